Background: an optimization exercise with open tools, aiming at small area. Do not read the settings as production practice. In this exercise RTL edits were held to simulation tests only and were not proved equivalent to the original. The runs stand in the order in which they began. Some may have run side by side, so a run need not build on the results above it, and the first need not be the original design. Some runs may be left out. An edit can pass the tests and still lose a function that they never use. No activity file was given, so power comes from the tool's default toggle rates.

===== design.v =====
module alu (
    input  logic [31:0] a, b,
    input  logic [7:0]  op,
    output logic [31:0] y,
    output logic [3:0]  nzcv
);
    logic c;
    always_comb begin
        unique case (op)
            0: y = a;          
            1: y = a + b;      
            2: y = a - b;      
            3: y = a & b;      
            4: y = a | b;      
            5: y = a ^ b;      
            6: y = ~a;         
            7: y = a << b[4:0];  
            8: y = a >> b[4:0];  
            9: y = $signed(a) >>> b[4:0];  
            default: y = 32'hDEAD_BEEF;
        endcase
        c = (op==1) && (y < a);
        nzcv = {y[31], (y==0), c, 1'b0};  
    end
endmodule
module regfile (
    input  logic        clk,
    input  logic        we,
    input  logic [3:0]  rs1, rs2, rd,
    input  logic [31:0] wd,
    output logic [31:0] rd1, rd2,
    output logic [511:0] dbg
);
    logic [31:0] regs[15:0];
    assign rd1 = (rs1 == 4'd0) ? 32'd0 : regs[rs1];
    assign rd2 = (rs2 == 4'd0) ? 32'd0 : regs[rs2];
    genvar gi;
    generate for (gi=0; gi<16; gi++) begin : G_DBG
        if (gi == 0) begin : G_ZERO
            assign dbg[31:0] = 32'd0;
        end else begin : G_REG
            assign dbg[gi*32 +: 32] = regs[gi];
        end
    end endgenerate
    always_ff @(posedge clk) begin
        if (we && rd != 4'd0) regs[rd] <= wd;
    end
endmodule
module sequencer (
    input  logic        clk, rst,
    input  logic [5:0]  ir_opcode,
    input  logic        flag_z, flag_n,
    input  logic [11:0] ui_next,
    input  logic        ui_dispatch,
    input  logic        ui_jam_z,
    input  logic        ui_jam_n,
    input  logic        ui_endi,
    output logic [11:0] upc
);
    logic [11:0] nxt;
    always_ff @(posedge clk or posedge rst) begin
        if (rst) upc <= 12'd0;
        else begin
            nxt = ui_next;
            if (ui_dispatch) nxt[11:6] = ir_opcode;
            if (ui_jam_z && flag_z) nxt[0] = 1'b1;
            if (ui_jam_n && flag_n) nxt[0] = 1'b1;
            upc <= ui_endi ? 12'd0 : nxt;
        end
    end
endmodule
module uart (
    input logic clk,
    input logic rst,
    input logic we,
    input logic [7:0] din,
    output logic [7:0] dout,
    output logic tx_ready
);
    logic [7:0] tx_reg;
    assign dout = tx_reg;
    assign tx_ready = we;
    always_ff @(posedge clk or posedge rst) begin
        if (rst) tx_reg <= 8'd0;
        else if (we) tx_reg <= din;
    end
endmodule
module timer (
    input logic clk,
    input logic rst,
    output logic irq
);
    logic [31:0] count;
    always_ff @(posedge clk or posedge rst) begin
        if (rst) begin
            count <= 0;
            irq <= 0;
        end else begin
            count <= count + 1;
            if (count == 100000) begin
                irq <= 1;
                count <= 0;
            end else irq <= 0;
        end
    end
endmodule
module soc_top (
    input  logic        clk,
    input  logic        rst,
    input  logic [45:0] ui,
    output logic [11:0] upc,
    output logic [31:0] mem_addr,
    output logic        mem_re,
    input  logic [31:0] mem_rdata,
    output logic        mem_we,
    output logic [31:0] mem_wdata,
    output logic        uart_tx_ready,
    output logic [7:0]  uart_tx_data,
    output logic [3:0]  flags,
    output logic        commit_valid,
    output logic [31:0] commit_instr,
    output logic [511:0] regfile_dbg
);
    wire [11:0] ui_next     = ui[11:0];
    wire        ui_jam_z    = ui[12];
    wire        ui_jam_n    = ui[13];
    wire        ui_dispatch = ui[14];
    wire        ui_endi     = ui[15];
    wire [7:0]  ui_alu_op   = ui[23:16];
    wire [3:0]  ui_src_a    = ui[27:24];
    wire [3:0]  ui_src_b    = ui[31:28];
    wire        ui_a_is_rs1 = ui[32];
    wire        ui_b_is_rs2 = ui[33];
    wire        ui_wr_rd    = ui[34];
    wire        ui_wr_pc    = ui[35];
    wire        ui_wr_mar   = ui[36];
    wire        ui_wr_mdr   = ui[37];
    wire        ui_mem_rd   = ui[39];
    wire        ui_mem_wr   = ui[40];
    wire        ui_ir_load  = ui[41];
    wire        ui_pc_inc   = ui[42];
    wire        ui_flags_we = ui[43];
    wire        ui_imm_load = ui[44];
    wire        ui_io_space = ui[45];
    logic [31:0] pc_q, pc_d;
    logic [31:0] ir_q;                  
    logic [3:0]  rs1, rs2, rd;          
    logic [17:0] imm18;                 
    logic [31:0] mar_q, mdr_q;          
    logic [31:0] imm_q;                 
    logic [3:0]  nzcv_q, nzcv_d;        
    logic        rf_we;
    logic [31:0] rf_rd1, rf_rd2, rf_wd;
    logic [31:0] alu_a, alu_b, alu_y;
    regfile rf (
        .clk (clk),
        .we  (rf_we),
        .rs1 (rs1),
        .rs2 (rs2),
        .rd  (rd),
        .wd  (rf_wd),
        .rd1 (rf_rd1),
        .rd2 (rf_rd2),
        .dbg (regfile_dbg)
    );
    alu alu0 (
        .a  (alu_a),
        .b  (alu_b),
        .op (ui_alu_op),
        .y  (alu_y),
        .nzcv(nzcv_d)
    );
    always_ff @(posedge clk or posedge rst) begin
        if (rst) nzcv_q <= '0; else if (ui_flags_we) nzcv_q <= nzcv_d; end
    assign flags = nzcv_q;
    always_comb begin
        pc_d = pc_q;
        if (ui_pc_inc) pc_d = pc_q + 32'd4;
        if (ui_wr_pc)  pc_d = alu_y;  
    end
    always_ff @(posedge clk or posedge rst) begin
        if (rst) pc_q <= 32'h0000_0000; else pc_q <= pc_d; end
    wire [5:0] opcode = ir_q[31:26];
    always_comb begin
        rd    = ir_q[25:22];
        rs1   = ir_q[21:18];
        rs2   = ir_q[17:14];
        imm18 = ir_q[17:0];
    end
    always_ff @(posedge clk or posedge rst) begin
        if (rst) ir_q <= 32'h0000_0000; else if (ui_ir_load) ir_q <= mdr_q; end
    always_ff @(posedge clk or posedge rst) begin
        if (rst)      imm_q <= 32'd0;
        else if (ui_imm_load) imm_q <= {{14{imm18[17]}}, imm18};
    end
    sequencer useq (
        .clk         (clk),
        .rst         (rst),
        .ir_opcode   (opcode),
        .flag_z      (nzcv_q[2]),  
        .flag_n      (nzcv_q[3]),  
        .ui_next     (ui_next),
        .ui_dispatch (ui_dispatch),
        .ui_jam_z    (ui_jam_z),
        .ui_jam_n    (ui_jam_n),
        .ui_endi     (ui_endi),
        .upc         (upc)
    );
    always_ff @(posedge clk or posedge rst) begin
        if (rst) begin
            commit_valid <= 1'b0;
            commit_instr <= 32'd0;
        end else begin
            commit_valid <= ui_endi;
            if (ui_endi) commit_instr <= ir_q;
        end
    end
    localparam SRC_REG  = 4'd0;
    localparam SRC_PC   = 4'd1;
    localparam SRC_MDR  = 4'd2;
    localparam SRC_IMM  = 4'd3;
    localparam SRC_MAR  = 4'd4;
    localparam SRC_C0   = 4'd5;
    localparam SRC_C1   = 4'd6;
    localparam SRC_C4   = 4'd7;
    logic [31:0] reg_sel_a, reg_sel_b;
    always_comb begin
        reg_sel_a = ui_a_is_rs1 ? rf_rd1 : rf_rd2;
        reg_sel_b = ui_b_is_rs2 ? rf_rd2 : rf_rd1;
    end
    always_comb begin
        case (ui_src_a)
            SRC_REG:  alu_a = reg_sel_a;
            SRC_PC:   alu_a = pc_q;
            SRC_MDR:  alu_a = mdr_q;
            SRC_IMM:  alu_a = imm_q;
            SRC_MAR:  alu_a = mar_q;
            SRC_C0:   alu_a = 32'd0;
            SRC_C1:   alu_a = 32'd1;
            SRC_C4:   alu_a = 32'd4;
            default:  alu_a = 32'd0;
        endcase
        case (ui_src_b)
            SRC_REG:  alu_b = reg_sel_b;
            SRC_PC:   alu_b = pc_q;
            SRC_MDR:  alu_b = mdr_q;
            SRC_IMM:  alu_b = imm_q;
            SRC_MAR:  alu_b = mar_q;
            SRC_C0:   alu_b = 32'd0;
            SRC_C1:   alu_b = 32'd1;
            SRC_C4:   alu_b = 32'd4;
            default:  alu_b = 32'd0;
        endcase
    end
    assign rf_we = ui_wr_rd;
    assign rf_wd = alu_y;  
    always_ff @(posedge clk or posedge rst) begin
        if (rst)      mar_q <= 32'd0; else if (ui_wr_mar) mar_q <= alu_y; end
    wire is_rom   = (mar_q[31:16] == 16'h0000);
    wire is_ram   = (mar_q[31:16] >= 16'h0001 && mar_q[31:16] <= 16'h000F);
    wire is_uart  = (mar_q[31:8] == 24'h100000);
    wire is_timer = (mar_q[31:8] == 24'h100010);
    logic        uart_we;
    logic [7:0]  uart_din, uart_dout;
    uart u_uart (
        .clk     (clk),
        .rst     (rst),
        .we      (uart_we),
        .din     (uart_din),
        .dout    (uart_dout),
        .tx_ready(uart_tx_ready)
    );
    assign uart_tx_data = uart_dout;
    logic timer_irq;
    timer u_tim (.clk(clk), .rst(rst), .irq(timer_irq));  
    wire io_uart  = ui_io_space && is_uart;
    wire io_timer = ui_io_space && is_timer;
    assign mem_addr  = mar_q;
    assign mem_wdata = mdr_q;
    assign mem_re    = ui_mem_rd && !io_uart && !io_timer && (is_rom || is_ram);
    assign mem_we    = ui_mem_wr && !io_uart && is_ram;
    always_ff @(posedge clk or posedge rst) begin
        if (rst) mdr_q <= 32'd0;
        else if (ui_mem_rd) begin
            if (io_uart) begin
                mdr_q <= {24'd0, uart_dout};
            end else if (io_timer) begin
                mdr_q <= {31'd0, timer_irq};
            end else if (is_rom || is_ram) begin
                mdr_q <= mem_rdata;
            end else begin
                mdr_q <= 32'hDEAD_BEEF;
            end
        end
        else if (ui_wr_mdr) mdr_q <= alu_y;
    end
    always_ff @(posedge clk) begin
        if (ui_mem_wr && io_uart) begin
            uart_we  <= 1'b1;
            uart_din <= mdr_q[7:0];
        end else begin
            uart_we  <= 1'b0;
        end
    end
endmodule

===== run.sh =====
#!/bin/bash
# synth_recipe.tcl (not shown) runs the flow's synth.tcl, then flattens the netlist and writes it again
# the make line also repeats each setting of config.mk as NAME=value (left out here)
make -C /OpenROAD-flow-scripts/flow DESIGN_CONFIG=/design/flow/config.mk WORK_HOME=/design/flow/orfs CLKGATE_MAP_FILE= SYNTH_SCRIPT=/design/flow/synth_recipe.tcl finish

===== config.mk =====
export PLATFORM = sky130hd
export DESIGN_NAME = soc_top
export DESIGN_NICKNAME = soc_top
export VERILOG_FILES = /design/flow/design.v
export SDC_FILE = /design/flow/constraint.sdc
export NUM_CORES = 4
export LEC_CHECK = 0
export CAP_MARGIN = 20
export CORE_MARGIN = 2
export CORE_UTILIZATION = 40
export SLEW_MARGIN = 20

===== constraint.sdc =====
create_clock -name core_clock -period 12.0 [get_ports {clk}]
set_input_delay 2.4000 -clock core_clock [delete_from_list [all_inputs] [get_ports {clk}]]
set_output_delay 2.4000 -clock core_clock [all_outputs]
set_load 0.01 [all_outputs]

==> results.toml, run 1 <==
[pwr]
leakagePower_nw = 21.4
p_per_area_nw_per_um2 = 129
p_switching_mw = 2.44
max-vdd-ir-drop_mv = 0.112
power.total_mw = 7.56
clkPwrFrac_pct = 35.9
p_int_mw = 5.12
seq_power_share_pct = 40.0
sw_frac_of_total_pct = 32.3
combinationalPowerShare_pct = 24.0

[clock_network]
cts_tree = "done"
cts_buffer_depth = 3
cts_setup_buffers = 0
cts_buffers = 85
ctsHoldBuffers = 0
clock_latency_ns = 0.70
htree_levels = 3
cts-root-buf = "clkbuf_16"
cts.repair.resized = 0
clk_pin_slew_worst_paths_ns = 0.08
numClockSinks = 756

[run_status]
outcome = "complete, no violations"

[sta]
rsz0062_at_grt = "false"
worst_slew_pin_slew_ns = 1.23
tns_ns = 0
period_minus_slack_ns = 10.99
setup_ws_ns = 1.01
finClkSkew_ns = 0.0675
drv_slew = 0
maxSlewHeadroom_pct = 16.9
finalHoldViolations = 0
setup-violations-final = 0
clock.fmax_ghz = 0.0910
period_share_pct = 91.6

[detailed_routing]
dr_total_vias = 41960
drc = 0
dr.pass1.iters = 9
avgViaCountPerCell = 6.66
wl_per_cell_um = 37.7
wirelength_um = 238000
drt_iter0_drc = 6127
ant_nets = 0

[setup_path]
reg2reg_slack_ns = 2.06
crit_slowest_cell = "clkdlybuf4s50_1"
cp_data_required_time_ns = 12.62
critPathLaunchType = "input port"
cp_max_fo = 38
cp.arrival_ns = 11.61
r2r_start = "ir_q[20]"
worstSetupPathType = "in -> reg"
r2r_cells = 33
critPathMaxStageDelay_ns = 0.58
worstSetupStartpoint = "ui[28]"
cp_common_cell = "a21oi_1"
r2r-end = "nzcv_q[1]"
end_kind = "register"
worstSetupEndpoint = "nzcv_q[1]"

[yosys]
ys_async_sr_fraction_pct = 31.1
yosys_warnings = 6
synth_cell_types = 117
netlist_area_um2 = 46700
yosysMostFrequentCell = "edfxtp_1"
avgSynthCellArea_um2 = 11.7
yosysSeqAreaShare_pct = 46.1
yosysTopAreaCellShare_pct = 33.4
ys.flop_type = "edfxtp_1"
synth_edf_count = 520
syn_inst = 4000
ys_seq_elements = 756
synth_area_leaders = "edfxtp_1 (33%), dfrtp_1 (13%), mux4_2 (11%)"
synth_largest_area_cell = "edfxtp_1"
synth.cells.most_frequent = "edfxtp_1 (520), nor2_1 (305), nand2_1 (245), a21oi_1 (235), dfrtp_1 (235)"

[place]
dpl.hpwl_um = 175000
io_buffers = 681
place.gp.congestion = 1.07
dpl_cell_area_um2 = 55500
place_ws_ns = 0.706

[grt]
antenna_found_initial = 20
grt_max_degree = 92
grt-ovfl-total = 0
grt_util_all_layers_pct = 38.5
grt_pass1_wl_um = 325000
grt_pass1_vias = 39750

[finish]
design_area_um2 = 58400
area_growth_pct = 25.1
nets = 4911
largest_reg_flops = 512
layout-drive-gt1-share_pct = 17.4
top_register = "rf.regs"

[worst_hold_path]
hold_class = "reg -> reg"

[die]
die-width_um = 346
rows = 125
core_area_um2 = 116000
ioPinCount = 716
start_util_pct = 40.3
die_h_um = 346
die-area_um2 = 120000

[flow_run]
drv_cap = 0
-- cells by family after synthesis --
kind of cell / count (synthesis) / share of synthesized area (%)
compound gates: 1043 / 15.5
simple gates: 997 / 10.3
flops: 756 / 46.1
mux: 517 / 17.7
buf+inv: 442 / 4.79
fa+ha+maj: 132 / 3.55
xor+xnor: 112 / 2.10
other cells: 1 / 0.00803
-- worst max-delay path, delay by kind of cell --
family                     cells  cell delay (ns)
buffers and inverters          6             1.82
AOI/OAI and AO/OA             13             3.35
adders and majority gates      2             0.61
and+or+nand+nor               12             3.04
xor gates and xnor gates       2             0.35
-- metal layers --
metal / vias to the layer above / track usage [%] / part of all wire [%]
met5: - / 0 / 0.056
met4: 18 / 22.8 / 7.4
met3: 714 / 9.96 / 11
met2: 3081 / 57.5 / 43
met1: 21228 / 50.6 / 38
li1: 16919 / - / -
-- layout by cell type (no fill, tap or decap), types with 93 or more instances in the layout --
cell type,netlist,layout
clkdlybuf4s50_1,0,675
mux2i_1,118,118
nand2_1,245,245
mux4_2,218,218
a21oi_1,235,235
inv_1,121,120
xnor2_1,93,93
dfrtp_1,235,228
buf_4,60,181
o21ai_0,216,216
edfxtp_1,520,520
nand3_1,121,120
a22oi_1,104,104
ha_1,131,131
nor2_1,305,291
mux2_2,170,170
-- power by group through the flow --
stage	Combinational, mW	Clock, mW	Sequential (mW)
2_1_floorplan	1.07	0	3.01
4_1_cts	1.77	2.74	3.02
5_1_grt	1.88	2.83	3.03
3_5_place_dp	1.76	0	3.07
6_report	1.82	2.72	3.02
3_3_place_gp	1.76	0	3.07
-- final cells by class --
type	count	area, um2
Antenna cell	6	15.0
Clock buffer	108	2290
Clock inverter	49	584
Fill cell	10435	57600
Inverter	125	477
Multi-Input combinational cell	2866	23400
Sequential cell	756	21500
Tap cell	1524	1910
Timing Repair Buffer	865	8220
-- how the worst min path moves through the flow --
stage / from / endpoint / slack (ns) / depth (start not counted)
2_1_floorplan: u_tim.count[31] / u_tim.count[31] / 0.45 / 1
3_3_place_gp: uart_din[2] / u_uart.tx_reg[2] / 0.46 / 1
3_5_place_dp: uart_din[7] / u_uart.tx_reg[7] / 0.46 / 1
4_1_cts: uart_din[7] / u_uart.tx_reg[7] / 0.47 / 1
5_1_grt: uart_din[4] / u_uart.tx_reg[4] / 0.49 / 1
6_report: u_tim.count[31] / u_tim.count[31] / 0.47 / 1
-- through the flow --
stage / cells / util, % / hold slack (ns)
4_1_cts: 6293 / 50.3 / 0.474
6_report: 6299 / 50.3 / 0.474
2_1_floorplan: 4064 / - / 0.446
3_5_place_dp: 6136 / 47.8 / 0.461
5_1_grt: 6298 / 50.3 / 0.491
3_3_place_gp: 6136 / 47.8 / 0.456
==> run 2: changes to the inputs <==
==> design.v (replaced) <==
module alu (
    input  logic [31:0] a, bm,
    input  logic        inv_b, cin,
    input  logic        m_p, m_c, m_g, m_shr, m_shl, sar, m_bad,
    output logic [31:0] y,
    output logic        n, z, cout
);
    localparam logic [31:0] DEAD = 32'hDEAD_BEEF;
    logic [31:0] b, p, g, sh, x;
    logic [32:0] c;
    always_comb begin
        b = bm ^ {32{inv_b}};
        p = a ^ b;
        g = a & b;
        c[0] = cin;
        for (int i = 0; i < 32; i++) c[i+1] = g[i] | (p[i] & c[i]);
        for (int i = 0; i < 32; i++) x[i] = m_shl ? a[31-i] : a[i];
        sh = 32'($signed({sar & a[31], x}) >>> bm[4:0]);
        for (int i = 0; i < 32; i++)
            y[i] = ((p[i] & m_p) ^ (c[i] & m_c)) | (g[i] & m_g) |
                   (sh[i] & m_shr) | (sh[31-i] & m_shl) |
                   (m_bad & DEAD[i]);
        n = y[31];
        z = (y == 32'd0);
        cout = c[32];
    end
endmodule
module regfile (
    input  logic        clk,
    input  logic        we,
    input  logic [3:0]  rd,
    input  logic [31:0] wd,
    output logic [511:0] dbg
);
    logic [31:0] regs [15:1];
    assign dbg[31:0] = 32'd0;
    genvar gi;
    generate for (gi = 1; gi < 16; gi++) begin : G_REG
        assign dbg[gi*32 +: 32] = regs[gi];
        always_ff @(posedge clk)
            if (we && rd == 4'(gi)) regs[gi] <= wd;
    end endgenerate
endmodule
module sequencer (
    input  logic        clk,
    input  logic [5:0]  ir_opcode,
    input  logic        flag_z, flag_n,
    input  logic [11:0] ui_next,
    input  logic        ui_dispatch,
    input  logic        ui_jam_z,
    input  logic        ui_jam_n,
    input  logic        ui_endi,
    output logic [11:0] upc
);
    logic [11:0] nxt;
    always_comb begin
        nxt = ui_next;
        if (ui_dispatch) nxt[11:6] = ir_opcode;
        if ((ui_jam_z && flag_z) || (ui_jam_n && flag_n)) nxt[0] = 1'b1;
    end
    always_ff @(posedge clk) upc <= ui_endi ? 12'd0 : nxt;
endmodule
module uart (
    input  logic       clk,
    input  logic       rst,
    input  logic       wr,
    input  logic [7:0] mdr_lo,
    output logic [7:0] dout,
    output logic       tx_ready
);
    logic       we;
    logic [7:0] din, tx_reg;
    assign dout = tx_reg;
    assign tx_ready = we;
    always_ff @(posedge clk) begin
        we  <= wr;
        din <= mdr_lo;
    end
    always_ff @(posedge clk or posedge rst) begin
        if (rst) tx_reg <= 8'd0;
        else if (we) tx_reg <= din;
    end
endmodule
module timer (
    input  logic clk,
    input  logic rst,
    output logic irq
);
    localparam logic [16:0] S0 = 17'h10ce3;
    localparam logic [16:0] X  = 17'h02ce3;
    logic [16:0] s;
    assign irq = (s == X);
    always_ff @(posedge clk or posedge rst) begin
        if (rst) s <= S0;
        else s <= {s[15:0], s[16] ^ s[13]} ^ {2'b0, irq, 14'b0};
    end
endmodule
module soc_top (
    input  logic        clk,
    input  logic        rst,
    input  logic [45:0] ui,
    output logic [11:0] upc,
    output logic [31:0] mem_addr,
    output logic        mem_re,
    input  logic [31:0] mem_rdata,
    output logic        mem_we,
    output logic [31:0] mem_wdata,
    output logic        uart_tx_ready,
    output logic [7:0]  uart_tx_data,
    output logic [3:0]  flags,
    output logic        commit_valid,
    output logic [31:0] commit_instr,
    output logic [511:0] regfile_dbg
);
    wire [11:0] ui_next     = ui[11:0];
    wire        ui_jam_z    = ui[12];
    wire        ui_jam_n    = ui[13];
    wire        ui_dispatch = ui[14];
    wire        ui_endi     = ui[15];
    wire [7:0]  ui_alu_op   = ui[23:16];
    wire [3:0]  ui_src_a    = ui[27:24];
    wire [3:0]  ui_src_b    = ui[31:28];
    wire        ui_a_is_rs1 = ui[32];
    wire        ui_b_is_rs2 = ui[33];
    wire        ui_wr_rd    = ui[34];
    wire        ui_wr_pc    = ui[35];
    wire        ui_wr_mar   = ui[36];
    wire        ui_wr_mdr   = ui[37];
    wire        ui_mem_rd   = ui[39];
    wire        ui_mem_wr   = ui[40];
    wire        ui_ir_load  = ui[41];
    wire        ui_pc_inc   = ui[42];
    wire        ui_flags_we = ui[43];
    wire        ui_imm_load = ui[44];
    wire        ui_io_space = ui[45];
    logic [31:0] pc_q, ir_q, mar_q, mdr_q;
    logic [17:0] imm_q;             
    logic        n_q, z_q, c_q;
    logic [31:0] alu_y;
    logic        alu_n, alu_z, alu_c;
    wire [3:0] rd  = ir_q[25:22];
    wire [3:0] rs1 = ir_q[21:18];
    wire [3:0] rs2 = ir_q[17:14];
    wire [31:0] imm = {{14{imm_q[17]}}, imm_q};
    wire op_hi0  = (ui_alu_op[7:4] == 4'd0);
    wire op_pass = op_hi0 && ui_alu_op[3:0] == 4'd0;
    wire op_add  = op_hi0 && ui_alu_op[3:0] == 4'd1;
    wire op_sub  = op_hi0 && ui_alu_op[3:0] == 4'd2;
    wire op_and  = op_hi0 && ui_alu_op[3:0] == 4'd3;
    wire op_or   = op_hi0 && ui_alu_op[3:0] == 4'd4;
    wire op_xor  = op_hi0 && ui_alu_op[3:0] == 4'd5;
    wire op_not  = op_hi0 && ui_alu_op[3:0] == 4'd6;
    wire op_shl  = op_hi0 && ui_alu_op[3:0] == 4'd7;
    wire op_shr  = op_hi0 && ui_alu_op[3:0] == 4'd8;
    wire op_sar  = op_hi0 && ui_alu_op[3:0] == 4'd9;
    wire op_bad  = !(op_pass | op_add | op_sub | op_and | op_or | op_xor |
                     op_not | op_shl | op_shr | op_sar);
    wire keep_b  = op_add | op_sub | op_and | op_or | op_xor | op_shl | op_shr | op_sar;
    wire inv_b   = op_sub | op_not;
    wire [3:0] ia = ui_a_is_rs1 ? rs1 : rs2;
    wire [3:0] ib = ui_b_is_rs2 ? rs2 : rs1;
    logic [15:1] sel_ra, sel_rb;
    always_comb begin
        for (int i = 1; i < 16; i++) begin
            sel_ra[i] = (ui_src_a == 4'd0) && (ia == 4'(i));
            sel_rb[i] = (ui_src_b == 4'd0) && (ib == 4'(i)) && keep_b;
        end
    end
    wire sa_pc  = ui_src_a == 4'd1;
    wire sa_mdr = ui_src_a == 4'd2;
    wire sa_imm = ui_src_a == 4'd3;
    wire sa_mar = ui_src_a == 4'd4;
    wire sa_c1  = ui_src_a == 4'd6;
    wire sa_c4  = ui_src_a == 4'd7;
    wire sb_pc  = ui_src_b == 4'd1 && keep_b;
    wire sb_mdr = ui_src_b == 4'd2 && keep_b;
    wire sb_imm = ui_src_b == 4'd3 && keep_b;
    wire sb_mar = ui_src_b == 4'd4 && keep_b;
    wire sb_c1  = ui_src_b == 4'd6 && keep_b;
    wire sb_c4  = ui_src_b == 4'd7 && keep_b;
    logic [31:0] opa, opb;
    always_comb begin
        opa = ({32{sa_pc}} & pc_q) | ({32{sa_mdr}} & mdr_q) |
              ({32{sa_imm}} & imm) | ({32{sa_mar}} & mar_q) |
              {29'd0, sa_c4, 1'b0, sa_c1};
        opb = ({32{sb_pc}} & pc_q) | ({32{sb_mdr}} & mdr_q) |
              ({32{sb_imm}} & imm) | ({32{sb_mar}} & mar_q) |
              {29'd0, sb_c4, 1'b0, sb_c1};
        for (int i = 1; i < 16; i++) begin
            opa = opa | ({32{sel_ra[i]}} & regfile_dbg[i*32 +: 32]);
            opb = opb | ({32{sel_rb[i]}} & regfile_dbg[i*32 +: 32]);
        end
    end
    alu alu0 (
        .a(opa), .bm(opb),
        .inv_b(inv_b), .cin(op_sub),
        .m_p(op_add | op_sub | op_pass | op_not | op_xor | op_or),
        .m_c(op_add | op_sub),
        .m_g(op_and | op_or),
        .m_shr(op_shr | op_sar),
        .m_shl(op_shl),
        .sar(op_sar),
        .m_bad(op_bad),
        .y(alu_y), .n(alu_n), .z(alu_z), .cout(alu_c)
    );
    regfile rf (
        .clk(clk), .we(ui_wr_rd), .rd(rd), .wd(alu_y),
        .dbg(regfile_dbg)
    );
    always_ff @(posedge clk or posedge rst) begin
        if (rst) begin
            n_q <= 1'b0; z_q <= 1'b0; c_q <= 1'b0;
        end else if (ui_flags_we) begin
            n_q <= alu_n; z_q <= alu_z; c_q <= alu_c && op_add;
        end
    end
    assign flags = {n_q, z_q, c_q, 1'b0};
    always_ff @(posedge clk or posedge rst) begin
        if (rst) pc_q <= 32'd0;
        else if (ui_wr_pc) pc_q <= alu_y;
        else if (ui_pc_inc) pc_q <= {pc_q[31:2] + 30'd1, pc_q[1:0]};
    end
    always_ff @(posedge clk or posedge rst) begin
        if (rst) ir_q <= 32'd0;
        else if (ui_ir_load) ir_q <= mdr_q;
    end
    always_ff @(posedge clk) begin
        if (ui_imm_load || rst) imm_q <= ir_q[17:0];
    end
    sequencer useq (
        .clk(clk), .ir_opcode(ir_q[31:26]), .flag_z(z_q), .flag_n(n_q),
        .ui_next(ui_next), .ui_dispatch(ui_dispatch), .ui_jam_z(ui_jam_z),
        .ui_jam_n(ui_jam_n), .ui_endi(ui_endi), .upc(upc)
    );
    always_ff @(posedge clk) begin
        commit_valid <= ui_endi;
        if (ui_endi || rst) commit_instr <= ir_q;
    end
    always_ff @(posedge clk or posedge rst) begin
        if (rst) mar_q <= 32'd0;
        else if (ui_wr_mar) mar_q <= alu_y;
    end
    wire is_mem   = (mar_q[31:20] == 12'h000);        
    wire is_ram   = is_mem && (mar_q[19:16] != 4'h0);
    wire io_uart  = ui_io_space && (mar_q[31:8] == 24'h100000);
    wire io_timer = ui_io_space && (mar_q[31:8] == 24'h100010);
    logic [7:0] uart_dout;
    logic       timer_irq;
    uart u_uart (
        .clk(clk), .rst(rst), .wr(ui_mem_wr && io_uart), .mdr_lo(mdr_q[7:0]),
        .dout(uart_dout), .tx_ready(uart_tx_ready)
    );
    assign uart_tx_data = uart_dout;
    timer u_tim (.clk(clk), .rst(rst), .irq(timer_irq));
    assign mem_addr  = mar_q;
    assign mem_wdata = mdr_q;
    assign mem_re    = ui_mem_rd && is_mem;
    assign mem_we    = ui_mem_wr && is_ram;
    always_ff @(posedge clk or posedge rst) begin
        if (rst) mdr_q <= 32'd0;
        else if (ui_mem_rd) begin
            if (io_uart)       mdr_q <= {24'd0, uart_dout};
            else if (io_timer) mdr_q <= {31'd0, timer_irq};
            else if (is_mem)   mdr_q <= mem_rdata;
            else               mdr_q <= 32'hDEAD_BEEF;
        end
        else if (ui_wr_mdr) mdr_q <= alu_y;
    end
endmodule
==> results.toml, run 2 <==
[worst_hold_path]
hold_class = "reg -> reg"
hold_path_depth = 0

[die]
start_util_pct = 40.3
rows = 114
die-area_um2 = 99800
die-width_um = 316
ioPinCount = 716
die_h_um = 316
core_area_um2 = 96600

[detailed_routing]
wirelength_um = 263000
drt_iter0_drc = 8779
ant_nets = 0
dr_total_vias = 41283
wl_per_cell_um = 47.0
drc = 0
dr.pass1.iters = 15
avgViaCountPerCell = 7.39

[sta]
rsz0062_at_grt = "false"
period_minus_slack_ns = 10.39
finClkSkew_ns = 0.0370
maxSlewHeadroom_pct = 15.7
hold-worst-slack_ns = 0.363
clock.fmax_ghz = 0.0962
setup-violations-final = 0
worst_slew_pin_slew_ns = 1.26
drv_slew = 0
period_share_pct = 86.6
finalHoldViolations = 0
setup_ws_ns = 1.61
tns_ns = 0

[yosys]
yosysTopAreaCellShare_pct = 40.9
synth.cells.most_frequent = "edfxtp_1 (530), nor2_1 (248), nand2_1 (217), clkbuf_1 (179), o21ai_0 (166)"
ys_seq_elements = 708
yosysSeqAreaShare_pct = 52.1
ys_async_sr_fraction_pct = 22.0
avgSynthCellArea_um2 = 11.0
yosys_warnings = 7
netlist_area_um2 = 38900
syn_inst = 3523
synth_area_leaders = "edfxtp_1 (41%), dfrtp_1 (9.5%), a22oi_1 (2.6%)"
ys.flop_type = "edfxtp_1"
yosysMostFrequentCell = "edfxtp_1"
synth_edf_count = 530
synth_cell_types = 118
synth_largest_area_cell = "edfxtp_1"

[clock_network]
cts_buffer_depth = 3
cts_tree = "done"
numClockSinks = 708
ctsHoldBuffers = 0
cts.repair.resized = 0
clk_pin_slew_worst_paths_ns = 0.06
htree_levels = 3
cts_setup_buffers = 0
cts-root-buf = "clkbuf_16"
clock_latency_ns = 0.70
cts_buffers = 75

[setup_path]
critPathLaunchType = "input port"
end_kind = "register"
cp_data_required_time_ns = 12.40
r2r_cells = 25
critPathMaxStageDelay_ns = 0.97
cp_common_cell = "a21oi_1"
cp_max_fo = 19
path_buf_inv = 6
cp.arrival_ns = 10.79
crit_cells = 28
crit_slowest_cell = "a211oi_4"
worstSetupPathType = "in -> reg"
path_delay_family = "compound AO/OA/AOI/OAI gates"

[place]
place_ws_ns = 1.21
io_buffers = 681
placed_cells = 5440
place.gp.congestion = 1.15
dpl.hpwl_um = 194000

[finish]
instances_no_fill = 5589
area_growth_pct = 30.5
top_register = "rf.regs"
nets = 4357
layout-drive-gt1-share_pct = 13.5
fin_util_pct = 52.6
final_cell_mix = "clkdlybuf4s50_1 (675), edfxtp_1 (530), buf_4 (242), nor2_1 (232), nand2_1 (217)"
final_common_cell = "clkdlybuf4s50_1"
largest_reg_flops = 480

[pwr]
leakagePower_nw = 18.0
p_switching_mw = 1.80
clkPwrFrac_pct = 39.0
p_per_area_nw_per_um2 = 120
combinationalPowerShare_pct = 14.3
p_int_mw = 4.32
seq_power_share_pct = 46.7
sw_frac_of_total_pct = 29.4
max-vdd-ir-drop_mv = 0.102

[grt]
grt_pass1_vias = 37716
antenna_found_initial = 37
grt-ovfl-total = 0
grt_util_all_layers_pct = 51.1
grt_pass1_wl_um = 345000
grt_max_degree = 100

[flow_run]
drv_cap = 0

[run_status]
outcome = "complete, no violations"
-- run 2: cell types whose count changed in the layout (fill, tap and decap cells not counted), sizes merged, moves of 43 or more --
cell	before	now
mux4	228	1
ha	131	33
mux2	171	77
dfrtp	235	148
inv	128	48
a21oi	237	162
a21boi	7	79
a222oi	3	70
buf	190	252
nor2	310	250
o21ai	243	183
o22ai	78	23
a22o	22	70
mux2i	118	75
-- run 2: cell families after synthesis --
logic type      after synthesis  synth area share [%]
other cells                   1               0.00964
xor+xnor                     90                  2.03
flops                       708                  52.1
buf+inv                     361                  4.22
fa+ha+maj                    33                  1.06
compound gates             1208                  23.5
mux                         153                  4.27
simple gates                969                  12.9
-- run 2: final timing paths --
kind,from,to,slack [ns]
min,u_tim.s[10],u_tim.s[11],0.36
max in group asynchronous,rst,ir_q[17],8.20
max,ui[33],rf.regs[1][31],1.61
max reg2reg,ir_q[21],rf.regs[1][31],3.42
min in group asynchronous,rst,ir_q[10],2.34
min reg2reg,u_tim.s[10],u_tim.s[11],0.36
-- run 2: worst reg2reg max path, cell delays in order, from the launching register on --
cell       delay (ns)
dfrtp_1          0.79
mux2i_2          1.10
o211ai_1         0.63
buf_4            0.37
o221ai_1         0.61
nor3b_1          0.12
or3b_2           0.51
ha_1             0.30
a21oi_1          0.13
o21ai_0          0.29
o2111ai_1        0.17
buf_4            0.18
a21oi_1          0.31
o2111ai_1        0.20
a21oi_1          0.25
o31a_1           0.27
o41a_1           0.25
a31oi_1          0.16
nand2b_1         0.19
a21oi_1          0.33
a21oi_1          0.18
o211a_1          0.23
nor3_1           0.31
buf_4            0.18
inv_1            0.07
buf_12           0.16
-- run 2: layout make-up --
cell class	instances	area, um2
Multi-Input combinational cell	2486	17500
Tap cell	1276	1600
Sequential cell	708	20300
Timing Repair Buffer	929	8710
Antenna cell	8	20.0
Clock inverter	34	367
Fill cell	8609	45800
Clock buffer	104	2090
Inverter	44	170
-- run 2: layer usage --
metal | share of wire, % | GRT usage, % | up-vias
met5 | 0.19 | 1.42 | -
met4 | 7.9 | 31.0 | 48
met3 | 16 | 24.0 | 1075
met2 | 40 | 71.2 | 4312
met1 | 36 | 64.0 | 20464
li1 | - | - | 15384
-- run 2: power groups by stage --
stage / Clock (mW) / Sequential (mW) / Combinational, mW
final: 2.39 / 2.86 / 0.872
after global placement: 0 / 2.89 / 0.817
after floorplan: 0 / 2.84 / 0.374
after detailed placement: 0 / 2.89 / 0.817
after global routing: 2.47 / 2.85 / 0.875
after CTS: 2.38 / 2.84 / 0.822
-- run 2: per-stage QoR --
stage               power, mW  area, um2
finish                   6.12      50800
global route             6.19      50700
CTS                      6.04      50700
floorplan                3.21      39000
global placement         3.71      48300
detailed placement       3.71      48300
==> run 3: changes to the inputs <==
--- a/design.v
+++ b/design.v
@@ -6,25 +6,113 @@
     output logic        n, z, cout
 );
     localparam logic [31:0] DEAD = 32'hDEAD_BEEF;
-    logic [31:0] b, p, g, sh, x;
-    logic [32:0] c;
+    logic [31:0] p, g, c, sh;
+    genvar i;
+    generate for (i = 0; i < 32; i++) begin : G_PG
+        alu_pg u (.a(a[i]), .b(bm[i]), .inv(inv_b), .p(p[i]), .g(g[i]));
+    end endgenerate
+    logic [4:0] bc;
+    assign bc[0] = cin;
+    generate for (i = 0; i < 4; i++) begin : G_BLK
+        logic [7:0] gp, pp;
+        alu_prefix8 u (.p(p[8*i +: 8]), .g(g[8*i +: 8]), .gp(gp), .pp(pp));
+        assign bc[i+1] = gp[7] | (pp[7] & bc[i]);
+        assign c[8*i] = bc[i];
+        for (genvar j = 1; j < 8; j++) begin : G_C
+            assign c[8*i + j] = gp[j-1] | (pp[j-1] & bc[i]);
+        end
+    end endgenerate
+    assign cout = bc[4];
+    alu_shift ush (.a(a), .s(bm[4:0]), .shl(m_shl), .f(sar & a[31]), .y(sh));
+    generate for (i = 0; i < 32; i++) begin : G_Y
+        if (DEAD[i]) begin : G_D
+            alu_res_d u (.p(p[i]), .c(c[i]), .g(g[i]), .sh(sh[i]), .shr(sh[31-i]),
+                         .m_p(m_p), .m_c(m_c), .m_g(m_g), .m_shr(m_shr), .m_shl(m_shl),
+                         .m_bad(m_bad), .y(y[i]));
+        end else begin : G_N
+            alu_res u (.p(p[i]), .c(c[i]), .g(g[i]), .sh(sh[i]), .shr(sh[31-i]),
+                       .m_p(m_p), .m_c(m_c), .m_g(m_g), .m_shr(m_shr), .m_shl(m_shl),
+                       .y(y[i]));
+        end
+    end endgenerate
+    assign n = y[31];
+    assign z = ~|y;
+endmodule
+module alu_pg (
+    input  logic a, b, inv,
+    output logic p, g
+);
+    logic bx;
+    assign bx = b ^ inv;
+    assign p = a ^ bx;
+    assign g = a & bx;
+endmodule
+module alu_prefix8 (
+    input  logic [7:0] p, g,
+    output logic [7:0] gp, pp
+);
     always_comb begin
-        b = bm ^ {32{inv_b}};
-        p = a ^ b;
-        g = a & b;
-        c[0] = cin;
-        for (int i = 0; i < 32; i++) c[i+1] = g[i] | (p[i] & c[i]);
-        for (int i = 0; i < 32; i++) x[i] = m_shl ? a[31-i] : a[i];
-        sh = 32'($signed({sar & a[31], x}) >>> bm[4:0]);
-        for (int i = 0; i < 32; i++)
-            y[i] = ((p[i] & m_p) ^ (c[i] & m_c)) | (g[i] & m_g) |
-                   (sh[i] & m_shr) | (sh[31-i] & m_shl) |
-                   (m_bad & DEAD[i]);
-        n = y[31];
-        z = (y == 32'd0);
-        cout = c[32];
+        gp[0] = g[0];
+        pp[0] = p[0];
+        for (int j = 1; j < 8; j++) begin
+            gp[j] = g[j] | (p[j] & gp[j-1]);
+            pp[j] = p[j] & pp[j-1];
+        end
     end
 endmodule
+module alu_res (
+    input  logic p, c, g, sh, shr,
+    input  logic m_p, m_c, m_g, m_shr, m_shl,
+    output logic y
+);
+    logic s, n1, n2;
+    assign s = p ^ c;
+    aoi222 u1 (s, m_c, p, m_p, g, m_g, n1);
+    assign n2 = ~((sh & m_shr) | (shr & m_shl));
+    assign y = ~(n1 & n2);
+endmodule
+module alu_res_d (
+    input  logic p, c, g, sh, shr,
+    input  logic m_p, m_c, m_g, m_shr, m_shl, m_bad,
+    output logic y
+);
+    logic s, n1, n2;
+    assign s = p ^ c;
+    aoi222 u1 (s, m_c, p, m_p, g, m_g, n1);
+    assign n2 = ~((sh & m_shr) | (shr & m_shl) | m_bad);
+    assign y = ~(n1 & n2);
+endmodule
+module alu_shift (
+    input  logic [31:0] a,
+    input  logic [4:0]  s,
+    input  logic        shl, f,
+    output logic [31:0] y
+);
+    logic [31:0] v [0:5];
+    genvar i, k;
+    generate
+        for (i = 0; i < 32; i++) begin : G_REV
+            mxi u (.a(a[i]), .b(a[31-i]), .s(shl), .y(v[0][i]));    
+        end
+        for (k = 0; k < 5; k++) begin : G_ST
+            wire fk = (k % 2 == 0) ? ~f : f;
+            for (i = 0; i < 32; i++) begin : G_B
+                if (i + (1 << k) < 32) begin : G_D
+                    mxi u (.a(v[k][i]), .b(v[k][i + (1 << k)]), .s(s[k]), .y(v[k+1][i]));
+                end else begin : G_F
+                    mxi u (.a(v[k][i]), .b(fk), .s(s[k]), .y(v[k+1][i]));
+                end
+            end
+        end
+    endgenerate
+    assign y = v[5];
+endmodule
+module mxi (
+    input  logic a, b, s,
+    output logic y
+);
+    assign y = ~(s ? b : a);
+endmodule
 module regfile (
     input  logic        clk,
     input  logic        we,
@@ -41,6 +129,43 @@
             if (we && rd == 4'(gi)) regs[gi] <= wd;
     end endgenerate
 endmodule
+module opsel (
+    input  logic [14:0] r, s,
+    input  logic [3:0]  o, so,
+    output logic        y
+);
+    logic [6:0] n;
+    aoi222 u0 (r[0],  s[0],  r[1],  s[1],  r[2],  s[2],  n[0]);
+    aoi222 u1 (r[3],  s[3],  r[4],  s[4],  r[5],  s[5],  n[1]);
+    aoi222 u2 (r[6],  s[6],  r[7],  s[7],  r[8],  s[8],  n[2]);
+    aoi222 u3 (r[9],  s[9],  r[10], s[10], r[11], s[11], n[3]);
+    aoi222 u4 (r[12], s[12], r[13], s[13], r[14], s[14], n[4]);
+    aoi222 u5 (o[0],  so[0], o[1],  so[1], o[2],  so[2], n[5]);
+    assign n[6] = ~(o[3] & so[3]);
+    assign y = ~&n;
+endmodule
+module opsel_k (
+    input  logic [14:0] r, s,
+    input  logic [3:0]  o, so,
+    input  logic        k,
+    output logic        y
+);
+    logic [6:0] n;
+    aoi222 u0 (r[0],  s[0],  r[1],  s[1],  r[2],  s[2],  n[0]);
+    aoi222 u1 (r[3],  s[3],  r[4],  s[4],  r[5],  s[5],  n[1]);
+    aoi222 u2 (r[6],  s[6],  r[7],  s[7],  r[8],  s[8],  n[2]);
+    aoi222 u3 (r[9],  s[9],  r[10], s[10], r[11], s[11], n[3]);
+    aoi222 u4 (r[12], s[12], r[13], s[13], r[14], s[14], n[4]);
+    aoi222 u5 (o[0],  so[0], o[1],  so[1], o[2],  so[2], n[5]);
+    assign n[6] = ~((o[3] & so[3]) | k);
+    assign y = ~&n;
+endmodule
+module aoi222 (
+    input  logic a1, a2, b1, b2, c1, c2,
+    output logic y
+);
+    assign y = ~((a1 & a2) | (b1 & b2) | (c1 & c2));
+endmodule
 module sequencer (
     input  logic        clk,
     input  logic [5:0]  ir_opcode,
@@ -162,7 +287,7 @@
     logic [15:1] sel_ra, sel_rb;
     always_comb begin
         for (int i = 1; i < 16; i++) begin
-            sel_ra[i] = (ui_src_a == 4'd0) && (ia == 4'(i));
+            sel_ra[i] = (ui_src_a == 4'd0) && (ia == 4'(i)) && !rst;
             sel_rb[i] = (ui_src_b == 4'd0) && (ib == 4'(i)) && keep_b;
         end
     end
@@ -179,22 +304,27 @@
     wire sb_c1  = ui_src_b == 4'd6 && keep_b;
     wire sb_c4  = ui_src_b == 4'd7 && keep_b;
     logic [31:0] opa, opb;
-    always_comb begin
-        opa = ({32{sa_pc}} & pc_q) | ({32{sa_mdr}} & mdr_q) |
-              ({32{sa_imm}} & imm) | ({32{sa_mar}} & mar_q) |
-              {29'd0, sa_c4, 1'b0, sa_c1};
-        opb = ({32{sb_pc}} & pc_q) | ({32{sb_mdr}} & mdr_q) |
-              ({32{sb_imm}} & imm) | ({32{sb_mar}} & mar_q) |
-              {29'd0, sb_c4, 1'b0, sb_c1};
-        for (int i = 1; i < 16; i++) begin
-            opa = opa | ({32{sel_ra[i]}} & regfile_dbg[i*32 +: 32]);
-            opb = opb | ({32{sel_rb[i]}} & regfile_dbg[i*32 +: 32]);
+    wire [3:0] sa_o = {sa_mar, sa_imm, sa_mdr, sa_pc};
+    wire [3:0] sb_o = {sb_mar, sb_imm, sb_mdr, sb_pc};
+    genvar gk, gi;
+    generate for (gk = 0; gk < 32; gk++) begin : G_OP
+        wire [14:0] rbit;
+        for (gi = 0; gi < 15; gi++) begin : G_R
+            assign rbit[gi] = regfile_dbg[(gi+1)*32 + gk];
         end
-    end
+        wire [3:0] obit = {mar_q[gk], imm[gk], mdr_q[gk], pc_q[gk]};
+        if (gk == 0 || gk == 2) begin : G_C
+            opsel_k ua (.r(rbit), .s(sel_ra), .o(obit), .so(sa_o), .k(gk == 0 ? sa_c1 : sa_c4), .y(opa[gk]));
+            opsel_k ub (.r(rbit), .s(sel_rb), .o(obit), .so(sb_o), .k(gk == 0 ? sb_c1 : sb_c4), .y(opb[gk]));
+        end else begin : G_N
+            opsel ua (.r(rbit), .s(sel_ra), .o(obit), .so(sa_o), .y(opa[gk]));
+            opsel ub (.r(rbit), .s(sel_rb), .o(obit), .so(sb_o), .y(opb[gk]));
+        end
+    end endgenerate
     alu alu0 (
         .a(opa), .bm(opb),
         .inv_b(inv_b), .cin(op_sub),
-        .m_p(op_add | op_sub | op_pass | op_not | op_xor | op_or),
+        .m_p(op_pass | op_not | op_xor | op_or),
         .m_c(op_add | op_sub),
         .m_g(op_and | op_or),
         .m_shr(op_shr | op_sar),
@@ -207,11 +337,9 @@
         .clk(clk), .we(ui_wr_rd), .rd(rd), .wd(alu_y),
         .dbg(regfile_dbg)
     );
-    always_ff @(posedge clk or posedge rst) begin
-        if (rst) begin
-            n_q <= 1'b0; z_q <= 1'b0; c_q <= 1'b0;
-        end else if (ui_flags_we) begin
-            n_q <= alu_n; z_q <= alu_z; c_q <= alu_c && op_add;
+    always_ff @(posedge clk) begin
+        if (ui_flags_we || rst) begin
+            n_q <= alu_n; z_q <= alu_z && !rst; c_q <= alu_c && op_add;
         end
     end
     assign flags = {n_q, z_q, c_q, 1'b0};
@@ -236,9 +364,8 @@
         commit_valid <= ui_endi;
         if (ui_endi || rst) commit_instr <= ir_q;
     end
-    always_ff @(posedge clk or posedge rst) begin
-        if (rst) mar_q <= 32'd0;
-        else if (ui_wr_mar) mar_q <= alu_y;
+    always_ff @(posedge clk) begin
+        if (ui_wr_mar || rst) mar_q <= alu_y;
     end
     wire is_mem   = (mar_q[31:20] == 12'h000);        
     wire is_ram   = is_mem && (mar_q[19:16] != 4'h0);
@@ -256,14 +383,13 @@
     assign mem_wdata = mdr_q;
     assign mem_re    = ui_mem_rd && is_mem;
     assign mem_we    = ui_mem_wr && is_ram;
-    always_ff @(posedge clk or posedge rst) begin
-        if (rst) mdr_q <= 32'd0;
-        else if (ui_mem_rd) begin
+    always_ff @(posedge clk) begin
+        if (ui_mem_rd) begin
             if (io_uart)       mdr_q <= {24'd0, uart_dout};
             else if (io_timer) mdr_q <= {31'd0, timer_irq};
             else if (is_mem)   mdr_q <= mem_rdata;
             else               mdr_q <= 32'hDEAD_BEEF;
         end
-        else if (ui_wr_mdr) mdr_q <= alu_y;
+        else if (ui_wr_mdr || rst) mdr_q <= alu_y;
     end
 endmodule
--- a/config.mk
+++ b/config.mk
@@ -9,3 +9,4 @@
 export CORE_MARGIN = 2
 export CORE_UTILIZATION = 40
 export SLEW_MARGIN = 20
+export SYNTH_HIERARCHICAL = 1
==> results.toml, run 3 <==
[grt]
grt_max_degree = 65
grt_pass1_vias = 29762
antenna_found_initial = 19
grt_pass1_wl_um = 237000
grt_util_all_layers_pct = 37.9
grt-ovfl-total = 0

[place]
dpl_cell_area_um2 = 43200
place_ws_ns = 1.43
io_buffers = 681
dpl.hpwl_um = 123000
place.gp.congestion = 1.01

[sta]
tns_ns = 0
drv_slew = 0
rsz0062_at_grt = "false"
maxSlewHeadroom_pct = 25.2
worst_slew_pin_slew_ns = 1.12
period_minus_slack_ns = 10.26
setup_ws_ns = 1.74
clock.fmax_ghz = 0.0974
finClkSkew_ns = 0.0504
setup-violations-final = 0
finalHoldViolations = 0
period_share_pct = 85.5

[clock_network]
cts_tree = "done"
cts_buffer_depth = 3
clock_latency_ns = 0.66
ctsHoldBuffers = 0
cts_buffers = 80
cts_setup_buffers = 0
htree_levels = 3
cts-root-buf = "clkbuf_16"
cts.repair.resized = 0
numClockSinks = 708
clk_pin_slew_worst_paths_ns = 0.06

[die]
core_area_um2 = 85100
start_util_pct = 40.4
die_h_um = 297
ioPinCount = 716
die-width_um = 297
die-area_um2 = 88300
rows = 107

[yosys]
ys.flop_type = "edfxtp_1"
synth_edf_count = 597
ys_seq_elements = 708
synth_area_leaders = "edfxtp_1 (52%), a222oi_1 (12%), dfrtp_1 (5.9%)"
synth_largest_area_cell = "edfxtp_1"
synth.cells.most_frequent = "edfxtp_1 (597), a222oi_1 (416), mux2i_1 (201), nand2_1 (177), buf_4 (109)"
yosysTopAreaCellShare_pct = 52.1
yosysMostFrequentCell = "edfxtp_1"
netlist_area_um2 = 34400
ys_async_sr_fraction_pct = 12.6
avgSynthCellArea_um2 = 13.9
yosysSeqAreaShare_pct = 59.9
synth_cell_types = 73
syn_inst = 2480
yosys_warnings = 15

[setup_path]
cp.arrival_ns = 10.76
end_kind = "register"
cp_data_required_time_ns = 12.50
critPathLaunchType = "input port"
cp_max_fo = 32
worstSetupPathType = "in -> reg"

[pwr]
max-vdd-ir-drop_mv = 0.115
leakagePower_nw = 15.8
p_per_area_nw_per_um2 = 127

[detailed_routing]
dr_total_vias = 31034
wirelength_um = 175000
avgViaCountPerCell = 6.93
drt_iter0_drc = 7042
drc = 0
dr.pass1.iters = 15
ant_nets = 0
wl_per_cell_um = 39.0

[run_status]
outcome = "complete, no violations"

[finish]
design_area_um2 = 45900
top_register = "rf.regs"
layout-drive-gt1-share_pct = 11.9
nFillCells = 7140
largest_reg_flops = 480
area_growth_pct = 33.6
final_common_cell = "clkdlybuf4s50_1"
nets = 3379
final_cell_mix = "clkdlybuf4s50_1 (679), edfxtp_1 (597), a222oi_1 (416), mux2i_1 (201), nand2_1 (177)"

[flow_run]
drv_cap = 0

[worst_hold_path]
hold_class = "reg -> reg"
==> run 3: cell count changes after synthesis, sizes merged, moves of 70 or more <==
cell    change
a222oi    +346
a21oi     -145
clkbuf    -156
nand3      -90
a22o       -70
a22oi     -125
mux2i     +126
o21ai     -139
a21boi     -79
nor2      -151
==> run 3: power breakdown <==
group / switching, mW / internal [mW]
clock: 1.08 / 1.49
combinational: 0.284 / 0.173
sequential: 0.0839 / 2.73
==> run 3: metrics by stage <==
step / hold slack, ns / util [%] / total power [mW] / cells
3_5_place_dp: 0.357 / 50.7 / 3.31 / 4328
3_3_place_gp: 0.354 / 50.7 / 3.30 / 4327
5_1_grt: 0.373 / 53.9 / 5.96 / 4475
2_1_floorplan: 0.346 / - / 3.05 / 2511
4_1_cts: 0.366 / 53.9 / 5.83 / 4474
6_report: 0.368 / 53.9 / 5.84 / 4481
==> run 3: cell families (layout without fill, tap and decap cells) <==
group,count (synthesis),after routing,share of synthesized area [%]
buffers and inverters,170,989,3.15
AOI/OAI and AO/OA,626,626,16.3
other,2,40,0.0218
xor gates and xnor gates,80,80,2.04
and+or+nand+nor,619,619,10.0
adders and majority gates,34,34,1.23
muxes,241,241,7.25
DFF,708,708,59.9
==> run 3: layout make-up <==
| type | instances | area [um2] | share of cell area [%] |
|---|---|---|---|
| clock inverter | 45 | 582 | 1.27 |
| timing repair buffer | 818 | 8000 | 17.4 |
| tap | 1144 | 1430 | 3.12 |
| antenna | 7 | 17.5 | 0.0381 |
| inverter | 25 | 96.3 | 0.210 |
| sequential | 708 | 20600 | 44.9 |
| multi-input combinational | 1633 | 13100 | 28.4 |
| clock buffer | 101 | 2130 | 4.64 |
==> run 3: final timing paths <==
check	slack [ns]	depth (start not counted)	startpoint	endpoint
worst max register to register	4.18	24	ir_q[15]	z_q
worst min register to register	0.37	0	u_tim.s[10]	u_tim.s[11]
worst min-delay path	0.37	0	u_tim.s[10]	u_tim.s[11]
worst max-delay path	1.74	26	ui[18]	z_q
min in group asynchronous	2.24	3	rst	u_uart.tx_reg[7]
max in group asynchronous	8.62	4	rst	ir_q[16]
==> run 3: layer usage <==
layer  global-route usage [%]  wire length [um]  vias up
li1                         -                 -    12329
met1                     45.9             60800    15550
met2                     60.5             80500     2646
met3                     13.2             23700      503
met4                     17.9              9650        6
met5                        0                44        -
==> run 3: Yosys stat by module, one instance, submodules excluded, excerpt <==
module	cell area, um2	cells	flops+latches	times used
aoi222	10.0	1	0	416
alu_res	20.0	3	0	8
uart	515	27	17	1
opsel	18.8	3	0	60
alu_pg	21.3	2	0	32
alu_res_d	25.0	4	0	24
alu_shift	3.75	1	0	1
timer	512	27	17	1
alu_prefix8	168	25	0	4
opsel_k	22.5	3	0	4
alu	415	66	0	1
mxi	10.0	1	0	192
soc_top	8380	707	182	1
==> run 3: worst max-delay path: stages <==
cell	delay [ns]
clkdlybuf4s50_1	0.59
and2_1	0.26
o21ai_0	0.65
nand4b_1	0.60
nor3_2	0.28
buf_4	0.55
a222oi_1	0.22
nand3_1	0.32
a211o_1	0.29
xor2_1	0.18
ha_1	0.31
and3_2	0.27
and4_4	0.20
and3_1	0.17
a21o_1	0.33
a21oi_4	0.47
inv_4	0.14
a21o_1	0.21
xor2_1	0.15
a222oi_1	0.45
nand4b_1	0.14
buf_4	0.23
nor4_1	0.61
nand4_1	0.16
nor2_1	0.33
nor2b_1	0.19
==> run 4: changes to the inputs <==
==> flow/run.sh (new file) <==
#!/bin/bash
# Own layout flow: the standard flow (standard synthesis unchanged), with
# plain buf_1 cells as the port buffers and a clock tree built from smaller
# clock buffers without dummy loads. make's full output goes to flow_make.log;
# ORFS also keeps each step's log under orfs/logs/.
set -euo pipefail
bash standard.sh \
  "BUFFER_PORTS_ARGS=-buffer_cell sky130_fd_sc_hd__buf_1" \
  "CTS_ARGS=-sink_clustering_enable -repair_clock_nets -dont_use_dummy_load -buf_list {sky130_fd_sc_hd__clkbuf_4 sky130_fd_sc_hd__clkbuf_8}" \
  finish > flow_make.log 2>&1
==> standard.sh (new file) <==
#!/bin/bash
# synth_recipe.tcl (not shown) runs the flow's synth.tcl, then flattens the netlist and writes it again
# the make line also repeats each setting of config.mk as NAME=value (left out here)
make -C /OpenROAD-flow-scripts/flow DESIGN_CONFIG=/design/flow/config.mk WORK_HOME=/design/flow/orfs CLKGATE_MAP_FILE= SYNTH_SCRIPT=/design/flow/synth_recipe.tcl "${@:-finish}"
removed: run.sh
==> results.toml, run 4 <==
[run_status]
outcome = "complete, no violations"

[sta]
period_minus_slack_ns = 10.14
finClkSkew_ns = 0.132
clock.fmax_ghz = 0.0986
hold-worst-slack_ns = 0.338
drv_slew = 0
finalHoldViolations = 0
rsz0062_at_grt = "false"
worst_slew_pin_slew_ns = 1.17
period_share_pct = 84.5
maxSlewHeadroom_pct = 21.9
setup-violations-final = 0
tns_ns = 0

[finish]
area_growth_pct = 17.9
top_register = "rf.regs"
final_common_cell = "buf_1"
largest_reg_flops = 480
nets = 3425
final_cell_mix = "buf_1 (678), edfxtp_1 (597), a222oi_1 (416), mux2i_1 (201), nand2_1 (177)"
layout-drive-gt1-share_pct = 12.1
nFillCells = 7823

[flow_run]
drv_cap = 0

[setup_path]
critPathLaunchType = "input port"
cp_data_required_time_ns = 12.53
crit_slowest_cell = "nor4_1"
reg2reg_slack_ns = 3.60
critPathMaxStageDelay_ns = 0.79
end_kind = "register"
worstPathCellList = "buf_1 > nor3_1 > o21ai_0 > nand4b_1 > nor3_2 > buf_4 > a222oi_1 > and4_1 > nand4_1 > xor2_1 > ha_1 > and4_4 > and3_1 > a21o_1 > a21oi_4 > o21ai_0 > xor2_1 > a222oi_1 > nand2_1 > nor4_1 > nand4_1 > nor2_1 > nor2b_1"
r2r_start = "ir_q[18]"
r2r_cells = 23
r2r-end = "z_q"
worstSetupPathType = "in -> reg"
cp_max_fo = 27
cp.arrival_ns = 10.68

[detailed_routing]
ant_nets = 0
drt_iter0_drc = 7747
dr_total_vias = 31667
wirelength_um = 171000
dr.pass1.iters = 15
avgViaCountPerCell = 7.09
drc = 0
wl_per_cell_um = 38.3

[pwr]
max-vdd-ir-drop_mv = 0.0951
sw_frac_of_total_pct = 25.9
seq_power_share_pct = 56.6
p_switching_mw = 1.29
p_int_mw = 3.68
combinationalPowerShare_pct = 7.9
p_per_area_nw_per_um2 = 123
leakagePower_nw = 13.6
clkPwrFrac_pct = 35.6

[yosys]
synth_xor_area_share_pct = 2.04
synth.mux.area_fraction_pct = 7.25
synth-adder-area-share_pct = 1.23
avgSynthCellArea_um2 = 13.9
syn_inst = 2480
ys_async_sr_fraction_pct = 12.6
synth_area_leaders = "edfxtp_1 (52%), a222oi_1 (12%), dfrtp_1 (5.9%)"
yosysSeqAreaShare_pct = 59.9
yosysMostFrequentCell = "edfxtp_1"
netlist_area_um2 = 34400
ys_seq_elements = 708
synth_top_family_by_area = "compound AO/OA/AOI/OAI gates"
yosysTopAreaCellShare_pct = 52.1
synth_compound_area_share_pct = 16.3
yosys_warnings = 15
synth.cells.most_frequent = "edfxtp_1 (597), a222oi_1 (416), mux2i_1 (201), nand2_1 (177), buf_4 (109)"
synth_largest_area_cell = "edfxtp_1"
synth_edf_count = 597
synth_cell_types = 73
ys.flop_type = "edfxtp_1"
yosys.area_share.simple_pct = 10.0

[clock_network]
numClockSinks = 708
cts_buffer_depth = 3
cts-root-buf = "clkbuf_8"
htree_levels = 3
clk_pin_slew_worst_paths_ns = 0.06
cts_tree = "done"
ctsHoldBuffers = 0
cts_setup_buffers = 0
cts.repair.resized = 0
clock_latency_ns = 0.81
cts_buffers = 117

[place]
place.gp.congestion = 1.03
dpl.hpwl_um = 120000
io_buffers = 681

[die]
die_h_um = 297
rows = 107
ioPinCount = 716
die-width_um = 297
core_area_um2 = 85100
start_util_pct = 40.4
die-area_um2 = 88300

[grt]
grt-ovfl-total = 0
grt_pass1_wl_um = 233000
grt_max_degree = 65
grt_pass1_vias = 30148
antenna_found_initial = 18
grt_util_all_layers_pct = 37.0

[worst_hold_path]
hold_path_depth = 0
hold_class = "reg -> reg"
min_to = "u_tim.s[5]"
hold_path.startpoint = "u_tim.s[4]"
==> run 4: cell counts after synthesis <==
Identical to the previous run, type by type.
==> run 4: Yosys stat by module (local to each module, per instance), a selection <==
module       area (um2)  flops+latches
alu_res            20.0              0
alu_pg             21.3              0
aoi222             10.0              0
timer               512             17
sequencer           383             12
alu_shift          3.75              0
uart                515             17
opsel_k            22.5              0
soc_top            8380            182
alu_prefix8         168              0
opsel              18.8              0
==> run 4: worst max-delay path by stage <==
stage | start | end | slack, ns | depth (start not counted)
after floorplan | ui[21] | z_q | 0.91 | 15
after global placement | ui[17] | z_q | 1.89 | 23
after detailed placement | ui[17] | z_q | 1.65 | 23
after CTS | ui[17] | z_q | 2.39 | 23
after global routing | ui[17] | z_q | 1.97 | 24
final | ui[17] | z_q | 1.86 | 23
==> run 4: layout make-up <==
type	count	area, um2	share of cell area, %
multi-input combinational	1633	13100	32.3
timing repair buffer	827	3680	9.08
tap	1144	1430	3.53
clock buffer	117	1610	3.97
inverter	25	96.3	0.238
sequential	708	20600	50.8
antenna	10	25.0	0.0617
==> run 4: cells by family (layout without fill, tap and decap cells) <==
| group | Yosys count | after routing |
|---|---|---|
| xor+xnor | 80 | 80 |
| simple gates | 619 | 619 |
| flops | 708 | 708 |
| compound gates | 626 | 626 |
| other cells | 2 | 43 |
| mux | 241 | 241 |
| buf+inv | 170 | 969 |
| fa+ha+maj | 34 | 34 |
==> run 4: critical path, delay by kind of cell <==
| kind | cells | cell delay [ns] |
|---|---|---|
| xor+xnor | 2 | 0.50 |
| fa+ha+maj | 1 | 0.34 |
| simple gates | 12 | 4.31 |
| buf+inv | 2 | 0.82 |
| compound gates | 6 | 2.22 |
==> run 4: metal layers <==
layer	up-vias	wire length [um]	GRT usage [%]
met1	15576	59300	45.5
met2	3018	74500	56.6
met4	14	12400	20.9
met5	-	91	0
li1	12356	-	-
met3	703	24900	13.2
==> run 4: through the flow <==
stage	power, mW	utilization, %	worst slack (ns)	cells	area, um2
after floorplan	3.05	-	0.912	2511	34500
after global placement	3.22	45.7	1.89	4337	38900
after detailed placement	3.23	45.7	1.65	4337	38900
after CTS	4.96	47.6	2.39	4454	40500
after global routing	5.09	47.6	1.97	4455	40500
final	4.97	47.6	1.86	4464	40600
==> run 4: power groups by stage <==
stage	Sequential (mW)	Clock, mW	Combinational, mW
floorplan	2.84	0	0.209
detailed placement	2.86	0	0.377
CTS	2.81	1.77	0.379
global placement	2.85	0	0.371
finish	2.81	1.77	0.391
global route	2.82	1.87	0.407
==> run 5: changes to the inputs <==
==> flow/run.sh (replaced) <==
#!/bin/bash
# Own layout flow: the standard flow (standard synthesis unchanged), with
# plain buf_1 cells as the port buffers and a clock tree of clkbuf_8 cells
# over clusters of up to 16 sinks, without dummy loads. make's full output
# goes to flow_make.log; ORFS also keeps each step's log under orfs/logs/.
set -euo pipefail
bash standard.sh \
  "BUFFER_PORTS_ARGS=-buffer_cell sky130_fd_sc_hd__buf_1" \
  "CTS_ARGS=-sink_clustering_enable -repair_clock_nets -dont_use_dummy_load -buf_list {sky130_fd_sc_hd__clkbuf_8} -sink_clustering_size 16 -sink_clustering_max_diameter 60" \
  SKIP_REPAIR_TIE_FANOUT=1 \
  finish > flow_make.log 2>&1
--- a/config.mk
+++ b/config.mk
@@ -5,8 +5,8 @@
 export SDC_FILE = /design/flow/constraint.sdc
 export NUM_CORES = 4
 export LEC_CHECK = 0
-export CAP_MARGIN = 20
+export CAP_MARGIN = 10
 export CORE_MARGIN = 2
 export CORE_UTILIZATION = 40
-export SLEW_MARGIN = 20
+export SLEW_MARGIN = 10
 export SYNTH_HIERARCHICAL = 1
==> results.toml, run 5 <==
[yosys]
synth_largest_area_cell = "edfxtp_1"
ys_async_sr_fraction_pct = 12.6
yosysTopAreaCellShare_pct = 52.1
avgSynthCellArea_um2 = 13.9
yosysSeqAreaShare_pct = 59.9
synth_edf_count = 597
synth_cell_types = 73
ys_seq_elements = 708
synth-adder-area-share_pct = 1.23
syn_inst = 2480
yosys_warnings = 15
synth_top_family_by_area = "compound AO/OA/AOI/OAI gates"
ys.flop_type = "edfxtp_1"
yosysMostFrequentCell = "edfxtp_1"
synth_area_leaders = "edfxtp_1 (52%), a222oi_1 (12%), dfrtp_1 (5.9%)"
synth_xor_area_share_pct = 2.04
netlist_area_um2 = 34400
synth.cells.most_frequent = "edfxtp_1 (597), a222oi_1 (416), mux2i_1 (201), nand2_1 (177), buf_4 (109)"
yosys.area_share.simple_pct = 10.0
synth_compound_area_share_pct = 16.3
synth.mux.area_fraction_pct = 7.25

[pwr]
power.total_mw = 4.45
leakagePower_nw = 13.1
max-vdd-ir-drop_mv = 0.104
p_per_area_nw_per_um2 = 112

[sta]
tns_ns = 0
rsz0062_at_grt = "false"
clock.fmax_ghz = 0.0976
drv_slew = 0
finClkSkew_ns = 0.167
finalHoldViolations = 0
setup_ws_ns = 1.75
period_share_pct = 85.4
worst_slew_pin_slew_ns = 1.31
period_minus_slack_ns = 10.25
maxSlewHeadroom_pct = 12.7
setup-violations-final = 0
hold-worst-slack_ns = 0.377

[clock_network]
cts_setup_buffers = 0
numClockSinks = 708
cts_buffers = 60
cts.repair.resized = 0
cts_tree = "done"
ctsHoldBuffers = 0
clk_pin_slew_worst_paths_ns = 0.09
cts-root-buf = "clkbuf_8"
cts_buffer_depth = 3
clock_latency_ns = 0.81
htree_levels = 2

[die]
die-width_um = 297
core_area_um2 = 85100
start_util_pct = 40.4
ioPinCount = 716
die_h_um = 297
die-area_um2 = 88300
rows = 107

[finish]
instances_no_fill = 4375
layout-drive-gt1-share_pct = 10.6
area_growth_pct = 15.5
nFillCells = 7976
top_register = "rf.regs"
design_area_um2 = 39700
final_common_cell = "buf_1"
fin_util_pct = 46.7
nets = 3332
final_cell_mix = "buf_1 (678), edfxtp_1 (597), a222oi_1 (416), mux2i_1 (201), nand2_1 (177)"
largest_reg_flops = 480

[detailed_routing]
wirelength_um = 170000
wl_met1_um = 59200
dr.pass1.iters = 15
dr_total_vias = 30732
wl_met3_um = 23600
avgViaCountPerCell = 7.02
wl_per_cell_um = 38.9
drt_iter0_drc = 6793
top_layer = "met5"
drc = 0
met2_length_um = 77900
ant_nets = 0

[grt]
antenna_found_initial = 22
grt-ovfl-total = 0
grt_util_all_layers_pct = 36.9
grt_max_degree = 65
grt_pass1_vias = 29069
grt_pass1_wl_um = 233000

[place]
place.gp.congestion = 1.04
dpl_cell_area_um2 = 38900
io_buffers = 681
place_ws_ns = 1.41
placed_cells = 4301
dpl.hpwl_um = 121000

[worst_hold_path]
hold_class = "reg -> reg"
min_to = "u_tim.s[1]"
hold_path_depth = 0
hold_path.startpoint = "u_tim.s[0]"

[setup_path]
cp.arrival_ns = 10.79
r2r-end = "z_q"
r2r_cells = 21
cp_data_required_time_ns = 12.54
r2r_start = "ir_q[14]"
worstSetupPathType = "in -> reg"
end_kind = "register"
cp_max_fo = 19
critPathLaunchType = "input port"
reg2reg_slack_ns = 3.69

[flow_run]
drv_cap = 0

[run_status]
outcome = "complete, no violations"
[run 5: cell type report]
cell class,count,area [um2],area share (%)
Multi-Input combinational cell,1602,13100,32.9
Tap cell,1144,1430,3.60
Antenna cell,14,35.0,0.0882
Sequential cell,708,20600,51.9
Clock buffer,60,826,2.08
Inverter,25,96.3,0.243
Timing Repair Buffer,822,3680,9.27
[run 5: power breakdown]
group          internal, mW  switching (mW)  leakage (nW)  total, mW
Clock                 0.443           0.814         0.431       1.26
Combinational         0.104           0.287          5.50      0.391
Sequential             2.72          0.0775          7.12       2.80
Total                  3.27            1.18          13.1       4.45
[run 5: per-layer routing]
layer  up-vias  track usage [%]
met1     15389             45.3
met5         -                0
met2      2663             58.9
met4        10             16.3
met3       469             12.9
li1      12201                -
[run 5: Yosys stat by module, one instance, submodules excluded, excerpt]
module / area [um2] / cells / times used / flops+latches
uart: 515 / 27 / 1 / 17
alu_res_d: 25.0 / 4 / 24 / 0
mxi: 10.0 / 1 / 192 / 0
aoi222: 10.0 / 1 / 416 / 0
alu: 415 / 66 / 1 / 0
alu_shift: 3.75 / 1 / 1 / 0
timer: 512 / 27 / 1 / 17
soc_top: 8380 / 707 / 1 / 182
regfile: 14800 / 535 / 1 / 480
alu_res: 20.0 / 3 / 8 / 0
opsel: 18.8 / 3 / 60 / 0
opsel_k: 22.5 / 3 / 4 / 0
[run 5: critical path, stage by stage]
cell and delay [ns]:
buf_1 0.12, nor4_1 0.68, buf_4 0.27, nor3b_1 0.35, nand4b_1 0.49, nor3_4 0.75, buf_4 0.36, a222oi_1 0.12
nand4b_1 0.22, a211o_1 0.17, xor2_1 0.28, ha_1 0.35, and3_2 0.25, and4_4 0.20, and3_1 0.18, a21o_1 0.34
a21oi_4 0.44, o21ai_0 0.19, xor2_1 0.18, a222oi_1 0.37, nand2_1 0.55, nor4_1 0.71, nand4_1 0.20, nor2_1 0.39
nor2b_1 0.19
[run 5: cells by family (layout without fill, tap and decap cells)]
kind of cell,count (synthesis),count (layout)
DFF,708,708
and+or+nand+nor,619,619
adders and majority gates,34,34
AOI/OAI and AO/OA,626,626
buffers and inverters,170,907
other,2,16
xor gates and xnor gates,80,80
muxes,241,241
[run 5: how the worst max path moves through the flow]
| stage | startpoint | to | slack, ns | cells past startpoint |
|---|---|---|---|---|
| after floorplan | ui[21] | z_q | 0.91 | 15 |
| after detailed placement | ui[21] | z_q | 1.41 | 25 |
| after global routing | ui[21] | z_q | 1.45 | 25 |
| after CTS | ui[21] | z_q | 2.11 | 25 |
| final | ui[21] | z_q | 1.75 | 25 |
| after global placement | ui[21] | z_q | 1.46 | 25 |
==> run 6: changes to the inputs <==
--- a/design.v
+++ b/design.v
@@ -8,21 +8,7 @@
     localparam logic [31:0] DEAD = 32'hDEAD_BEEF;
     logic [31:0] p, g, c, sh;
     genvar i;
-    generate for (i = 0; i < 32; i++) begin : G_PG
-        alu_pg u (.a(a[i]), .b(bm[i]), .inv(inv_b), .p(p[i]), .g(g[i]));
-    end endgenerate
-    logic [4:0] bc;
-    assign bc[0] = cin;
-    generate for (i = 0; i < 4; i++) begin : G_BLK
-        logic [7:0] gp, pp;
-        alu_prefix8 u (.p(p[8*i +: 8]), .g(g[8*i +: 8]), .gp(gp), .pp(pp));
-        assign bc[i+1] = gp[7] | (pp[7] & bc[i]);
-        assign c[8*i] = bc[i];
-        for (genvar j = 1; j < 8; j++) begin : G_C
-            assign c[8*i + j] = gp[j-1] | (pp[j-1] & bc[i]);
-        end
-    end endgenerate
-    assign cout = bc[4];
+    alu_add uadd (.a(a), .bm(bm), .inv(inv_b), .cin(cin), .p(p), .g(g), .c(c), .cout(cout));
     alu_shift ush (.a(a), .s(bm[4:0]), .shl(m_shl), .f(sar & a[31]), .y(sh));
     generate for (i = 0; i < 32; i++) begin : G_Y
         if (DEAD[i]) begin : G_D
@@ -38,26 +24,33 @@
     assign n = y[31];
     assign z = ~|y;
 endmodule
-module alu_pg (
-    input  logic a, b, inv,
-    output logic p, g
-);
-    logic bx;
-    assign bx = b ^ inv;
-    assign p = a ^ bx;
-    assign g = a & bx;
-endmodule
-module alu_prefix8 (
-    input  logic [7:0] p, g,
-    output logic [7:0] gp, pp
+module alu_add (
+    input  logic [31:0] a, bm,
+    input  logic        inv, cin,
+    output logic [31:0] p, g, c,
+    output logic        cout
 );
+    logic [31:0] bx;
+    logic [4:0]  bc;
+    logic [7:0]  gp [0:3];
+    logic [7:0]  pp [0:3];
     always_comb begin
-        gp[0] = g[0];
-        pp[0] = p[0];
-        for (int j = 1; j < 8; j++) begin
-            gp[j] = g[j] | (p[j] & gp[j-1]);
-            pp[j] = p[j] & pp[j-1];
+        bx = bm ^ {32{inv}};
+        p = a ^ bx;
+        g = a & bx;
+        bc[0] = cin;
+        for (int i = 0; i < 4; i++) begin
+            gp[i][0] = g[8*i];
+            pp[i][0] = p[8*i];
+            for (int j = 1; j < 8; j++) begin
+                gp[i][j] = g[8*i+j] | (p[8*i+j] & gp[i][j-1]);
+                pp[i][j] = p[8*i+j] & pp[i][j-1];
+            end
+            bc[i+1] = gp[i][7] | (pp[i][7] & bc[i]);
+            c[8*i] = bc[i];
+            for (int j = 1; j < 8; j++) c[8*i+j] = gp[i][j-1] | (pp[i][j-1] & bc[i]);
         end
+        cout = bc[4];
     end
 endmodule
 module alu_res (
==> flow/run.sh (replaced) <==
#!/bin/bash
# Own layout flow: the standard flow (standard synthesis unchanged), with
# plain buf_1 cells as the port buffers and a clock tree of clkbuf_8 cells
# over clusters of up to 14 sinks, without dummy loads. make's full output
# goes to flow_make.log; ORFS also keeps each step's log under orfs/logs/.
set -euo pipefail
bash standard.sh \
  "BUFFER_PORTS_ARGS=-buffer_cell sky130_fd_sc_hd__buf_1" \
  "CTS_ARGS=-sink_clustering_enable -repair_clock_nets -dont_use_dummy_load -buf_list {sky130_fd_sc_hd__clkbuf_8} -sink_clustering_size 14 -sink_clustering_max_diameter 60" \
  SKIP_REPAIR_TIE_FANOUT=1 \
  finish > flow_make.log 2>&1
==> results.toml, run 6 <==
[pwr]
max-vdd-ir-drop_mv = 0.0968
p_per_area_nw_per_um2 = 115
leakagePower_nw = 12.8

[yosys]
synth_largest_area_cell = "edfxtp_1"
synth_area_leaders = "edfxtp_1 (53%), a222oi_1 (12%), dfrtp_1 (5.9%)"
synth.cells.most_frequent = "edfxtp_1 (597), a222oi_1 (416), mux2i_1 (202), nand2_1 (175), buf_4 (102)"
yosysTopAreaCellShare_pct = 52.6
ys_async_sr_fraction_pct = 12.6
yosysMostFrequentCell = "edfxtp_1"
synth_edf_count = 597
yosys_warnings = 17
avgSynthCellArea_um2 = 14.0
netlist_area_um2 = 34100
ys.flop_type = "edfxtp_1"
syn_inst = 2438
ys_seq_elements = 708
yosysSeqAreaShare_pct = 60.5
synth_cell_types = 78

[die]
die-width_um = 296
ioPinCount = 716
start_util_pct = 40.2
die-area_um2 = 87600
core_area_um2 = 84700
rows = 107
die_h_um = 296

[clock_network]
cts_buffer_depth = 3
cts-root-buf = "clkbuf_8"
numClockSinks = 708
cts_tree = "done"
cts.repair.resized = 0
clk_pin_slew_worst_paths_ns = 0.09
cts_setup_buffers = 0
htree_levels = 3
clock_latency_ns = 0.71
ctsHoldBuffers = 0
cts_buffers = 70

[detailed_routing]
dr.pass1.iters = 14
dr_total_vias = 30404
drt_iter0_drc = 6602
ant_nets = 0
wirelength_um = 167000
avgViaCountPerCell = 7.02
drc = 0
wl_per_cell_um = 38.5

[setup_path]
cp_max_fo = 19
end_kind = "register"
cp_data_required_time_ns = 12.52
worstSetupPathType = "in -> reg"
critPathLaunchType = "input port"
cp.arrival_ns = 10.18

[finish]
register_area_um2 = 20600
final_common_cell = "buf_1"
area_growth_pct = 15.6
fin_util_pct = 46.5
nets = 3295
top_register = "rf.regs"
layout-drive-gt1-share_pct = 10.4
largest_reg_flops = 480
final_cell_mix = "buf_1 (679), edfxtp_1 (597), a222oi_1 (416), mux2i_1 (202), nand2_1 (175)"
multiInputGateArea_um2 = 12700
nFillCells = 7770
design_area_um2 = 39400

[sta]
drv_slew = 0
tns_ns = 0
setup-violations-final = 0
rsz0062_at_grt = "false"
finalHoldViolations = 0
period_minus_slack_ns = 9.66
worst_slew_pin_slew_ns = 1.16
finClkSkew_ns = 0.0971
maxSlewHeadroom_pct = 22.0
clock.fmax_ghz = 0.103
setup_ws_ns = 2.34
period_share_pct = 80.5

[grt]
grt-ovfl-total = 0
antenna_found_initial = 19
grt_pass1_vias = 28697
grt_max_degree = 65
grt_util_all_layers_pct = 36.6
grt_pass1_wl_um = 225000

[place]
dpl.hpwl_um = 118000
dpl_cell_area_um2 = 38400
place_ws_ns = 1.81
place.gp.congestion = 0.995
io_buffers = 681

[run_status]
outcome = "complete, no violations"

[worst_hold_path]
hold_class = "reg -> reg"

[flow_run]
drv_cap = 0
[run 6: cell types whose count changed in the layout (fill, tap and decap cells not counted), sizes merged, moves of 7 or more]
cell    delta
a21o      -16
buf       -12
and2      -11
o21ai     -11
a31oi     +10
clkbuf     +9
nand3      +9
o21a       -8
o31ai      +7
[run 6: report_power, final]
part	internal, mW	total (mW)	switching (mW)
Clock	0.521	1.36	0.835
Combinational	0.104	0.390	0.286
Sequential	2.72	2.80	0.0766
[run 6: critical path, stage by stage]
cell and delay, ns:
buf_1 0.08, or4_1 0.61, nor3b_1 0.73, nand4b_1 0.56, nor3_2 0.78, buf_4 0.40, a222oi_1 0.14, and4_1 0.38
nand4_1 0.20, xor2_1 0.18, ha_1 0.29, and3_2 0.19, a22o_1 0.27, a21o_2 0.26, a41o_4 0.32, nand2_1 0.13
a21oi_1 0.09, xor2_1 0.16, a222oi_1 0.38, nand4b_1 0.14, buf_4 0.25, nor4_1 0.63, nand4_1 0.17, nor2_1 0.24
nor2b_1 0.16
[run 6: final cells by class]
cell class	count	area share, %
flip-flops and latches	708	52.3
multi-input cells	1566	32.3
repair buffers	809	9.03
well taps	1144	3.63
clock buffers	70	2.44
inverters	27	0.257
diodes	8	0.0508
[run 6: final timing paths]
kind,startpoint,to,slack (ns),depth (start not counted)
max reg2reg,ir_q[15],z_q,4.41,21
min reg2reg,u_tim.s[10],u_tim.s[11],0.34,0
min,u_tim.s[10],u_tim.s[11],0.34,0
max in group asynchronous,rst,pc_q[2],8.87,4
min in group asynchronous,rst,ir_q[31],2.00,3
max,ui[21],z_q,2.34,25
[run 6: cell families (layout without fill, tap and decap cells)]
group	after synthesis	in the layout	synth area share (%)
AOI/OAI and AO/OA	593	593	15.9
xor gates and xnor gates	76	76	1.95
adders and majority gates	34	34	1.24
buffers and inverters	164	906	3.04
DFF	708	708	60.5
muxes	241	241	7.31
other	2	10	0.0220
and+or+nand+nor	620	620	10.1
[run 6: layer usage]
| metal | part of all wire, % | track usage (%) | vias to the layer above |
|---|---|---|---|
| li1 | - | - | 12076 |
| met1 | 35 | 45.0 | 15242 |
| met2 | 46 | 58.9 | 2530 |
| met3 | 13 | 11.6 | 544 |
| met4 | 6.2 | 16.9 | 12 |
| met5 | 0.052 | 0 | - |
[run 6: per-stage QoR]
| stage | hold slack (ns) | power (mW) | std cells |
|---|---|---|---|
| detailed placement | 0.361 | 3.23 | 4254 |
| global route | 0.357 | 4.66 | 4327 |
| CTS | 0.347 | 4.54 | 4324 |
| finish | 0.344 | 4.55 | 4332 |
| global placement | 0.350 | 3.22 | 4254 |
| floorplan | 0.346 | 3.05 | 2438 |
[run 6: modules after synthesis, one instance, submodules excluded, a selection]
module	area, um2	cells inside
soc_top	8400	705
timer	512	27
sequencer	383	33
opsel_k	22.5	3
alu_res	20.0	3
opsel	18.8	3
mxi	10.0	1
==> run 7: changes to the inputs <==
--- a/config.mk
+++ b/config.mk
@@ -7,6 +7,6 @@
 export LEC_CHECK = 0
 export CAP_MARGIN = 10
 export CORE_MARGIN = 2
-export CORE_UTILIZATION = 40
+export CORE_UTILIZATION = 48
 export SLEW_MARGIN = 10
 export SYNTH_HIERARCHICAL = 1
==> results.toml, run 7 <==
[yosys]
ys_seq_elements = 708
synth.mux.area_fraction_pct = 7.31
ys_async_sr_fraction_pct = 12.6
yosysTopAreaCellShare_pct = 52.6
yosys.area_share.simple_pct = 10.1
synth.cells.most_frequent = "edfxtp_1 (597), a222oi_1 (416), mux2i_1 (202), nand2_1 (175), buf_4 (102)"
synth_edf_count = 597
syn_inst = 2438
synth-adder-area-share_pct = 1.24
synth_largest_area_cell = "edfxtp_1"
avgSynthCellArea_um2 = 14.0
yosys_warnings = 17
synth_compound_area_share_pct = 15.9
yosysSeqAreaShare_pct = 60.5
yosysMostFrequentCell = "edfxtp_1"
synth_top_family_by_area = "compound AO/OA/AOI/OAI gates"
synth_area_leaders = "edfxtp_1 (53%), a222oi_1 (12%), dfrtp_1 (5.9%)"
synth_cell_types = 78
synth_xor_area_share_pct = 1.95
netlist_area_um2 = 34100
ys.flop_type = "edfxtp_1"

[detailed_routing]
ant_nets = 0
wl_per_cell_um = 40.1
dr.pass1.iters = 17
drt_iter0_drc = 7142
wirelength_um = 165000
drc = 0
avgViaCountPerCell = 7.47
dr_total_vias = 30669

[clock_network]
clock_latency_ns = 0.76
cts-root-buf = "clkbuf_8"
cts_setup_buffers = 0
cts_buffers = 61
clk_pin_slew_worst_paths_ns = 0.09
cts_tree = "done"
ctsHoldBuffers = 0
cts.repair.resized = 0
cts_buffer_depth = 3
numClockSinks = 708
htree_levels = 2

[die]
rows = 97
die-width_um = 270
die_h_um = 270
core_area_um2 = 70100
die-area_um2 = 73200
ioPinCount = 716
start_util_pct = 48.6

[setup_path]
cp_max_fo = 33
critPathLaunchType = "input port"
reg2reg_slack_ns = 4.14
cp.arrival_ns = 10.16
end_kind = "register"
worstSetupPathType = "in -> reg"
cp_data_required_time_ns = 12.54

[sta]
period_minus_slack_ns = 9.62
maxSlewHeadroom_pct = 10.6
period_share_pct = 80.2
rsz0062_at_grt = "false"
tns_ns = 0
worst_slew_pin_slew_ns = 1.33
finClkSkew_ns = 0.113
drv_slew = 0
clock.fmax_ghz = 0.104
finalHoldViolations = 0
setup-violations-final = 0

[finish]
nets = 3267
area_growth_pct = 14.0
top_register = "rf.regs"
layout-drive-gt1-share_pct = 9.64
final_cell_mix = "buf_1 (679), edfxtp_1 (597), a222oi_1 (416), mux2i_1 (202), nand2_1 (175)"
design_area_um2 = 38900
nFillCells = 6115
largest_reg_flops = 480
final_common_cell = "buf_1"

[grt]
grt_max_degree = 65
grt-ovfl-total = 0
grt_pass1_vias = 28406
antenna_found_initial = 17
grt_util_all_layers_pct = 43.3
grt_pass1_wl_um = 224000

[place]
io_buffers = 681
dpl.hpwl_um = 113000
place.gp.congestion = 1.03
dpl_cell_area_um2 = 38000

[worst_hold_path]
hold_class = "reg -> reg"

[flow_run]
drv_cap = 0

[pwr]
p_per_area_nw_per_um2 = 114
max-vdd-ir-drop_mv = 0.0902
leakagePower_nw = 12.6

[run_status]
outcome = "complete, no violations"
-- run 7: cell counts after synthesis --
Identical to the previous run, type by type.
-- run 7: layout make-up --
cell class / instances / area, um2 / share of cell area, %
Tap cell: 940 / 1180 / 3.03
Antenna cell: 11 / 27.5 / 0.0708
Timing Repair Buffer: 790 / 3380 / 8.69
Sequential cell: 708 / 20600 / 53.0
Inverter: 27 / 101 / 0.261
Multi-Input combinational cell: 1566 / 12700 / 32.8
Clock buffer: 61 / 840 / 2.16
-- run 7: stage by stage --
step                hold slack, ns  std cells  utilization (%)  power [mW]  setup WS, ns
floorplan                    0.346       2438                -        3.05          1.55
global placement             0.353       4031             54.2        3.22          2.07
detailed placement           0.357       4031             54.2        3.23          2.06
CTS                          0.370       4092             55.4        4.42          2.73
global route                 0.374       4098             55.4        4.54          2.12
finish                       0.368       4103             55.4        4.45          2.38
-- run 7: critical path, cell delays in order --
cell,delay (ns)
buf_1,0.08
or4_1,0.58
nor3b_1,0.68
nand4_1,0.55
nor3_2,0.32
buf_4,0.56
a222oi_1,0.22
nand3_1,0.26
a211o_1,0.15
buf_4,0.47
xor2_1,0.15
ha_1,0.36
a21o_2,0.24
a22o_1,0.27
a21o_2,0.26
a41o_4,0.32
o31ai_4,0.35
o21ai_0,0.15
xor2_1,0.18
a222oi_1,0.37
nand4b_1,0.14
buf_4,0.25
nor4_1,0.41
nand4_1,0.14
nor2_1,0.12
nor2b_1,0.15
-- run 7: path summary, 6_finish.rpt --
kind / start / end / cells after the start
setup / recovery: ui[21] / z_q / 26
hold / removal: u_tim.s[5] / u_tim.s[6] / 0
setup reg to reg: ir_q[14] / z_q / 21
hold reg to reg: u_tim.s[5] / u_tim.s[6] / 0
max in group asynchronous: rst / ir_q[21] / 4
min in group asynchronous: rst / ir_q[26] / 3
-- run 7: where the power goes --
group          internal, mW  leakage (nW)  switching (mW)
sequential             2.72          7.11          0.0765
clock                 0.450         0.439           0.809
combinational         0.103          5.09           0.285
total                  3.28          12.6            1.17
-- run 7: cell families after synthesis --
family | count (synthesis)
mux | 241
buf+inv | 164
other cells | 2
fa+ha+maj | 34
flops | 708
simple gates | 620
xor+xnor | 76
compound gates | 593
-- run 7: per-module statistics from Yosys (local to each module, per instance), a selection --
module / cells / cell area [um2] / flops+latches / times used
alu: 13 / 86.3 / 0 / 1
alu_res_d: 4 / 25.0 / 0 / 24
alu_shift: 1 / 3.75 / 0 / 1
aoi222: 1 / 10.0 / 0 / 416
regfile: 535 / 14800 / 480 / 1
soc_top: 705 / 8400 / 182 / 1
timer: 27 / 512 / 17 / 1
uart: 27 / 515 / 17 / 1
-- run 7: layer usage --
metal	GRT usage (%)	part of all wire (%)	up-vias
met4	20.3	6.3	8
met2	68.0	45	2818
met3	12.6	14	573
met1	55.4	35	15253
li1	-	-	12017
met5	0.592	0.033	-
==> run 8: changes to the inputs <==
--- a/config.mk
+++ b/config.mk
@@ -7,6 +7,6 @@
 export LEC_CHECK = 0
 export CAP_MARGIN = 10
 export CORE_MARGIN = 2
-export CORE_UTILIZATION = 48
+export CORE_UTILIZATION = 52
 export SLEW_MARGIN = 10
 export SYNTH_HIERARCHICAL = 1
==> results.toml, run 8 <==
[sta]
rsz0062_at_grt = "false"
period_minus_slack_ns = 9.87
setup-violations-final = 0
finalHoldViolations = 0
finClkSkew_ns = 0.120
period_share_pct = 82.2
tns_ns = 0
clock.fmax_ghz = 0.101
drv_slew = 0
worst_slew_pin_slew_ns = 1.21
maxSlewHeadroom_pct = 18.8

[clock_network]
cts_tree = "done"
cts_setup_buffers = 0
cts_buffer_depth = 3
cts.repair.resized = 0
numClockSinks = 708
htree_levels = 2
clock_latency_ns = 0.78
ctsHoldBuffers = 0
cts-root-buf = "clkbuf_8"
cts_buffers = 61
clk_pin_slew_worst_paths_ns = 0.09

[worst_hold_path]
hold_path.startpoint = "u_tim.s[5]"
hold_class = "reg -> reg"

[setup_path]
cp_data_required_time_ns = 12.57
cp.arrival_ns = 10.44
worstSetupStartpoint = "ui[21]"
crit_slowest_cell = "nor3b_1"
worstPathCellList = "buf_1 > or4_1 > nor3b_1 > nand4b_1 > nor3_2 > buf_4 > a222oi_1 > and4_1 > nand4_1 > xor2_1 > ha_1 > and3_2 > a22o_1 > a21o_2 > a41o_4 > nand2_1 > a21oi_1 > xor2_1 > a222oi_1 > nand2_1 > nor4_1 > nand4_1 > nor2_1 > nor2b_1"
critPathMaxStageDelay_ns = 0.78
cp_max_fo = 19
end_kind = "register"
r2r_start = "ir_q[20]"
worstSetupPathType = "in -> reg"
critPathLaunchType = "input port"

[detailed_routing]
ant_nets = 0
drt_iter0_drc = 7947
dr.pass1.iters = 15
wirelength_um = 159000
drc = 0
wl_per_cell_um = 39.5
dr_total_vias = 30808
avgViaCountPerCell = 7.67

[yosys]
yosysMostFrequentCell = "edfxtp_1"
synth_edf_count = 597
ys_async_sr_fraction_pct = 12.6
ys.flop_type = "edfxtp_1"
syn_inst = 2438
synth.cells.most_frequent = "edfxtp_1 (597), a222oi_1 (416), mux2i_1 (202), nand2_1 (175), buf_4 (102)"
netlist_area_um2 = 34100
ys_seq_elements = 708
synth_largest_area_cell = "edfxtp_1"
synth_cell_types = 78
avgSynthCellArea_um2 = 14.0
yosysTopAreaCellShare_pct = 52.6
synth_area_leaders = "edfxtp_1 (53%), a222oi_1 (12%), dfrtp_1 (5.9%)"
yosys_warnings = 17
yosysSeqAreaShare_pct = 60.5

[finish]
design_area_um2 = 38800
top_register = "rf.regs"
layout-drive-gt1-share_pct = 9.88
largest_reg_flops = 480
nets = 3274
final_common_cell = "buf_1"
area_growth_pct = 13.8
nFillCells = 5346
final_cell_mix = "buf_1 (679), edfxtp_1 (597), a222oi_1 (416), mux2i_1 (202), nand2_1 (175)"

[die]
core_area_um2 = 64600
start_util_pct = 52.8
die-area_um2 = 67600
die_h_um = 260
die-width_um = 260
rows = 93
ioPinCount = 716

[pwr]
max-vdd-ir-drop_mv = 0.114
clkPwrFrac_pct = 28.4
sw_frac_of_total_pct = 26.2
p_switching_mw = 1.16
power.total_mw = 4.44
seq_power_share_pct = 63.1
p_int_mw = 3.28
leakagePower_nw = 12.7
combinationalPowerShare_pct = 8.6
p_per_area_nw_per_um2 = 115

[grt]
use_met3_pct = 15.7
grt_max_degree = 65
grt_pass1_vias = 29112
grt_use_met2_pct = 70.1
grt-ovfl-total = 0
gr-max-usage-layer = "met2"
antenna_found_initial = 19
met1_usage_pct = 57.1
grt_pass1_wl_um = 218000
grt_util_all_layers_pct = 45.7

[flow_run]
drv_cap = 0

[place]
io_buffers = 681
place.gp.congestion = 1.00
dpl_cell_area_um2 = 37900
dpl.hpwl_um = 107000

[run_status]
outcome = "complete, no violations"
run 8: worst paths after layout:
check / end / slack (ns) / cells past startpoint
setup / recovery: z_q / 2.13 / 24
hold / removal: u_tim.s[6] / 0.36 / 0
setup reg to reg: z_q / 4.50 / 20
hold reg to reg: u_tim.s[6] / 0.36 / 0
max in group asynchronous: ir_q[23] / 9.12 / 4
min in group asynchronous: ir_q[29] / 1.74 / 3
run 8: area by class of cell:
type / count / area, um2 / area share, %
Inverter: 27 / 101 / 0.261
Antenna cell: 5 / 12.5 / 0.0323
Multi-Input combinational cell: 1566 / 12700 / 32.8
Sequential cell: 708 / 20600 / 53.1
Clock buffer: 61 / 840 / 2.17
Timing Repair Buffer: 797 / 3430 / 8.84
Tap cell: 855 / 1070 / 2.76
run 8: layer usage:
layer	part of all wire (%)	up-vias
met5	0.057	-
met4	7.0	14
met3	15	640
met2	44	3023
met1	33	15106
li1	-	12025
run 8: cell families after synthesis:
family	synth area share, %
DFF	60.5
and+or+nand+nor	10.1
AOI/OAI and AO/OA	15.9
muxes	7.31
buffers and inverters	3.04
xor gates and xnor gates	1.95
adders and majority gates	1.24
other	0.0220
run 8: per-module statistics from Yosys, one instance, submodules excluded, a selection:
module | times used | area [um2]
alu_add | 1 | 1360
soc_top | 1 | 8400
mxi | 192 | 10.0
alu | 1 | 86.3
sequencer | 1 | 383
opsel | 60 | 18.8
alu_shift | 1 | 3.75
timer | 1 | 512
regfile | 1 | 14800
uart | 1 | 515
run 8: power groups by stage:
stage                     combinational (mW)  clock [mW]  sequential [mW]
after floorplan                        0.209           0             2.84
after global placement                 0.361           0             2.85
after detailed placement               0.368           0             2.85
after CTS                              0.369        1.24             2.80
after global routing                   0.399        1.33             2.81
final                                  0.381        1.26             2.80
run 8: critical path, delay by kind of cell:
family	cells	cell delay (ns)
adders and majority gates	1	0.32
buffers and inverters	2	0.47
and+or+nand+nor	13	5.37
AOI/OAI and AO/OA	6	1.46
xor gates and xnor gates	2	0.39
run 8: per-stage QoR:
step,utilization (%),worst slack [ns],std cells,hold WS [ns]
finish,60.0,2.13,4019,0.361
global route,60.0,1.93,4018,0.369
CTS,60.0,2.66,4014,0.366
detailed placement,58.7,1.93,3953,0.356
global placement,58.7,2.07,3953,0.353
floorplan,-,1.55,2438,0.346
==> run 9: changes to the inputs <==
--- a/config.mk
+++ b/config.mk
@@ -7,6 +7,6 @@
 export LEC_CHECK = 0
 export CAP_MARGIN = 10
 export CORE_MARGIN = 2
-export CORE_UTILIZATION = 52
+export CORE_UTILIZATION = 56
 export SLEW_MARGIN = 10
 export SYNTH_HIERARCHICAL = 1
==> results.toml, run 9 <==
[die]
start_util_pct = 56.6
ioPinCount = 716
die-area_um2 = 62900
rows = 90
die-width_um = 251
core_area_um2 = 60200
die_h_um = 251

[finish]
fin_util_pct = 64.3
top_register = "rf.regs"
layout-drive-gt1-share_pct = 9.90
design_area_um2 = 38700
final_cell_mix = "buf_1 (679), edfxtp_1 (597), a222oi_1 (416), mux2i_1 (202), nand2_1 (175)"
area_growth_pct = 13.6
instances_no_fill = 3955
nFillCells = 4680
nets = 3277
final_common_cell = "buf_1"
largest_reg_flops = 480

[detailed_routing]
ant_nets = 0
wirelength_um = 154000
wl_per_cell_um = 38.9
drc = 0
dr.pass1.iters = 15
drt_iter0_drc = 7499
dr_total_vias = 30824
avgViaCountPerCell = 7.79

[setup_path]
crit_slowest_cell = "nor3_2"
worstSetupPathType = "in -> reg"
worstSetupStartpoint = "ui[21]"
cp_common_cell = "nand4_1"
path_buf_inv = 3
cp_data_required_time_ns = 12.52
r2r_cells = 20
r2r_start = "ir_q[17]"
cp_max_fo = 19
reg2reg_slack_ns = 4.40
cp.arrival_ns = 10.56
path_delay_family = "simple AND/OR/NAND/NOR gates"
end_kind = "register"
r2r-end = "z_q"
critPathMaxStageDelay_ns = 1.16
critPathLaunchType = "input port"

[clock_network]
cts_setup_buffers = 0
cts_buffer_depth = 3
ctsHoldBuffers = 0
cts-root-buf = "clkbuf_8"
cts.repair.resized = 0
clock_latency_ns = 0.78
cts_buffers = 60
numClockSinks = 708
htree_levels = 2
cts_tree = "done"
clk_pin_slew_worst_paths_ns = 0.09

[flow_run]
drv_cap = 0

[yosys]
yosysTopAreaCellShare_pct = 52.6
yosysSeqAreaShare_pct = 60.5
yosysMostFrequentCell = "edfxtp_1"
synth_cell_types = 78
ys_async_sr_fraction_pct = 12.6
netlist_area_um2 = 34100
ys.flop_type = "edfxtp_1"
avgSynthCellArea_um2 = 14.0
synth_area_leaders = "edfxtp_1 (53%), a222oi_1 (12%), dfrtp_1 (5.9%)"
ys_seq_elements = 708
syn_inst = 2438
synth_edf_count = 597
synth.cells.most_frequent = "edfxtp_1 (597), a222oi_1 (416), mux2i_1 (202), nand2_1 (175), buf_4 (102)"
yosys_warnings = 17
synth_largest_area_cell = "edfxtp_1"

[worst_hold_path]
hold_path.startpoint = "u_tim.s[6]"
hold_path_depth = 0
min_to = "u_tim.s[7]"
hold_class = "reg -> reg"

[grt]
grt_max_degree = 65
grt_pass1_wl_um = 211000
grt-ovfl-total = 0
grt_pass1_vias = 28541
grt_util_all_layers_pct = 47.2
antenna_found_initial = 19

[sta]
period_share_pct = 83.6
setup_ws_ns = 1.97
hold-worst-slack_ns = 0.365
period_minus_slack_ns = 10.03
maxSlewHeadroom_pct = 17.2
clock.fmax_ghz = 0.0997
setup-violations-final = 0
rsz0062_at_grt = "false"
worst_slew_pin_slew_ns = 1.24
finClkSkew_ns = 0.174
finalHoldViolations = 0
tns_ns = 0
drv_slew = 0

[pwr]
leakagePower_nw = 12.7
p_per_area_nw_per_um2 = 114
power.total_mw = 4.42
max-vdd-ir-drop_mv = 0.127

[place]
place.gp.congestion = 1.02
dpl_cell_area_um2 = 37900
dpl.hpwl_um = 105000
place_ws_ns = 1.78
placed_cells = 3884
io_buffers = 681

[run_status]
outcome = "complete, no violations"
-- run 9: modules after synthesis, one instance, submodules excluded, excerpt --
module | cells | copies in the design | flops+latches
alu_res_d | 4 | 24 | 0
sequencer | 33 | 1 | 12
regfile | 535 | 1 | 480
opsel_k | 3 | 4 | 0
alu_shift | 1 | 1 | 0
mxi | 1 | 192 | 0
alu_add | 177 | 1 | 0
alu | 13 | 1 | 0
timer | 27 | 1 | 17
aoi222 | 1 | 416 | 0
opsel | 3 | 60 | 0
uart | 27 | 1 | 17
alu_res | 3 | 8 | 0
-- run 9: worst max path at each step --
stage,end,slack (ns),cells past startpoint
finish,z_q,1.97,25
global route,z_q,1.94,24
detailed placement,z_q,1.78,25
floorplan,z_q,1.55,23
global placement,z_q,1.93,25
CTS,z_q,2.46,25
-- run 9: worst reg2reg max path: cells and delay by family (launching register included) --
family | cells | cell delay [ns]
AO/OA/AOI/OAI | 2 | 1.04
AND/OR/NAND/NOR | 11 | 3.60
buffers and inverters | 2 | 1.01
flip-flops | 1 | 0.53
multiplexers | 5 | 1.22
-- run 9: area by class of cell --
type                    instances  area, um2  share of cell area [%]
multi-input cells            1566      12700                    32.8
clock buffers                  60        826                    2.13
repair buffers                801       3460                    8.94
well taps                     782        978                    2.53
inverters                      27        101                   0.262
diodes                         11       27.5                  0.0711
flip-flops and latches        708      20600                    53.2
-- run 9: cell families (layout without fill, tap and decap cells) --
| kind of cell | after synthesis | count (layout) | share of synthesized area (%) |
|---|---|---|---|
| other | 2 | 13 | 0.0220 |
| buffers and inverters | 164 | 888 | 3.04 |
| DFF | 708 | 708 | 60.5 |
| xor gates and xnor gates | 76 | 76 | 1.95 |
| adders and majority gates | 34 | 34 | 1.24 |
| AOI/OAI and AO/OA | 593 | 593 | 15.9 |
| muxes | 241 | 241 | 7.31 |
| and+or+nand+nor | 620 | 620 | 10.1 |
-- run 9: metal layers --
| metal | vias up | global-route usage, % | wire (um) |
|---|---|---|---|
| met1 | 15018 | 58.3 | 49700 |
| met3 | 657 | 18.0 | 25100 |
| met4 | 14 | 24.9 | 11100 |
| met2 | 3116 | 72.2 | 67900 |
| li1 | 12019 | - | - |
| met5 | - | 1.93 | 247 |
-- run 9: power breakdown --
group / internal, mW / switching (mW) / leakage (nW) / total [mW]
Combinational: 0.104 / 0.278 / 5.14 / 0.382
Sequential: 2.72 / 0.0754 / 7.11 / 2.80
Clock: 0.443 / 0.793 / 0.431 / 1.24
==> run 10: changes to the inputs <==
--- a/design.v
+++ b/design.v
@@ -153,6 +153,21 @@
     assign n[6] = ~((o[3] & so[3]) | k);
     assign y = ~&n;
 endmodule
+module opsel_s (
+    input  logic [14:0] r, s,
+    input  logic [2:0]  o, so,
+    input  logic        tn,
+    output logic        y
+);
+    logic [5:0] n;
+    aoi222 u0 (r[0],  s[0],  r[1],  s[1],  r[2],  s[2],  n[0]);
+    aoi222 u1 (r[3],  s[3],  r[4],  s[4],  r[5],  s[5],  n[1]);
+    aoi222 u2 (r[6],  s[6],  r[7],  s[7],  r[8],  s[8],  n[2]);
+    aoi222 u3 (r[9],  s[9],  r[10], s[10], r[11], s[11], n[3]);
+    aoi222 u4 (r[12], s[12], r[13], s[13], r[14], s[14], n[4]);
+    aoi222 u5 (o[0],  so[0], o[1],  so[1], o[2],  so[2], n[5]);
+    assign y = ~(&n & tn);
+endmodule
 module aoi222 (
     input  logic a1, a2, b1, b2, c1, c2,
     output logic y
@@ -299,6 +314,8 @@
     logic [31:0] opa, opb;
     wire [3:0] sa_o = {sa_mar, sa_imm, sa_mdr, sa_pc};
     wire [3:0] sb_o = {sb_mar, sb_imm, sb_mdr, sb_pc};
+    wire sa_imm_hi_n = ~(sa_imm & imm_q[17]);
+    wire sb_imm_hi_n = ~(sb_imm & imm_q[17]);
     genvar gk, gi;
     generate for (gk = 0; gk < 32; gk++) begin : G_OP
         wire [14:0] rbit;
@@ -306,7 +323,12 @@
             assign rbit[gi] = regfile_dbg[(gi+1)*32 + gk];
         end
         wire [3:0] obit = {mar_q[gk], imm[gk], mdr_q[gk], pc_q[gk]};
-        if (gk == 0 || gk == 2) begin : G_C
+        if (gk >= 17) begin : G_S
+            opsel_s ua (.r(rbit), .s(sel_ra), .o({mar_q[gk], mdr_q[gk], pc_q[gk]}),
+                        .so({sa_mar, sa_mdr, sa_pc}), .tn(sa_imm_hi_n), .y(opa[gk]));
+            opsel_s ub (.r(rbit), .s(sel_rb), .o({mar_q[gk], mdr_q[gk], pc_q[gk]}),
+                        .so({sb_mar, sb_mdr, sb_pc}), .tn(sb_imm_hi_n), .y(opb[gk]));
+        end else if (gk == 0 || gk == 2) begin : G_C
             opsel_k ua (.r(rbit), .s(sel_ra), .o(obit), .so(sa_o), .k(gk == 0 ? sa_c1 : sa_c4), .y(opa[gk]));
             opsel_k ub (.r(rbit), .s(sel_rb), .o(obit), .so(sb_o), .k(gk == 0 ? sb_c1 : sb_c4), .y(opb[gk]));
         end else begin : G_N
--- a/config.mk
+++ b/config.mk
@@ -7,6 +7,6 @@
 export LEC_CHECK = 0
 export CAP_MARGIN = 10
 export CORE_MARGIN = 2
-export CORE_UTILIZATION = 56
+export CORE_UTILIZATION = 48
 export SLEW_MARGIN = 10
 export SYNTH_HIERARCHICAL = 1
==> results.toml, run 10 <==
[run_status]
outcome = "complete, no violations"

[place]
io_buffers = 681
place_ws_ns = 1.57
dpl_cell_area_um2 = 38100
dpl.hpwl_um = 123000
place.gp.congestion = 0.981

[setup_path]
path_delay_family = "simple AND/OR/NAND/NOR gates"
critPathMaxStageDelay_ns = 1.04
cp_max_fo = 22
worstPathCellList = "buf_1 > nor4_2 > and3_1 > nand3_1 > nor2_4 > a222oi_1 > and4_1 > nand4_1 > xor2_1 > ha_1 > and3_2 > a22o_1 > a21o_2 > a41o_4 > o31ai_4 > inv_2 > a21o_1 > xor2_1 > a222oi_1 > nand2_1 > nor4_1 > nand4_1 > nor2_1 > nor2b_1"
worstSetupPathType = "in -> reg"
cp.arrival_ns = 10.69
end_kind = "register"
critPathLaunchType = "input port"
crit_slowest_cell = "nor2_4"
cp_data_required_time_ns = 12.59
path_buf_inv = 2

[flow_run]
drv_cap = 0

[finish]
multiInputGateArea_um2 = 12700
fin_util_pct = 55.5
layout-drive-gt1-share_pct = 9.76
final_cell_mix = "buf_1 (679), edfxtp_1 (597), a222oi_1 (416), mux2i_1 (199), nand2_1 (146)"
area_growth_pct = 14.2
design_area_um2 = 39000
nets = 3260
register_area_um2 = 20600
largest_reg_flops = 480
top_register = "rf.regs"
nFillCells = 6143
final_common_cell = "buf_1"

[detailed_routing]
wirelength_um = 173000
dr.pass1.iters = 15
drc = 0
ant_nets = 0
wl_per_cell_um = 42.3
drt_iter0_drc = 7243
dr_total_vias = 31140
avgViaCountPerCell = 7.61

[clock_network]
clk_pin_slew_worst_paths_ns = 0.09
cts.repair.resized = 0
clock_latency_ns = 0.77
numClockSinks = 708
htree_levels = 2
cts-root-buf = "clkbuf_8"
cts_tree = "done"
cts_setup_buffers = 0
cts_buffers = 60
cts_buffer_depth = 3
ctsHoldBuffers = 0

[yosys]
synth_edf_count = 597
ys_async_sr_fraction_pct = 12.6
yosysSeqAreaShare_pct = 60.4
synth_top_family_by_area = "compound AO/OA/AOI/OAI gates"
ys.flop_type = "edfxtp_1"
netlist_area_um2 = 34100
synth_largest_area_cell = "edfxtp_1"
avgSynthCellArea_um2 = 14.0
yosys_warnings = 17
synth_cell_types = 75
yosys.area_share.simple_pct = 9.43
syn_inst = 2440
synth.cells.most_frequent = "edfxtp_1 (597), a222oi_1 (416), mux2i_1 (199), nand2_1 (146), buf_4 (102)"
yosysTopAreaCellShare_pct = 52.6
ys_seq_elements = 708
synth.mux.area_fraction_pct = 7.18
synth-adder-area-share_pct = 1.24
synth_xor_area_share_pct = 2.03
synth_area_leaders = "edfxtp_1 (53%), a222oi_1 (12%), dfrtp_1 (5.9%)"
synth_compound_area_share_pct = 16.3
yosysMostFrequentCell = "edfxtp_1"

[sta]
finalHoldViolations = 0
rsz0062_at_grt = "false"
setup-violations-final = 0
setup_ws_ns = 1.90
finClkSkew_ns = 0.0967
worst_slew_pin_slew_ns = 1.30
hold-worst-slack_ns = 0.369
clock.fmax_ghz = 0.0991
period_share_pct = 84.1
period_minus_slack_ns = 10.10
tns_ns = 0
drv_slew = 0
maxSlewHeadroom_pct = 13.1

[grt]
antenna_found_initial = 5
grt_util_all_layers_pct = 45.6
grt_pass1_vias = 29219
grt-ovfl-total = 0
grt_max_degree = 65
grt_pass1_wl_um = 234000

[pwr]
leakagePower_nw = 12.8
p_switching_mw = 1.18
clkPwrFrac_pct = 28.0
p_int_mw = 3.28
seq_power_share_pct = 63.5
p_per_area_nw_per_um2 = 114
combinationalPowerShare_pct = 8.5
sw_frac_of_total_pct = 26.4
max-vdd-ir-drop_mv = 0.107

[die]
ioPinCount = 716
core_area_um2 = 70100
die_h_um = 271
die-width_um = 271
die-area_um2 = 73200
rows = 97
start_util_pct = 48.6

[worst_hold_path]
hold_class = "reg -> reg"
==> run 10: layer usage <==
| layer | GRT usage (%) | vias up | wire, um |
|---|---|---|---|
| li1 | - | 12003 | - |
| met2 | 67.8 | 3094 | 74000 |
| met4 | 26.1 | 0 | 12400 |
| met1 | 57.7 | 15397 | 60400 |
| met5 | 0 | - | 0 |
| met3 | 16.2 | 646 | 26100 |
==> run 10: cells by family after synthesis <==
kind of cell	Yosys count
simple gates	567
other cells	2
fa+ha+maj	34
mux	237
buf+inv	196
compound gates	617
flops	708
xor+xnor	79
==> run 10: worst paths after layout <==
path | to | startpoint | cells past startpoint | slack (ns)
max in group asynchronous | ir_q[18] | rst | 3 | 9.01
setup reg to reg | z_q | ir_q[14] | 22 | 3.83
hold / removal | u_tim.s[11] | u_tim.s[10] | 0 | 0.37
setup / recovery | z_q | ui[20] | 24 | 1.90
min in group asynchronous | u_uart.tx_reg[2] | rst | 2 | 1.94
hold reg to reg | u_tim.s[11] | u_tim.s[10] | 0 | 0.37
==> run 10: worst reg2reg max path: stages (launching register included) <==
cell,delay [ns]
dfrtp_1,0.70
nor3b_1,0.12
a31oi_1,0.75
nor2_4,0.35
buf_4,0.37
a222oi_1,0.38
and4_1,0.43
nand4_1,0.42
ha_1,0.50
and3_2,0.22
a22o_1,0.30
a21o_2,0.29
a41o_4,0.33
o31ai_4,0.34
inv_2,0.07
a21o_1,0.19
xor2_1,0.15
a222oi_1,0.35
nand2_1,0.51
nor4_1,0.55
nand4_1,0.20
nor2_1,0.31
nor2b_1,0.17
==> run 10: area by class of cell <==
type / count / share of cell area (%)
antenna: 7 / 0.0450
clock buffer: 60 / 2.12
inverter: 46 / 0.443
multi-input combinational: 1536 / 32.7
sequential: 708 / 52.9
tap: 940 / 3.02
timing repair buffer: 795 / 8.76
==> run 10: per-module statistics from Yosys, one instance, submodules excluded, a selection <==
module / cells inside / flip-flops and latches
alu: 13 / 0
opsel_s: 2 / 0
aoi222: 1 / 0
regfile: 535 / 480
opsel_k: 3 / 0
soc_top: 737 / 182
alu_add: 177 / 0
timer: 27 / 17
uart: 27 / 17
sequencer: 33 / 12
alu_res_d: 4 / 0
opsel: 3 / 0
alu_shift: 1 / 0
mxi: 1 / 0
==> run 10: stage by stage <==
stage                     std cells  power (mW)
after global placement         4025        3.23
after detailed placement       4025        3.24
after floorplan                2440        3.06
after CTS                      4085        4.43
after global routing           4088        4.55
final                          4092        4.45
==> run 10: power groups by stage <==
stage	Clock (mW)	Combinational (mW)	Sequential [mW]
floorplan	0	0.210	2.85
global placement	0	0.361	2.87
detailed placement	0	0.366	2.88
CTS	1.24	0.368	2.82
global route	1.32	0.394	2.83
finish	1.25	0.378	2.83

==> what the ideal ports hide <==
The flow's constraints put no driver on any port. The routed layouts listed below were extracted and timed again, unchanged, in two steps.
Step 1, drivers: a clkbuf_16 drives clk and a buf_2 each remaining input, both assumed.
Step 2 moves the port delays by t, midway between the first and last clock arrival at a register: inputs arrive t later, outputs are due t later. That takes back most of the time a late clock gives input paths.
Slacks: ideal / step 1 / step 2; pairs: ideal / step 1.
| run | shift t [ns] | setup slack, ns | worst data-port slew with drivers (ns) | cell pins on the clock port's net |
|---|---|---|---|---|
| run 1 | 0.748 | 1.005 / 1.061 / 0.314 | 0.12 | 1 |
| run 2 | 0.762 | 1.608 / 1.646 / 0.885 | 0.14 | 1 |
| run 3 | 0.709 | 1.738 / 1.768 / 1.059 | 0.15 | 1 |
| run 4 | 0.811 | 1.856 / 1.875 / 1.063 | 0.16 | 1 |
| run 5 | 0.797 | 1.751 / 1.791 / 0.994 | 0.14 | 1 |
| run 6 | 0.734 | 2.338 / 2.370 / 1.637 | 0.16 | 1 |
| run 7 | 0.769 | 2.378 / 2.425 / 1.656 | 0.21 | 1 |
| run 8 | 0.785 | 2.130 / 2.174 / 1.389 | 0.12 | 1 |
| run 9 | 0.757 | 1.968 / 2.009 / 1.252 | 0.14 | 1 |
| run 10 | 0.782 | 1.905 / 1.940 / 1.157 | 0.18 | 1 |
After both steps every run listed still meets setup and hold. The setup slack of run 4, which loses most, moves by +0.019 ns with the drivers and by -0.793 ns with both steps.
